Context: an optimization exercise on an open-source flow, tuned for small area. The choices shown serve that exercise and are no tape-out recipe. RTL that was checked went through simulation tests only; none was proved equivalent to the original. The runs stand in the order in which they began. Some may have run side by side, so a run need not build on the results above it, and the first need not be the original design. The series may have gaps, and a smaller design here may also do less where the tests do not look. For runs 1, 8 and 9, only the layout was checked, not whether the RTL still works. The clock cells of run 9 come from the design's own scripts or RTL, not from TritonCTS. No driver is modelled on the clock port, so clock power and skew are understated where the tree is cut down; a real chip needs a root buffer or a tree. Power is estimated from default activity; no workload was simulated.

===== flow/run.sh =====
#!/bin/bash
# synth_recipe.tcl (not shown) runs the flow's synth.tcl, then flattens the netlist and writes it again
# the make line also repeats each setting of config.mk as NAME=value (left out here)
make -C /OpenROAD-flow-scripts/flow DESIGN_CONFIG=/design/flow/config.mk WORK_HOME=/design/flow/orfs CLKGATE_MAP_FILE= SYNTH_SCRIPT=/design/flow/synth_recipe.tcl finish

===== flow/design.v =====
module timer (
    input clk, reset,
    output reg [5:0] hour, minute
);
reg [25:0] counter;
reg [25:0] counter_n;
reg [5:0] hour_n, minute_n;
always @(*) begin
    counter_n = counter + 1;
    minute_n = minute;
    hour_n = hour;
    if (counter_n >= 60) begin counter_n = 0; minute_n = minute_n + 1; end
    if (minute_n >= 60) begin minute_n = 0; hour_n = hour_n + 1; end
    if (hour_n >= 24) begin hour_n = 0; end
end
always @(posedge clk, posedge reset) begin
    if (reset) begin
        hour <= 6'b0;
        minute <= 6'b0;
        counter <= 26'b0;
    end else begin
        hour <= hour_n;
        minute <= minute_n;
        counter <= counter_n;
    end
end
endmodule
module board (
    input clk, reset, car_entered, is_uni_car_entered, car_exited, is_uni_car_exited,
    output reg [15:0] uni_parked_car, parked_car,
    output [15:0] uni_vacated_space, vacated_space,
    output uni_is_vacated_space, is_vacated_space
);
wire [5:0] hour, minute;
timer tmr (clk, reset, hour, minute);
reg [15:0] uni_max, pub_max;
assign uni_vacated_space = uni_max <= uni_parked_car ? 0 : (pub_max > parked_car ? uni_max - uni_parked_car : 700 - parked_car - uni_parked_car);
assign vacated_space = pub_max <= parked_car ? 0 : (uni_max > uni_parked_car ? pub_max - parked_car : 700 - parked_car - uni_parked_car);
assign uni_is_vacated_space = uni_vacated_space > 0;
assign is_vacated_space = vacated_space > 0;
always @(*) begin
    uni_max = 0; pub_max = 0;
    if (hour >= 8 && hour < 13) begin uni_max = 500; pub_max = 200; end
    else if (hour == 13) begin uni_max = 450; pub_max = 250; end
    else if (hour == 14) begin uni_max = 400; pub_max = 300; end
    else if (hour == 15) begin uni_max = 350; pub_max = 350; end
    else if (hour >= 16 && hour < 21) begin uni_max = 200; pub_max = 500; end
end
reg [15:0] uni_parked_car_n, parked_car_n;
always @(*) begin
    uni_parked_car_n = uni_parked_car;
    parked_car_n = parked_car;
    if (car_exited) begin
        if (is_uni_car_exited && uni_parked_car_n != 0) uni_parked_car_n = uni_parked_car_n - 1;
        else if (parked_car_n != 0) parked_car_n = parked_car_n - 1;
    end
    if (car_entered) begin
        if (is_uni_car_entered && uni_parked_car_n < uni_max) uni_parked_car_n = uni_parked_car_n + 1;
        else if (parked_car_n < pub_max) parked_car_n = parked_car_n + 1;
    end
end
always @(posedge clk, posedge reset) begin
    if (reset) begin
        uni_parked_car <= 16'b0;
        parked_car <= 16'b0;
    end else begin
        uni_parked_car <= uni_parked_car_n;
        parked_car <= parked_car_n;
    end
end
endmodule

===== flow/constraint.sdc =====
create_clock -name core_clock -period 10.0 [get_ports {clk}]
set_input_delay 2.0000 -clock core_clock [delete_from_list [all_inputs] [get_ports {clk}]]
set_output_delay 2.0000 -clock core_clock [all_outputs]
set_load 0.01 [all_outputs]

===== flow/config.mk =====
export PLATFORM = sky130hd
export DESIGN_NAME = board
export DESIGN_NICKNAME = board
export VERILOG_FILES = /design/flow/design.v
export SDC_FILE = /design/flow/constraint.sdc
export NUM_CORES = 4
export LEC_CHECK = 0
export CAP_MARGIN = 20
export CORE_MARGIN = 2
export CORE_UTILIZATION = 40
export SLEW_MARGIN = 20

==> flow_summary.toml, run 1 <==
[timing]
whs_ps = 531.6
fin_crit_sh_pct = 77.08
fin_skew_ps = 9.323
hold_violations = 0
worst_pin_slew_ps = 718.4
period_needed_ps = 7708
maxSlewViolCount = 0
rsz0062_at_grt = "false"
fin_tns_setup_ps = 0
setup_viol = 0
fmax_mhz = 129.7
relSlewSlack_pct = 51.76

[die]
initial_core_util_pct = 40.98
core_mm2 = 0.01664
die-width_um = 134.6
dieHeight_um = 134.6
ios = 72
num_rows = 47
die_area_mm2 = 0.01811

[global_route]
grt_max_degree = 40
track_usage_pct = 22.70
grt_pass1_vias = 5923
antenna_found_initial = 0
grt-ovfl-total = 0
grt_first_pass_wirelength_mm = 31.92

[placed_design]
dp.final_hpwl_mm = 15.75
io_buffers = 71
gp_congestion = 0.9379

[detailed_routing]
vias_per_cell = 5.416
postRouteAntennaNets = 0
dr_total_vias = 6256
drc = 0
dr.pass1.iters = 5
wl_per_cell_um = 17.16
wl_mm = 19.82
drtIter0Drc = 442

[cts]
cts_htree_levels = 3
cts_tree = "built"
cts_sinks = 70
hold_buffers = 0
clockBufferDepth = 2
ctsResizeCount = 0
clk_pin_slew_ps = 60
cts_buffers = 9
post_cts_buffers = 0
worstSkewPairLatency_ps = 350
root_buffer = "clkbuf_16"

[logic_synthesis]
ys_seq_area_share_pct = 25.68
synth_seq_cells = 70
ys_async_sr_fraction_pct = 100.0
synth_area_mm2 = 0.006820
synth_edf_count = 0
synth_warnings = 2
ys_types = 68
synth-main-ff-cell = "dfrtp_1"
syn_inst = 844
synth_area_per_cell_um2 = 8.081

[cells_and_area]
multi_input_area_mm2 = 0.004741
n_antenna_cell = 0
area_growth_pct = 18.93
n_fill_cell = 1641
drive_above_1_share_pct = 4.064
seqCellArea_mm2 = 0.001752
nNetsFinal = 1014

[setup_path]
cp_slowest_cell = "clkdlybuf4s50_1"
worstPathRequired_ps = 8000
path_common_cell = "nor2b_1"
worst_setup_path_start_kind = "flop"
slowest_delay_ps = 520
critical_path.cell_chain = "nor2b_1 > nor2b_1 > o21ai_0 > nand2_1 > inv_1 > ha_1 > nor2b_1 > o21ai_0 > a21oi_1 > o21bai_1 > a211oi_1 > or2_2 > mux2i_1 > a21oi_1 > nor4_1 > nand4bb_1 > or4_1 > clkdlybuf4s50_1"
critPathKind = "flop to output pin"
cp_max_fo = 15
crit_path_end_kind = "output pin"
worstPathArrival_ps = 5710

[power]
peakVddDrop_mv = 0.1912
power_leakage_nw = 3.529
powerDensity_mw_per_mm2 = 206.6

[job]
drv_cap = 0

[hold_path]
hp-class = "flop to flop"

[outcome]
status = "no timing/DRC/antenna violations"
## Yosys cell counts (all sizes together), types with 3 or more instances
| cell type | number | area [µm²] |
|---|---|---|
| a41o | 3 | 30.03 |
| o2111ai | 3 | 26.28 |
| mux2 | 3 | 33.78 |
| nor4b | 3 | 26.28 |
| o21a | 8 | 60.06 |
| nor3b | 4 | 30.03 |
| clkbuf | 18 | 67.56 |
| nand2 | 73 | 276.5 |
| a21o | 8 | 60.06 |
| and3 | 10 | 62.56 |
| a21boi | 4 | 30.03 |
| o21bai | 4 | 30.03 |
| fa | 3 | 60.06 |
| nor2 | 75 | 289.0 |
| nand2b | 8 | 57.55 |
| and4 | 5 | 43.79 |
| xor2 | 18 | 157.7 |
| nand4 | 17 | 106.4 |
| nor3 | 34 | 170.2 |
| xnor2 | 67 | 586.8 |
| a21oi | 50 | 254.0 |
| a211oi | 7 | 52.55 |
| a22oi | 3 | 22.52 |
| o211ai | 4 | 30.03 |
| nor2b | 13 | 81.33 |
| inv | 87 | 326.6 |
| a211o | 4 | 35.03 |
| dfrtp | 70 | 1752 |
| ha | 75 | 938.4 |
| mux2i | 12 | 120.1 |
| o21ai | 37 | 185.2 |
| nor4 | 17 | 136.4 |
| or4 | 8 | 67.56 |
| and2 | 6 | 40.04 |
| nand4b | 4 | 35.03 |
| nand3b | 7 | 77.58 |
| nand3 | 33 | 165.2 |
| or3 | 6 | 37.54 |
| a31oi | 8 | 50.05 |
## registers in the layout, summed over array words and instances, names as in the netlist
register        count
tmr.counter        26
parked_car         16
uni_parked_car     16
tmr.hour            6
tmr.minute          6
## per-layer routing
layer  share of wire [%]  routed length (µm)  track usage (%)
met5                   0                   0                0
met1                  48                9486            31.50
met3                 5.6                1106            4.880
met2                  44                8757            35.69
met4                 2.4                 474            6.550
## cell type report
class / instances / area share, %
Sequential cell: 70 / 21.59
Inverter: 87 / 4.026
Tap cell: 220 / 3.393
Clock buffer: 11 / 2.992
Clock inverter: 5 / 0.4165
Multi-Input combinational cell: 687 / 58.45
Timing Repair Buffer: 75 / 9.132
## cells in the final DEF (no fill, tap or decap), types with 12 or more instances in the layout
cell             count
nor4_1              15
nand4_1             17
clkdlybuf4s50_1     71
nor2_1              74
nor2b_1             13
nand2_1             72
conb_1              21
nor3_1              34
xnor2_1             67
nand3_1             33
o21ai_0             36
a21oi_1             49
xor2_1              18
dfrtp_1             70
inv_1               86
mux2i_1             12
ha_1                75
## where the power goes
| group | internal, W | total (W) | switching (W) |
|---|---|---|---|
| sequential | 0.000331 | 0.000431 | 0.000101 |
| clock | 0.000175 | 0.000308 | 0.000133 |
| combinational | 0.000393 | 0.000937 | 0.000544 |
## kinds of logic after synthesis
group	synth area share (%)
simple gates	25.89
compound gates	14.66
buf+inv	5.907
xor+xnor	10.92
fa+ha+maj	14.64
flops	25.68
mux	2.257
other cells	0.05498
## final timing paths
path / startpoint / end / slack (ps) / cells past startpoint
max: tmr.hour[4]$_DFF_PP0_ / uni_is_vacated_space / 2290 / 18
min: uni_parked_car[14]$_DFF_PP0_ / uni_parked_car[14]$_DFF_PP0_ / 530 / 1
max reg2reg: uni_parked_car[3]$_DFF_PP0_ / parked_car[3]$_DFF_PP0_ / 4850 / 17
min reg2reg: uni_parked_car[14]$_DFF_PP0_ / uni_parked_car[14]$_DFF_PP0_ / 530 / 1
max in group asynchronous: reset / uni_parked_car[0]$_DFF_PP0_ / 6960 / 3
min in group asynchronous: reset / tmr.counter[11]$_DFF_PP0_ / 2080 / 2
## metrics by stage
step / setup WS [ps] / area, µm² / power, W / util, % / cells
after floorplan: 3760 / 6895 / 0.001081 / - / 864
after global placement: 2906 / 7835 / 0.001361 / 47.08 / 1139
after detailed placement: 2833 / 7835 / 0.001359 / 47.08 / 1139
after CTS: 2439 / 8112 / 0.001681 / 48.74 / 1155
after global routing: 1983 / 8112 / 0.001831 / 48.74 / 1155
final: 2292 / 8112 / 0.001676 / 48.74 / 1155
## worst max-delay path: cells and delay by family (launching register included)
kind,cells,cell delay (ps)
buffers and inverters,2,610
AOI/OAI and AO/OA,6,1090
adders and majority gates,1,350
muxes,1,290
DFF,1,470
and+or+nand+nor,8,2540
==> run 2, diff against run 1 <==
==> flow/design.v (replaced) <==
module timer (
    input clk, reset,
    output reg [4:0] hour
);
reg [11:0] sec;
wire tick = sec == 12'h452;
wire fb = ~(sec[11] ^ sec[5] ^ sec[2] ^ sec[0]) ^ tick;
always @(posedge clk, posedge reset) begin
    if (reset) begin
        sec <= 12'h8a4;
        hour <= 5'd0;
    end else begin
        sec <= {sec[10:0], fb};
        if (tick) hour <= (hour == 5'd23) ? 5'd0 : hour + 5'd1;
    end
end
endmodule
module fa (input a, b, c, output s, co);
assign s = a ^ b ^ c;
assign co = (a & b) | (c & (a | b));
endmodule
module board (
    input clk, reset, car_entered, is_uni_car_entered, car_exited, is_uni_car_exited,
    output [15:0] uni_parked_car, parked_car,
    output [15:0] uni_vacated_space, vacated_space,
    output uni_is_vacated_space, is_vacated_space
);
wire [4:0] hour;
timer tmr (clk, reset, hour);
reg [8:0] u, p;
assign uni_parked_car = {7'b0, u};
assign parked_car = {7'b0, p};
reg [8:0] nU, nP;
always @(*) begin
    case (hour)
    5'd8, 5'd9, 5'd10, 5'd11, 5'd12: begin nU = ~9'd500; nP = ~9'd200; end
    5'd13: begin nU = ~9'd450; nP = ~9'd250; end
    5'd14: begin nU = ~9'd400; nP = ~9'd300; end
    5'd15: begin nU = ~9'd350; nP = ~9'd350; end
    5'd16, 5'd17, 5'd18, 5'd19, 5'd20: begin nU = ~9'd200; nP = ~9'd500; end
    default: begin nU = ~9'd0; nP = ~9'd0; end
    endcase
end
wire [9:0] SA, SB, SD;
wire [9:0] ca, cb, cd;
assign ca[1] = u[0], SA[0] = ~u[0];
assign cb[1] = p[0], SB[0] = ~p[0];
assign cd[1] = ~(u[0] & p[0]), SD[0] = ~(u[0] ^ p[0]);
genvar i;
generate for (i = 1; i < 9; i = i + 1) begin : ar
    fa fa_a (nU[i], u[i], ca[i], SA[i], ca[i+1]);
    fa fa_b (nP[i], p[i], cb[i], SB[i], cb[i+1]);
    fa fa_d (SA[i], SB[i], cd[i], SD[i], cd[i+1]);
end endgenerate
assign SA[9] = ~ca[9];       
assign SB[9] = ~cb[9];
assign SD[9] = SA[9] ^ SB[9] ^ cd[9];
wire le_u = SA[9], lt_u = le_u & ~&SA[8:0];
wire le_p = SB[9], lt_p = le_p & ~&SB[8:0];
wire sel_a = lt_u & lt_p, sel_du = lt_u & ~lt_p, sel_dp = lt_p & ~lt_u;
wire neg = ~SD[9];
assign uni_vacated_space = {{7{sel_du & neg}}, ~(({9{sel_a}} & SA[8:0]) | ({9{sel_du}} & SD[8:0])) & {9{sel_a | sel_du}}};
assign vacated_space = {{7{sel_dp & neg}}, ~(({9{sel_a}} & SB[8:0]) | ({9{sel_dp}} & SD[8:0])) & {9{sel_a | sel_dp}}};
wire nzD = ~&SD;
assign uni_is_vacated_space = lt_u & (lt_p | nzD);
assign is_vacated_space = lt_p & (lt_u | nzD);
wire nz_u = |u, nz_p = |p;
wire dec_u = car_exited & is_uni_car_exited & nz_u;
wire dec_p = car_exited & ~(is_uni_car_exited & nz_u) & nz_p;
wire room_u = dec_u ? le_u : lt_u;
wire room_p = dec_p ? le_p : lt_p;
wire inc_u = car_entered & is_uni_car_entered & room_u;
wire inc_p = car_entered & ~(is_uni_car_entered & room_u) & room_p;
wire dn_u = dec_u & ~inc_u, dn_p = dec_p & ~inc_p;
wire [9:0] cu, cp;
wire [8:0] un, pn;
assign cu[0] = inc_u & ~dec_u;
assign cp[0] = inc_p & ~dec_p;
generate for (i = 0; i < 9; i = i + 1) begin : ct
    fa fa_u (u[i], dn_u, cu[i], un[i], cu[i+1]);
    fa fa_p (p[i], dn_p, cp[i], pn[i], cp[i+1]);
end endgenerate
always @(posedge clk, posedge reset) begin
    if (reset) begin
        u <= 9'b0;
        p <= 9'b0;
    end else begin
        u <= un;
        p <= pn;
    end
end
endmodule
==> flow/flow/run.sh (new file) <==
#!/bin/bash
# Standard ORFS layout with single-drive port buffers and a clock tree
# without dummy loads.
set -uo pipefail
export BUFFER_PORTS_ARGS="-buffer_cell sky130_fd_sc_hd__buf_1"
export CTS_ARGS="-sink_clustering_enable -repair_clock_nets -dont_use_dummy_load -buf_list sky130_fd_sc_hd__clkbuf_4"
bash standard.sh > standard.log 2>&1
==> flow/standard.sh (new file) <==
#!/bin/bash
# synth_recipe.tcl (not shown) runs the flow's synth.tcl, then flattens the netlist and writes it again
# the make line also repeats each setting of config.mk as NAME=value (left out here)
make -C /OpenROAD-flow-scripts/flow DESIGN_CONFIG=/design/flow/config.mk WORK_HOME=/design/flow/orfs CLKGATE_MAP_FILE= SYNTH_SCRIPT=/design/flow/synth_recipe.tcl "${@:-finish}"
--- a/flow/config.mk
+++ b/flow/config.mk
@@ -10,2 +10,4 @@
 export CORE_UTILIZATION = 40
 export SLEW_MARGIN = 20
+export SYNTH_HIERARCHICAL = 1
+export SYNTH_MINIMUM_KEEP_SIZE = 0
removed: flow/run.sh
==> run 2 against run 1 <==
Still clean. Wire length down 73%. Fmax down 18%. Cell area is 64% lower. Synthesized cell count is 73% lower. Register-to-register slack lost 4300 ps. Critical path depth rose by 7. Area after synthesis is 59% lower. Clock skew is 15 ps higher. Non-clock buffer count down 16. First-iteration DRC count shrank 80%. Hold slack worse by 150 ps. Setup slack worse by 1700 ps. Critical path type is now flop to flop. Largest cell class unchanged.
==> flow_summary.toml, run 2 <==
[outcome]
status = "no timing/DRC/antenna violations"

[cts]
cts_sinks = 35
clk_pin_slew_ps = 110
ctsResizeCount = 0
root_buffer = "clkbuf_4"
clockBufferDepth = 2
cts_tree = "built"
worstSkewPairLatency_ps = 340
post_cts_buffers = 0
hold_buffers = 0
cts_htree_levels = 2
cts_buffers = 5

[logic_synthesis]
synth_area_leaders = "fa_1 (30%), dfrtp_1 (28%), buf_4 (7.8%)"
yosysTopAreaCell = "fa_1"
yosysMostFrequentCell = "fa_1"
ys_seq_area_share_pct = 31.73
synth_top_cell_area_share_pct = 30.28
synth_warnings = 8
ys_types = 40
synth_area_mm2 = 0.002776
synth_seq_cells = 35
ys_async_sr_fraction_pct = 100.0
syn_inst = 228
synth_area_per_cell_um2 = 12.18
synth_edf_count = 0
yosys-top-cells-count = "fa_1 (42), dfrtp_1 (31), buf_4 (29)"
synth-main-ff-cell = "dfrtp_1"

[setup_path]
slowest_delay_ps = 610
startpoint = "tmr.hour[3]$_DFFE_PP0N_"
r2r-start = "tmr.hour[3]$_DFFE_PP0N_"
critPathKind = "flop to flop"
cp_max_fo = 9
crit_path_end_kind = "flop"
path_common_cell = "fa_1"
worstPathArrival_ps = 9620
cp_slowest_cell = "or4_1"
reg2reg_depth = 25
worstPathRequired_ps = 10190
crit_family = "adder cells"
r2r_end = "p[8]$_DFF_PP0_"
r2r_slack_ps = 570
crit_buf_inv = 2
worst_setup_path_start_kind = "flop"

[global_route]
grt-ovfl-total = 0
grt_first_pass_wirelength_mm = 9.121
grt_pass1_vias = 1843
grt_max_degree = 20
track_usage_pct = 15.58
antenna_found_initial = 0

[die]
num_rows = 30
die-width_um = 87.31
dieHeight_um = 87.31
die_area_mm2 = 0.007623
core_mm2 = 0.006756
initial_core_util_pct = 41.09
ios = 72

[power]
comb_power_share_pct = 59.3
power_frac_seq_pct = 32.6
swShare_pct = 48.25
peakVddDrop_mv = 0.1226
p_sw_w = 0.0003847
internal-power_w = 0.0004126
powerDensity_mw_per_mm2 = 269.5
power_frac_clock_pct = 8.1
power_leakage_nw = 1.155
p_total_w = 0.0007973

[cells_and_area]
largest_reg_flops = 12
final_cell_mix = "buf_1 (57), fa_1 (42), dfrtp_1 (31)"
area_growth_pct = 6.535
nNetsFinal = 330
top_regs = "tmr.sec (12), p (9), u (9)"
regMostFlops = "tmr.sec"
mostFrequentLayoutCell = "buf_1"
n_fill_cell = 652
n_antenna_cell = 0
drive_above_1_share_pct = 7.664

[timing]
period_needed_ps = 9427
fmax_mhz = 106.1
worst_pin_slew_ps = 675.6
hold_violations = 0
setup_viol = 0
relSlewSlack_pct = 54.91
fin_crit_sh_pct = 94.27
fin_skew_ps = 24.63
maxSlewViolCount = 0
rsz0062_at_grt = "false"
whs_ps = 380.1
fin_tns_setup_ps = 0

[detailed_routing]
drtIter0Drc = 90
wl_mm = 5.404
postRouteAntennaNets = 0
dr_total_vias = 1833
vias_per_cell = 5.178
drc = 0
dr.pass1.iters = 5
wl_per_cell_um = 15.27

[hold_path]
hp-class = "flop to flop"
worstHoldPathCells = 0
hold_start = "tmr.sec[6]$_DFF_PP0_"
worstHoldEndpoint = "tmr.sec[7]$_DFF_PP1_"

[placed_design]
io_buffers = 57
gp_congestion = 0.8488
dp.final_hpwl_mm = 4.452

[job]
drv_cap = 0
run 2: worst max path at each step:
stage	to	slack (ps)	cells past startpoint
floorplan	p[8]$_DFF_PP0_	750	24
global placement	p[8]$_DFF_PP0_	850	25
detailed placement	p[8]$_DFF_PP0_	630	25
CTS	p[8]$_DFF_PP0_	590	25
global route	p[8]$_DFF_PP0_	70	25
finish	p[8]$_DFF_PP0_	570	25
run 2: power by group through the flow:
stage	clock network (W)	registers, W	logic [W]
6_report	0.0000647	0.000260	0.000473
5_1_grt	0.0000738	0.000273	0.000550
4_1_cts	0.0000681	0.000264	0.000473
3_5_place_dp	0	0.000267	0.000470
3_3_place_gp	0	0.000266	0.000466
2_1_floorplan	0	0.000259	0.000344
run 2: through the flow:
step	cells	util, %	cell area [µm²]	worst slack, ps
6_report	354	43.78	2958	572.7
5_1_grt	354	43.78	2958	73.50
4_1_cts	354	43.78	2958	585.5
3_5_place_dp	349	43.22	2920	633.2
3_3_place_gp	349	43.22	2920	848.4
2_1_floorplan	241	-	2825	747.2
run 2: modules after synthesis (local to each module, per instance):
module  cells  area (µm²)
board     145        1282
timer      41       653.1
fa          1       20.02
run 2: cells by family (layout without fill, tap and decap cells):
group,count (synthesis),in the layout,share of synthesized area [%]
xor+xnor,7,7,2.208
flops,35,35,31.73
fa+ha+maj,48,48,32.99
mux,4,4,1.622
other cells,1,14,0.1351
simple gates,47,47,11.00
buf+inv,45,78,10.32
compound gates,41,41,10.00
run 2: layout make-up:
class                   instances  area [µm²]  share of cell area (%)
clock buffers                   5       37.54                   1.269
inverters                      14       52.55                   1.777
multi-input cells             161        1658                   56.05
flip-flops and latches         35       880.8                   29.78
well taps                      80       100.1                   3.384
repair buffers                 59       229.0                   7.741
run 2: layer usage:
layer  vias up  routed length, µm  global-route usage, %
li1        841                  -                      -
met1       895               2479                  22.60
met2        93               2456                  23.76
met3         4                409                  3.128
met4         0                 58                  4.615
met5         -                  0                      0
==> run 3, diff against run 2 <==
==> flow/run.sh (new file) <==
#!/bin/bash
# synth_recipe.tcl (not shown) runs the flow's synth.tcl, then flattens the netlist and writes it again
# the make line also repeats each setting of config.mk as NAME=value (left out here)
make -C /OpenROAD-flow-scripts/flow DESIGN_CONFIG=/design/flow/config.mk WORK_HOME=/design/flow/orfs CLKGATE_MAP_FILE= SYNTH_SCRIPT=/design/flow/synth_recipe.tcl finish
removed: flow/flow/run.sh
removed: flow/standard.sh
==> run 3 against run 2 <==
Synthesized cell count unchanged. Wire length rose by 6.7%. Core utilization increased by 6.1 points. Global-route usage is 1.1 points higher. Critical endpoint unchanged.
==> flow_summary.toml, run 3 <==
[setup_path]
r2r-start = "tmr.hour[3]$_DFFE_PP0N_"
worstPathArrival_ps = 9570
crit_path_end_kind = "flop"
worstPathRequired_ps = 10170
critPathKind = "flop to flop"
startpoint = "tmr.hour[3]$_DFFE_PP0N_"
cp_max_fo = 9
cp_slowest_cell = "or4_1"
crit_buf_inv = 2
slowest_delay_ps = 620
worst_setup_path_start_kind = "flop"
path_common_cell = "fa_1"
crit_family = "adder cells"

[cts]
cts_htree_levels = 2
root_buffer = "clkbuf_8"
cts_buffers = 5
hold_buffers = 0
clockBufferDepth = 2
cts_tree = "built"
cts_sinks = 35
worstSkewPairLatency_ps = 290
ctsResizeCount = 0
clk_pin_slew_ps = 70
post_cts_buffers = 0

[logic_synthesis]
ys_async_sr_fraction_pct = 100.0
synthAdderAreaFrac_pct = 32.99
yosys-mux-area-fraction_pct = 1.622
synth_area_per_cell_um2 = 12.18
synth_area_mm2 = 0.002776
synth_top_family_by_area = "adder cells"
synth-main-ff-cell = "dfrtp_1"
yosys-top-cells-count = "fa_1 (42), dfrtp_1 (31), buf_4 (29)"
synth_warnings = 8
syn_inst = 228
yosys.area_share.simple_pct = 11.00
synth_compound_area_share_pct = 10.00
synth_seq_cells = 35
yosysTopAreaCell = "fa_1"
synth_edf_count = 0
ys_types = 40
synth_xor_area_share_pct = 2.208
yosysMostFrequentCell = "fa_1"
synth_area_leaders = "fa_1 (30%), dfrtp_1 (28%), buf_4 (7.8%)"
ys_seq_area_share_pct = 31.73
synth_top_cell_area_share_pct = 30.28

[job]
drv_cap = 0

[cells_and_area]
largest_reg_flops = 12
layoutNonFillerInstCount = 357
regMostFlops = "tmr.sec"
drive_above_1_share_pct = 8.303
final_cell_mix = "clkdlybuf4s50_1 (57), fa_1 (42), dfrtp_1 (31)"
seqCellArea_um2 = 880.8
area_growth_pct = 21.32
multi_input_area_mm2 = 0.001658
n_antenna_cell = 0
nNetsFinal = 330
top_regs = "tmr.sec (12), p (9), u (9)"
n_fill_cell = 602
mostFrequentLayoutCell = "clkdlybuf4s50_1"

[global_route]
antenna_found_initial = 0
grt_max_degree = 20
track_usage_pct = 16.65
grt-ovfl-total = 0
grt_pass1_vias = 1895
grt_first_pass_wirelength_mm = 9.584

[detailed_routing]
dr.pass1.iters = 4
dr_total_vias = 1885
drtIter0Drc = 122
wl_per_cell_um = 16.15
postRouteAntennaNets = 0
wl_mm = 5.767
vias_per_cell = 5.280
drc = 0

[timing]
worst_pin_slew_ps = 665.1
relSlewSlack_pct = 55.61
fin_tns_setup_ps = 0
period_needed_ps = 9403
whs_ps = 377.5
maxSlewViolCount = 0
rsz0062_at_grt = "false"
fin_skew_ps = 8.249
fin_crit_sh_pct = 94.03
hold_violations = 0
setup_viol = 0
fmax_mhz = 106.3

[die]
die-width_um = 87.31
dieHeight_um = 87.31
core_mm2 = 0.006756
die_area_mm2 = 0.007623
ios = 72
initial_core_util_pct = 41.09
num_rows = 30

[placed_design]
gp_congestion = 0.8102
io_buffers = 57
dp.final_hpwl_mm = 4.735
dp_cells = 349

[power]
p_total_w = 0.0008933
powerDensity_mw_per_mm2 = 265.2
peakVddDrop_mv = 0.1824
power_leakage_nw = 1.318

[hold_path]
hold_start = "tmr.sec[6]$_DFF_PP0_"
hp-class = "flop to flop"

[outcome]
status = "no timing/DRC/antenna violations"
## run 3: cells by family (layout without fill, tap and decap cells)
| kind of cell | Yosys count | in the layout |
|---|---|---|
| other | 1 | 14 |
| xor gates and xnor gates | 7 | 7 |
| buffers and inverters | 45 | 81 |
| and+or+nand+nor | 47 | 47 |
| DFF | 35 | 35 |
| adders and majority gates | 48 | 48 |
| AOI/OAI and AO/OA | 41 | 41 |
| muxes | 4 | 4 |
## run 3: power breakdown
part           internal, W  switching [W]  total (W)
clock            0.0000555      0.0000493   0.000105
sequential        0.000182      0.0000836   0.000265
combinational     0.000257       0.000266   0.000523
## run 3: worst paths after layout
path / to / slack [ps] / depth (start not counted)
max: p[8]$_DFF_PP0_ / 600 / 25
min: tmr.sec[7]$_DFF_PP1_ / 380 / 0
max reg2reg: p[8]$_DFF_PP0_ / 600 / 25
min reg2reg: tmr.sec[7]$_DFF_PP1_ / 380 / 0
max in group asynchronous: tmr.sec[10]$_DFF_PP0_ / 7440 / 2
min in group asynchronous: p[7]$_DFF_PP0_ / 2130 / 2
## run 3: cell type report
class	instances	share of cell area, %
multi-input cells	161	49.22
flip-flops and latches	35	26.15
repair buffers	59	17.38
well taps	80	2.972
clock buffers	7	2.563
inverters	14	1.560
clock inverters	1	0.1486
## run 3: metal layers
layer | wire (µm) | track usage, % | vias to the layer above
met5 | 0 | 0 | -
met4 | 102 | 7.273 | 0
met3 | 369 | 3.223 | 9
met2 | 2591 | 23.21 | 81
met1 | 2703 | 25.11 | 945
li1 | - | - | 850
## run 3: per-module statistics from Yosys, one instance, submodules excluded
module,area (µm²),cells
board,1282,145
timer,653.1,41
fa,20.02,1
## run 3: per-stage QoR
step	instance area (µm²)	util [%]	setup WS (ps)
floorplan	2825	-	747.2
global route	3368	49.85	106.1
finish	3368	49.85	597.0
detailed placement	3277	48.50	609.3
global placement	3277	48.50	858.8
CTS	3368	49.85	601.0
==> run 4, diff against run 3 <==
==> flow/flow/run.sh (new file) <==
#!/bin/bash
# Layout with the standard ORFS flow and these changes:
#  - full adders are extracted only inside module fa; everything else is
#    mapped by ABC with the area script in abc_area.script;
#  - single-drive port buffers, a clock tree without dummy loads.
set -uo pipefail
here=$(pwd)
S=$here/scripts_mod
rm -rf "$S"; cp -r "$FLOW_HOME/scripts" "$S"
sed -i 's/extract_fa {\*}\[dont_use_extract_fa_args\]/extract_fa {*}[dont_use_extract_fa_args] fa/' "$S/synth.tcl"
cp "$here/flow/abc_area.script" "$S/abc_area.script"
export SCRIPTS_DIR=$S
export BUFFER_PORTS_ARGS="-buffer_cell sky130_fd_sc_hd__buf_1"
export CTS_ARGS="-sink_clustering_enable -repair_clock_nets -dont_use_dummy_load -buf_list sky130_fd_sc_hd__clkbuf_4"
export SKIP_REPAIR_TIE_FANOUT=1
bash standard.sh > standard.log 2>&1
==> flow/flow/abc_area.script (new file) <==
strash
dc2
&get -n
&dch -f
&nf -R 1000
&put
topo
==> flow/standard.sh (new file) <==
#!/bin/bash
# synth_recipe.tcl (not shown) runs the flow's synth.tcl, then flattens the netlist and writes it again
# the make line also repeats each setting of config.mk as NAME=value (left out here)
make -C /OpenROAD-flow-scripts/flow DESIGN_CONFIG=/design/flow/config.mk WORK_HOME=/design/flow/orfs CLKGATE_MAP_FILE= SYNTH_SCRIPT=/design/flow/synth_recipe.tcl "${@:-finish}"
--- a/flow/config.mk
+++ b/flow/config.mk
@@ -6,4 +6,5 @@
 export NUM_CORES = 4
 export LEC_CHECK = 0
+export ABC_AREA = 1
 export CAP_MARGIN = 20
 export CORE_MARGIN = 2
removed: flow/run.sh
==> run 4 against run 3 <==
Still clean. Clock power is 38% lower. Die area is 8.4% lower. Cell area is 20% lower. Sequential power is 2% lower. Setup slack better by 91 ps. Register-to-register slack better by 90 ps. Global-route usage is 0.57 points lower. Clock-buffer cell count is 2 lower. Combinational power is 11% lower. Non-clock buffer count stayed put. Core utilization is 5.3 points lower. First-iteration DRC count is 29% lower. Critical path type unchanged. Largest power group unchanged.
==> flow_summary.toml, run 4 <==
[detailed_routing]
wl_per_cell_um = 15.75
postRouteAntennaNets = 0
dr.pass1.iters = 4
wl_mm = 5.133
drc = 0
drtIter0Drc = 87
vias_per_cell = 5.423
dr_total_vias = 1768

[cells_and_area]
drive_above_1_share_pct = 4.382
nNetsFinal = 301
top_regs = "tmr.sec (12), p (9), u (9)"
area_growth_pct = 5.926
regMostFlops = "tmr.sec"
n_fill_cell = 604
seqCellArea_um2 = 880.8
final_cell_mix = "buf_1 (57), fa_1 (42), dfrtp_1 (31)"
multi_input_area_mm2 = 0.001420
largest_reg_flops = 12
mostFrequentLayoutCell = "buf_1"
utilization_pct = 44.54
n_antenna_cell = 0

[timing]
rsz0062_at_grt = "false"
relSlewSlack_pct = 58.30
period_needed_ps = 9312
fin_ws_ps = 688.1
fin_tns_setup_ps = 0
maxSlewViolCount = 0
fmax_mhz = 107.4
fin_skew_ps = 16.24
hold_violations = 0
whs_ps = 384.5
fin_crit_sh_pct = 93.12
worst_pin_slew_ps = 621.7
setup_viol = 0

[logic_synthesis]
synth-main-ff-cell = "dfrtp_1"
synth_edf_count = 0
synth_top_cell_area_share_pct = 33.19
yosysMostFrequentCell = "fa_1"
ys_async_sr_fraction_pct = 100.0
ys_seq_area_share_pct = 34.77
synth_seq_cells = 35
yosysTopAreaCell = "fa_1"
syn_inst = 215
yosys-top-cells-count = "fa_1 (42), dfrtp_1 (31), buf_4 (28)"
synth_area_per_cell_um2 = 11.78
synth_warnings = 8
synth_area_mm2 = 0.002534
synth_area_leaders = "fa_1 (33%), dfrtp_1 (31%), buf_4 (8.3%)"
ys_types = 28

[die]
num_rows = 28
initial_core_util_pct = 42.05
core_mm2 = 0.006026
die-width_um = 83.59
dieHeight_um = 83.59
ios = 72
die_area_mm2 = 0.006986

[cts]
post_cts_buffers = 0
cts_buffers = 5
cts_tree = "built"
cts_htree_levels = 2
cts_sinks = 35
worstSkewPairLatency_ps = 320
hold_buffers = 0
root_buffer = "clkbuf_4"
clockBufferDepth = 2
ctsResizeCount = 0
clk_pin_slew_ps = 100

[power]
power_leakage_nw = 0.9935
power_frac_seq_pct = 33.0
p_sw_w = 0.0003771
swShare_pct = 47.89
internal-power_w = 0.0004102
powerDensity_mw_per_mm2 = 293.3
power_frac_clock_pct = 8.2
peakVddDrop_mv = 0.1602
comb_power_share_pct = 58.8

[placed_design]
place_ws_ps = 681.6
gp_congestion = 0.8255
io_buffers = 57
dp.final_hpwl_mm = 4.231

[setup_path]
cp_max_fo = 9
crit_path_end_kind = "flop"
worst_setup_path_start_kind = "flop"
critPathKind = "flop to flop"
cp_slowest_cell = "fa_1"
worstPathRequired_ps = 10210
worstPathArrival_ps = 9520
r2r-start = "tmr.hour[3]$_DFFE_PP0N_"
slowest_delay_ps = 600
crit_family = "adder cells"
path_common_cell = "fa_1"
r2r_slack_ps = 690
crit_buf_inv = 1
startpoint = "tmr.hour[3]$_DFFE_PP0N_"
critical_path.cell_chain = "nor2b_1 > buf_4 > nand3_1 > fa_1 > fa_1 > fa_1 > fa_1 > fa_1 > fa_1 > fa_1 > fa_1 > nand3_1 > nor4_1 > a21oi_1 > o21a_1 > fa_1 > fa_1 > fa_1 > fa_1 > fa_1 > fa_1 > fa_1 > fa_1 > fa_1"

[global_route]
grt-ovfl-total = 0
antenna_found_initial = 0
grt_first_pass_wirelength_mm = 9.087
grt_pass1_vias = 1782
track_usage_pct = 16.08
grt_max_degree = 19

[hold_path]
hold_start = "tmr.sec[8]$_DFF_PP0_"
hp-class = "flop to flop"

[job]
drv_cap = 0

[outcome]
status = "no timing/DRC/antenna violations"
==> run 4: per-stage QoR <==
step	area, µm²	instances	total power, W
2_1_floorplan	2534	215	0.0005960
3_3_place_gp	2646	321	0.0007168
3_5_place_dp	2646	321	0.0007270
4_1_cts	2684	326	0.0007944
5_1_grt	2684	326	0.0008656
6_report	2684	326	0.0007873
==> run 4: modules after synthesis (local to each module, per instance) <==
| module | copies in the design | cells inside | flops+latches | area, µm² |
|---|---|---|---|---|
| board | 1 | 133 | 18 | 1135 |
| timer | 1 | 40 | 17 | 558.0 |
| fa | 42 | 1 | 0 | 20.02 |
==> run 4: path summary, 6_finish.rpt <==
check / to / depth (start not counted)
worst max-delay path: p[8]$_DFF_PP0_ / 24
worst min-delay path: tmr.sec[9]$_DFF_PP0_ / 0
worst max register to register: p[8]$_DFF_PP0_ / 24
worst min register to register: tmr.sec[9]$_DFF_PP0_ / 0
max in group asynchronous: p[4]$_DFF_PP0_ / 2
min in group asynchronous: tmr.sec[0]$_DFF_PP0_ / 2
==> run 4: area by class of cell <==
type                       count  area share (%)
clock buffer                   5           1.399
inverter                       6          0.8392
multi-input combinational    146           52.91
sequential                    35           32.82
tap                           75           3.497
timing repair buffer          59           8.531
==> run 4: worst register-to-register path, stage by stage (launching register included) <==
cell and delay, ps:
dfrtp_1 420, nor2b_1 150, buf_4 160, nand3_1 180
fa_1 470, fa_1 390, fa_1 390, fa_1 390
fa_1 390, fa_1 390, fa_1 390, fa_1 600
nand3_1 110, nor4_1 440, a21oi_1 220, o21a_1 450
fa_1 510, fa_1 390, fa_1 390, fa_1 390
fa_1 390, fa_1 390, fa_1 390, fa_1 400
fa_1 440
==> run 4: kinds of logic after synthesis <==
logic type / count (synthesis) / synth area share, %
simple gates: 58 / 11.51
fa+ha+maj: 42 / 33.19
compound gates: 38 / 8.790
flops: 35 / 34.77
buf+inv: 34 / 9.185
xor+xnor: 7 / 2.420
other cells: 1 / 0.1480
==> run 4: power by group through the flow <==
stage | logic [W] | clock network (W) | registers [W]
after floorplan | 0.000336 | 0 | 0.000260
after global placement | 0.000451 | 0 | 0.000266
after detailed placement | 0.000462 | 0 | 0.000265
after CTS | 0.000464 | 0.0000677 | 0.000263
after global routing | 0.000518 | 0.0000749 | 0.000273
final | 0.000463 | 0.0000646 | 0.000260
==> run 4: routing by layer <==
metal	vias up	GRT usage, %	part of all wire (%)
met3	6	2.770	5.9
li1	791	-	-
met4	0	4.399	1.2
met1	904	24.94	50
met2	67	23.27	43
met5	-	0	0
==> run 5, diff against run 4 <==
--- a/flow/flow/run.sh
+++ b/flow/flow/run.sh
@@ -12,5 +12,5 @@
 export SCRIPTS_DIR=$S
 export BUFFER_PORTS_ARGS="-buffer_cell sky130_fd_sc_hd__buf_1"
-export CTS_ARGS="-sink_clustering_enable -repair_clock_nets -dont_use_dummy_load -buf_list sky130_fd_sc_hd__clkbuf_4"
+export CTS_ARGS="-dont_use_dummy_load -buf_list sky130_fd_sc_hd__clkbuf_8 -sink_clustering_size 40 -sink_clustering_max_diameter 400 -sink_clustering_enable"
 export SKIP_REPAIR_TIE_FANOUT=1
 bash standard.sh > standard.log 2>&1
--- a/flow/config.mk
+++ b/flow/config.mk
@@ -7,8 +7,8 @@
 export LEC_CHECK = 0
 export ABC_AREA = 1
-export CAP_MARGIN = 20
+export CAP_MARGIN = 0
 export CORE_MARGIN = 2
 export CORE_UTILIZATION = 40
-export SLEW_MARGIN = 20
+export SLEW_MARGIN = 0
 export SYNTH_HIERARCHICAL = 1
 export SYNTH_MINIMUM_KEEP_SIZE = 0
==> run 5 against run 4 <==
Clock skew fell by 9.4 ps. Power is 3.0% higher. Die area stayed put. Combinational power hardly changed. Core utilization rose by 0.52 points. Sequential share of layout area fell by 0.38 points. Setup slack gained 38 ps. Fmax is 0.41% higher. Final cell count is the same. Critical endpoint unchanged. Largest power group unchanged.
==> flow_summary.toml, run 5 <==
[detailed_routing]
drtIter0Drc = 98
wl_per_cell_um = 15.76
dr.pass1.iters = 4
postRouteAntennaNets = 0
drc = 0
vias_per_cell = 5.387
dr_total_vias = 1756
wl_mm = 5.139

[placed_design]
dp_cells = 321
io_buffers = 57
dp.final_hpwl_mm = 4.231
gp_congestion = 0.8255
place_ws_ps = 681.6
place_area_mm2 = 0.002646

[cts]
hold_buffers = 0
cts_sinks = 35
clockBufferDepth = 2
ctsResizeCount = 0
cts_buffers = 5
root_buffer = "clkbuf_8"
cts_htree_levels = 2
post_cts_buffers = 0
cts_tree = "built"
clk_pin_slew_ps = 60
worstSkewPairLatency_ps = 270

[logic_synthesis]
yosysTopAreaCell = "fa_1"
yosys.area_share.simple_pct = 11.51
ys_seq_area_share_pct = 34.77
synth_area_mm2 = 0.002534
synth_edf_count = 0
synth_top_cell_area_share_pct = 33.19
synth-main-ff-cell = "dfrtp_1"
ys_async_sr_fraction_pct = 100.0
synth_top_family_by_area = "adder cells"
synth_warnings = 8
ys_types = 28
syn_inst = 215
synth_seq_cells = 35
yosysMostFrequentCell = "fa_1"
synth_compound_area_share_pct = 8.790
synth_area_per_cell_um2 = 11.78
yosys-top-cells-count = "fa_1 (42), dfrtp_1 (31), buf_4 (28)"
synth_xor_area_share_pct = 2.420
synthAdderAreaFrac_pct = 33.19
yosys-mux-area-fraction_pct = 0
synth_area_leaders = "fa_1 (33%), dfrtp_1 (31%), buf_4 (8.3%)"

[timing]
fin_ws_ps = 726.1
worst_pin_slew_ps = 623.6
setup_viol = 0
fin_crit_sh_pct = 92.74
maxSlewViolCount = 0
fin_skew_ps = 6.866
fmax_mhz = 107.8
hold_violations = 0
fin_tns_setup_ps = 0
rsz0062_at_grt = "false"
relSlewSlack_pct = 58.17
period_needed_ps = 9274

[setup_path]
cp_max_fo = 9
crit_family = "adder cells"
path_common_cell = "fa_1"
worst_setup_path_start_kind = "flop"
critPathKind = "flop to flop"
r2r_slack_ps = 730
worstPathRequired_ps = 10150
cp_slowest_cell = "fa_1"
crit_buf_inv = 1
crit_path_end_kind = "flop"
worstPathArrival_ps = 9420
critical_path.cell_chain = "nor2b_1 > buf_4 > nand3_1 > fa_1 > fa_1 > fa_1 > fa_1 > fa_1 > fa_1 > fa_1 > fa_1 > nand3_1 > nor4_1 > a21oi_1 > o21a_1 > fa_1 > fa_1 > fa_1 > fa_1 > fa_1 > fa_1 > fa_1 > fa_1 > fa_1"
slowest_delay_ps = 600

[global_route]
grt_use_met2_pct = 23.56
antenna_found_initial = 0
grtUsageMet1_pct = 24.68
grt-ovfl-total = 0
grt_max_degree = 19
grt_use_met3_pct = 3.066
track_usage_pct = 16.08
grt_pass1_vias = 1787
grt_first_pass_wirelength_mm = 9.080
grt.busiest_layer = "met1"

[hold_path]
hp-class = "flop to flop"

[cells_and_area]
regMostFlops = "tmr.sec"
n_antenna_cell = 0
area_growth_pct = 7.160
design_area_mm2 = 0.002715
drive_above_1_share_pct = 4.382
largest_reg_flops = 12
mostFrequentLayoutCell = "buf_1"
top_regs = "tmr.sec (12), p (9), u (9)"
final_cell_mix = "buf_1 (57), fa_1 (42), dfrtp_1 (31)"
nNetsFinal = 301
layoutNonFillerInstCount = 326

[die]
core_mm2 = 0.006026
ios = 72
dieHeight_um = 83.59
die_area_mm2 = 0.006986
die-width_um = 83.59
num_rows = 28
initial_core_util_pct = 42.05

[power]
powerDensity_mw_per_mm2 = 298.7
power_leakage_nw = 1.006
p_total_w = 0.0008111
peakVddDrop_mv = 0.1624

[outcome]
status = "no timing/DRC/antenna violations"

[job]
drv_cap = 0
-- run 5: layer usage --
| metal | part of all wire [%] | vias to the layer above |
|---|---|---|
| met5 | 0 | - |
| met4 | 0.66 | 0 |
| met3 | 6.0 | 2 |
| met2 | 44 | 71 |
| met1 | 49 | 891 |
| li1 | - | 792 |
-- run 5: metrics by stage --
stage	utilization [%]	hold slack [ps]
2_1_floorplan	-	346.4
3_3_place_gp	43.92	356.7
3_5_place_dp	43.92	362.5
4_1_cts	45.06	376.4
5_1_grt	45.06	389.7
6_report	45.06	377.1
-- run 5: worst register-to-register path: cells and delay by family, from the launching register on --
family                     cells  cell delay [ps]
adders and majority gates     17             7090
AOI/OAI and AO/OA              2              670
and+or+nand+nor                4              860
DFF                            1              410
buffers and inverters          1              160
-- run 5: worst paths after layout --
| kind | start | to | depth (start not counted) |
|---|---|---|---|
| setup / recovery | tmr.hour[3]$_DFFE_PP0N_ | p[8]$_DFF_PP0_ | 24 |
| hold / removal | tmr.sec[8]$_DFF_PP0_ | tmr.sec[9]$_DFF_PP0_ | 0 |
| max in group asynchronous | reset | p[0]$_DFF_PP0_ | 2 |
| setup reg to reg | tmr.hour[3]$_DFFE_PP0N_ | p[8]$_DFF_PP0_ | 24 |
| hold reg to reg | tmr.sec[8]$_DFF_PP0_ | tmr.sec[9]$_DFF_PP0_ | 0 |
| min in group asynchronous | reset | tmr.sec[0]$_DFF_PP0_ | 2 |
-- run 5: Yosys stat by module (local to each module, per instance) --
module | cell area, µm² | cells inside
timer | 558.0 | 40
board | 1135 | 133
fa | 20.02 | 1
-- run 5: final cells by class --
type | instances | area [µm²]
Clock buffer | 5 | 68.82
Timing Repair Buffer | 59 | 229.0
Multi-Input combinational cell | 146 | 1420
Fill cell | 602 | 3311
Sequential cell | 35 | 880.8
Tap cell | 75 | 93.84
Inverter | 6 | 22.52
-- run 5: logic make-up after synthesis --
family	after synthesis
flip-flops	35
other	1
XOR/XNOR	7
AO/OA/AOI/OAI	38
AND/OR/NAND/NOR	58
adder cells (fa/ha/maj)	42
buffers and inverters	34
-- run 5: where the power goes --
group	switching [W]	total [W]	internal [W]
Sequential	0.0000786	0.000260	0.000182
Clock	0.0000433	0.0000881	0.0000448
Combinational	0.000257	0.000463	0.000205
Total	0.000379	0.000811	0.000432
==> run 6, diff against run 5 <==
--- a/flow/flow/run.sh
+++ b/flow/flow/run.sh
@@ -12,5 +12,5 @@
 export SCRIPTS_DIR=$S
 export BUFFER_PORTS_ARGS="-buffer_cell sky130_fd_sc_hd__buf_1"
-export CTS_ARGS="-dont_use_dummy_load -buf_list sky130_fd_sc_hd__clkbuf_8 -sink_clustering_size 40 -sink_clustering_max_diameter 400 -sink_clustering_enable"
+export CTS_ARGS="-dont_use_dummy_load -buf_list sky130_fd_sc_hd__clkbuf_8 -root_buf sky130_fd_sc_hd__clkbuf_8 -sink_clustering_enable -sink_clustering_size 50 -sink_clustering_max_diameter 1000 -sink_clustering_levels 1"
 export SKIP_REPAIR_TIE_FANOUT=1
 bash standard.sh > standard.log 2>&1
--- a/flow/config.mk
+++ b/flow/config.mk
@@ -7,8 +7,8 @@
 export LEC_CHECK = 0
 export ABC_AREA = 1
-export CAP_MARGIN = 0
+export CAP_MARGIN = 20
 export CORE_MARGIN = 2
 export CORE_UTILIZATION = 40
-export SLEW_MARGIN = 0
+export SLEW_MARGIN = 20
 export SYNTH_HIERARCHICAL = 1
 export SYNTH_MINIMUM_KEEP_SIZE = 0
==> run 6 against run 5 <==
First-iteration DRC count is the same. Clock skew is the same. Global-route usage is the same. Critical path type unchanged. Setup slack is the same.
==> flow_summary.toml, run 6 <==
[timing]
whs_ps = 377.1
period_needed_ps = 9274
worst_pin_slew_ps = 623.6
setup_viol = 0
fin_tns_setup_ps = 0
fin_crit_sh_pct = 92.74
fin_ws_ps = 726.1
fin_skew_ps = 6.866
relSlewSlack_pct = 58.17
rsz0062_at_grt = "false"
maxSlewViolCount = 0
fmax_mhz = 107.8
hold_violations = 0

[power]
swShare_pct = 46.75
power_frac_clock_pct = 10.9
powerDensity_mw_per_mm2 = 298.7
power_leakage_nw = 1.006
comb_power_share_pct = 57.0
internal-power_w = 0.0004319
peakVddDrop_mv = 0.1624
power_frac_seq_pct = 32.1
p_sw_w = 0.0003791

[setup_path]
worstPathRequired_ps = 10150
crit_path_end_kind = "flop"
critPathKind = "flop to flop"
worstPathArrival_ps = 9420
slowest_delay_ps = 600
cp_max_fo = 9
path_common_cell = "fa_1"
worst_setup_path_start_kind = "flop"
cp_slowest_cell = "fa_1"
critical_path.cell_chain = "nor2b_1 > buf_4 > nand3_1 > fa_1 > fa_1 > fa_1 > fa_1 > fa_1 > fa_1 > fa_1 > fa_1 > nand3_1 > nor4_1 > a21oi_1 > o21a_1 > fa_1 > fa_1 > fa_1 > fa_1 > fa_1 > fa_1 > fa_1 > fa_1 > fa_1"

[logic_synthesis]
ys_types = 28
synth_edf_count = 0
synth-main-ff-cell = "dfrtp_1"
synth_seq_cells = 35
synth_area_mm2 = 0.002534
synth_area_per_cell_um2 = 11.78
synth_warnings = 8
syn_inst = 215
ys_async_sr_fraction_pct = 100.0
synth_top_cell_area_share_pct = 33.19
ys_seq_area_share_pct = 34.77
yosysMostFrequentCell = "fa_1"
yosys-top-cells-count = "fa_1 (42), dfrtp_1 (31), buf_4 (28)"
yosysTopAreaCell = "fa_1"
synth_area_leaders = "fa_1 (33%), dfrtp_1 (31%), buf_4 (8.3%)"

[hold_path]
hp-class = "flop to flop"

[placed_design]
dp_cells = 321
place_ws_ps = 681.6
gp_congestion = 0.8255
io_buffers = 57
dp.final_hpwl_mm = 4.231

[detailed_routing]
dr_total_vias = 1756
wl_per_cell_um = 15.76
wl_mm = 5.139
vias_per_cell = 5.387
postRouteAntennaNets = 0
drc = 0
dr.pass1.iters = 4
drtIter0Drc = 98

[die]
num_rows = 28
ios = 72
dieHeight_um = 83.59
die-width_um = 83.59
initial_core_util_pct = 42.05
die_area_mm2 = 0.006986
core_mm2 = 0.006026

[cts]
cts_tree = "built"
post_cts_buffers = 0
ctsResizeCount = 0
hold_buffers = 0
clockBufferDepth = 2
root_buffer = "clkbuf_8"
clk_pin_slew_ps = 60
cts_htree_levels = 2
worstSkewPairLatency_ps = 270
cts_sinks = 35
cts_buffers = 5

[global_route]
track_usage_pct = 16.08
grt_first_pass_wirelength_mm = 9.080
antenna_found_initial = 0
grt_pass1_vias = 1787
grt-ovfl-total = 0
grt_max_degree = 19

[cells_and_area]
regMostFlops = "tmr.sec"
utilization_pct = 45.06
largest_reg_flops = 12
top_regs = "tmr.sec (12), p (9), u (9)"
n_fill_cell = 602
area_growth_pct = 7.160
nNetsFinal = 301
mostFrequentLayoutCell = "buf_1"
drive_above_1_share_pct = 4.382
final_cell_mix = "buf_1 (57), fa_1 (42), dfrtp_1 (31)"
layoutNonFillerInstCount = 326
n_antenna_cell = 0

[outcome]
status = "no timing/DRC/antenna violations"

[job]
drv_cap = 0
==> run 6: through the flow <==
stage | total power (W) | area (µm²)
final | 0.0008111 | 2715
after global placement | 0.0007168 | 2646
after detailed placement | 0.0007270 | 2646
after floorplan | 0.0005960 | 2534
after CTS | 0.0008189 | 2715
after global routing | 0.0008899 | 2715
==> run 6: area by class of cell <==
class                   instances  area, µm²  share of cell area, %
multi-input cells             146       1420                  52.30
flip-flops and latches         35      880.8                  32.44
repair buffers                 59      229.0                  8.433
well taps                      75      93.84                  3.456
clock buffers                   5      68.82                  2.535
inverters                       6      22.52                 0.8295
==> run 6: final timing paths <==
kind,startpoint,end,slack [ps],cells after the start
worst min register to register,tmr.sec[8]$_DFF_PP0_,tmr.sec[9]$_DFF_PP0_,380,0
max in group asynchronous,reset,p[0]$_DFF_PP0_,7960,2
worst max register to register,tmr.hour[3]$_DFFE_PP0N_,p[8]$_DFF_PP0_,730,24
min in group asynchronous,reset,tmr.sec[0]$_DFF_PP0_,1710,2
worst max-delay path,tmr.hour[3]$_DFFE_PP0N_,p[8]$_DFF_PP0_,730,24
worst min-delay path,tmr.sec[8]$_DFF_PP0_,tmr.sec[9]$_DFF_PP0_,380,0
==> run 6: modules after synthesis, one instance, submodules excluded <==
module,cells inside,times used,flip-flops and latches,area (µm²)
board,133,1,18,1135
fa,1,42,0,20.02
timer,40,1,17,558.0
==> run 6: layer usage <==
metal  track usage (%)  part of all wire, %  vias up
met5                 0                    0        -
met4             3.959                 0.66        0
met3             3.066                  6.0        2
met2             23.56                   44       71
met1             24.68                   49      891
li1                  -                    -      792
==> run 6: cells by family (layout without fill, tap and decap cells) <==
| family | count (synthesis) | after routing | synth area share [%] |
|---|---|---|---|
| buf+inv | 34 | 70 | 9.185 |
| compound gates | 38 | 38 | 8.790 |
| fa+ha+maj | 42 | 42 | 33.19 |
| other cells | 1 | 1 | 0.1480 |
| flops | 35 | 35 | 34.77 |
| xor+xnor | 7 | 7 | 2.420 |
| simple gates | 58 | 58 | 11.51 |
==> run 6: critical path: cells and delay by family (launching register included) <==
family | cells | cell delay, ps
compound gates | 2 | 670
fa+ha+maj | 17 | 7080
buf+inv | 1 | 160
flops | 1 | 410
simple gates | 4 | 860
==> run 6: power by group through the flow <==
stage / registers [W] / logic (W) / clock network (W)
after floorplan: 0.000260 / 0.000336 / 0
after global placement: 0.000266 / 0.000451 / 0
after detailed placement: 0.000265 / 0.000462 / 0
after CTS: 0.000263 / 0.000464 / 0.0000918
after global routing: 0.000273 / 0.000518 / 0.0000989
final: 0.000260 / 0.000463 / 0.0000881
==> run 7, diff against run 6 <==
--- a/flow/flow/run.sh
+++ b/flow/flow/run.sh
@@ -12,5 +12,6 @@
 export SCRIPTS_DIR=$S
 export BUFFER_PORTS_ARGS="-buffer_cell sky130_fd_sc_hd__buf_1"
-export CTS_ARGS="-dont_use_dummy_load -buf_list sky130_fd_sc_hd__clkbuf_8 -root_buf sky130_fd_sc_hd__clkbuf_8 -sink_clustering_enable -sink_clustering_size 50 -sink_clustering_max_diameter 1000 -sink_clustering_levels 1"
+export CTS_ARGS="-dont_use_dummy_load -buf_list sky130_fd_sc_hd__clkbuf_16 -root_buf sky130_fd_sc_hd__clkbuf_16 -sink_clustering_size 50 -sink_clustering_max_diameter 1000"
+export GPL_KEEP_OVERFLOW=0
 export SKIP_REPAIR_TIE_FANOUT=1
 bash standard.sh > standard.log 2>&1
==> run 7 against run 6 <==
Register-to-register slack got worse by 50 ps. Critical path type unchanged. Global-route usage shrank 0.48 points. Synthesized cell count is the same. Sequential power about the same. Non-clock buffer count fell by 2. Clock-buffer cell count stayed put. Sequential share of layout area fell by 0.56 points. Setup slack worse by 47 ps. Largest cell class unchanged. Power grew 5.0%. Highest routed layer unchanged. Cell area up 1.8%. Area after synthesis unchanged.
==> flow_summary.toml, run 7 <==
[setup_path]
critical_path.cell_chain = "nor2b_2 > nand3_1 > fa_1 > fa_1 > fa_1 > fa_1 > fa_1 > fa_1 > fa_1 > fa_1 > nand3_1 > nor4_1 > a21oi_1 > o21a_1 > fa_1 > fa_1 > fa_1 > fa_1 > fa_1 > fa_1 > fa_1 > fa_1 > fa_1"
slowest_delay_ps = 600
critPathKind = "flop to flop"
worstPathArrival_ps = 9460
crit_buf_inv = 0
crit_family = "adder cells"
path_common_cell = "fa_1"
cp_max_fo = 9
worst_setup_path_start_kind = "flop"
worstPathRequired_ps = 10140
crit_path_end_kind = "flop"
cp_slowest_cell = "fa_1"

[die]
core_mm2 = 0.006026
ios = 72
die-width_um = 83.59
dieHeight_um = 83.59
num_rows = 28
die_area_mm2 = 0.006986
initial_core_util_pct = 42.05

[logic_synthesis]
synth-main-ff-cell = "dfrtp_1"
synth_area_mm2 = 0.002534
yosys-top-cells-count = "fa_1 (42), dfrtp_1 (31), buf_4 (28)"
synth_area_leaders = "fa_1 (33%), dfrtp_1 (31%), buf_4 (8.3%)"
synth_area_per_cell_um2 = 11.78
ys_async_sr_fraction_pct = 100.0
yosysMostFrequentCell = "fa_1"
synth_edf_count = 0
ys_types = 28
yosysTopAreaCell = "fa_1"
syn_inst = 215
synth_seq_cells = 35
synth_warnings = 8
synth_top_cell_area_share_pct = 33.19
ys_seq_area_share_pct = 34.77

[detailed_routing]
postRouteAntennaNets = 0
dr_total_vias = 1741
vias_per_cell = 5.373
wl_mm = 4.966
wl_per_cell_um = 15.33
dr.pass1.iters = 4
drtIter0Drc = 80
drc = 0

[global_route]
grt_first_pass_wirelength_mm = 8.631
track_usage_pct = 15.61
grt_pass1_vias = 1687
grt-ovfl-total = 0
grt_max_degree = 19
antenna_found_initial = 0

[placed_design]
io_buffers = 57
place_area_mm2 = 0.002635
gp_congestion = 0.8187
dp_cells = 319
dp.final_hpwl_mm = 4.148

[power]
power_leakage_nw = 1.021
powerDensity_mw_per_mm2 = 308.3
peakVddDrop_mv = 0.1467

[timing]
whs_ps = 365.1
rsz0062_at_grt = "false"
maxSlewViolCount = 0
fmax_mhz = 107.3
hold_violations = 0
setup_viol = 0
fin_crit_sh_pct = 93.21
relSlewSlack_pct = 48.70
worst_pin_slew_ps = 769.4
fin_skew_ps = 10.29
period_needed_ps = 9321
fin_tns_setup_ps = 0

[cells_and_area]
design_area_mm2 = 0.002763
nNetsFinal = 299
regMostFlops = "tmr.sec"
area_growth_pct = 9.037
top_regs = "tmr.sec (12), p (9), u (9)"
n_antenna_cell = 0
utilization_pct = 45.85
mostFrequentLayoutCell = "buf_1"
final_cell_mix = "buf_1 (57), fa_1 (42), dfrtp_1 (31)"
layoutNonFillerInstCount = 324
drive_above_1_share_pct = 4.418
seqCellArea_um2 = 880.8
largest_reg_flops = 12
n_fill_cell = 576
multi_input_area_mm2 = 0.001426

[cts]
worstSkewPairLatency_ps = 270
clockBufferDepth = 2
clk_pin_slew_ps = 50
cts_buffers = 5
cts_tree = "built"
cts_sinks = 35
hold_buffers = 0
root_buffer = "clkbuf_16"
cts_htree_levels = 2

[job]
drv_cap = 0

[hold_path]
hp-class = "flop to flop"

[outcome]
status = "no timing/DRC/antenna violations"
## run 7: cell counts after synthesis
Identical to the previous run, type by type.
## run 7: area by class of cell
| type | instances | share of cell area [%] |
|---|---|---|
| multi-input combinational | 146 | 51.63 |
| inverter | 6 | 0.8152 |
| tap | 75 | 3.397 |
| timing repair buffer | 57 | 7.745 |
| sequential | 35 | 31.88 |
| clock buffer | 5 | 4.529 |
## run 7: timing repair
item	in CTS	in global routing
resized for setup	0	1
setup endpoints to repair	0	1
setup buffers	0	0
## run 7: worst register-to-register path: stages (launching register included)
cell,delay (ps)
dfrtp_1,400
nor2b_2,330
nand3_1,240
fa_1,480
fa_1,380
fa_1,380
fa_1,380
fa_1,390
fa_1,390
fa_1,390
fa_1,600
nand3_1,100
nor4_1,420
a21oi_1,240
o21a_1,440
fa_1,500
fa_1,390
fa_1,390
fa_1,390
fa_1,380
fa_1,380
fa_1,390
fa_1,390
fa_1,430
## run 7: path summary, 6_finish.rpt
kind                                        endpoint                    start  slack (ps)  cells after the start
worst max-delay path                  p[8]$_DFF_PP0_  tmr.hour[3]$_DFFE_PP0N_         680                     23
worst min-delay path            tmr.sec[4]$_DFF_PP0_     tmr.sec[3]$_DFF_PP0_         370                      0
worst max register to register        p[8]$_DFF_PP0_  tmr.hour[3]$_DFFE_PP0N_         680                     23
worst min register to register  tmr.sec[4]$_DFF_PP0_     tmr.sec[3]$_DFF_PP0_         370                      0
max in group asynchronous             p[0]$_DFF_PP0_                    reset        7950                      2
min in group asynchronous       tmr.sec[0]$_DFF_PP0_                    reset        1700                      2
## run 7: report_power, final
part	internal, W	total [W]	switching (W)
sequential	0.000182	0.000259	0.0000773
combinational	0.000203	0.000457	0.000253
clock	0.0000875	0.000136	0.0000483
## run 7: Yosys stat by module (local to each module, per instance)
module	times used	flops+latches	area, µm²
board	1	18	1135
fa	42	0	20.02
timer	1	17	558.0
## run 7: cell families (layout without fill, tap and decap cells)
logic type               after synthesis  count (layout)  synth area share [%]
buffers and inverters                 34              68                 9.185
XOR/XNOR                               7               7                 2.420
AND/OR/NAND/NOR                       58              58                 11.51
AO/OA/AOI/OAI                         38              38                 8.790
adder cells (fa/ha/maj)               42              42                 33.19
other                                  1               1                0.1480
flip-flops                            35              35                 34.77
## run 7: through the flow
step           setup slack [ps]  power (W)
2_1_floorplan              1044  0.0005960
6_report                  678.6  0.0008518
3_5_place_dp              433.1  0.0007261
4_1_cts                   444.4  0.0008662
5_1_grt                   79.77  0.0009349
3_3_place_gp              760.2  0.0007151
## run 7: per-layer routing
| metal | track usage [%] | vias up | part of all wire [%] |
|---|---|---|---|
| li1 | - | 786 | - |
| met1 | 23.58 | 876 | 48 |
| met2 | 22.76 | 74 | 44 |
| met3 | 3.066 | 5 | 6.8 |
| met4 | 4.839 | 0 | 1.3 |
| met5 | 0 | - | 0 |
==> run 8, diff against run 7 <==
--- a/flow/design.v
+++ b/flow/design.v
@@ -1,16 +1,34 @@
 module timer (
     input clk, reset,
-    output reg [4:0] hour
+    output [8:0] nU, nP        
 );
 reg [11:0] sec;
-wire tick = sec == 12'h452;
-wire fb = ~(sec[11] ^ sec[5] ^ sec[2] ^ sec[0]) ^ tick;
+reg [2:0] r;
+reg [1:0] q;                   
+wire tick = (sec & 12'hedf) == 12'ha10;
+wire fb = ~(sec[11] ^ sec[8] ^ sec[3]);
+wire wrap = tick & (&r);
+wire lt5 = ~r[2] | ~(r[1] | r[0]);
+wire q1 = q[0], q2 = q[1];
+wire c8 = q1 & lt5;
+wire c13 = q1 & (r == 3'd5);
+wire c14 = q1 & (r == 3'd6);
+wire c15 = q1 & (r == 3'd7);
+wire c16 = q2 & lt5;
+wire [8:0] U = {c8 | c13 | c14 | c15, c8 | c13 | c14 | c16, c8 | c13 | c15 | c16, c8,
+                c8 | c14 | c15, c15 | c16, c8 | c15, c13 | c15, 1'b0};
+wire [8:0] P = {c14 | c15 | c16, c8 | c13 | c16, c8 | c13 | c15 | c16, c13 | c14 | c16,
+                c13 | c15 | c16, c8 | c13 | c14 | c15, c14 | c15 | c16, c13 | c15, 1'b0};
+assign nU = ~U;
+assign nP = ~P;
 always @(posedge clk, posedge reset) begin
     if (reset) begin
-        sec <= 12'h8a4;
-        hour <= 5'd0;
+        sec <= 12'h420;
+        r <= 3'd0;
+        q <= 2'd0;
     end else begin
-        sec <= {sec[10:0], fb};
-        if (tick) hour <= (hour == 5'd23) ? 5'd0 : hour + 5'd1;
+        sec <= {sec[10:6], sec[5] & ~tick, sec[4:0], fb};
+        if (tick) r <= r + 3'd1;
+        if (wrap) q <= {q[0], ~(q[0] | q[1])};
     end
 end
@@ -26,20 +44,9 @@
     output uni_is_vacated_space, is_vacated_space
 );
-wire [4:0] hour;
-timer tmr (clk, reset, hour);
+wire [8:0] nU, nP;
+timer tmr (clk, reset, nU, nP);
 reg [8:0] u, p;
 assign uni_parked_car = {7'b0, u};
 assign parked_car = {7'b0, p};
-reg [8:0] nU, nP;
-always @(*) begin
-    case (hour)
-    5'd8, 5'd9, 5'd10, 5'd11, 5'd12: begin nU = ~9'd500; nP = ~9'd200; end
-    5'd13: begin nU = ~9'd450; nP = ~9'd250; end
-    5'd14: begin nU = ~9'd400; nP = ~9'd300; end
-    5'd15: begin nU = ~9'd350; nP = ~9'd350; end
-    5'd16, 5'd17, 5'd18, 5'd19, 5'd20: begin nU = ~9'd200; nP = ~9'd500; end
-    default: begin nU = ~9'd0; nP = ~9'd0; end
-    endcase
-end
 wire [9:0] SA, SB, SD;
 wire [9:0] ca, cb, cd;
==> flow/flow/run.sh (replaced) <==
#!/bin/bash
# Layout with the standard ORFS flow and these changes:
#  - full adders are extracted only inside module fa; everything else is
#    mapped by ABC with the area script in abc_area.script;
#  - single-drive port buffers;
#  - one clock buffer (flow/clock_buffer.tcl) instead of a clock tree;
#  - one tie cell for all constant outputs; no buffers kept from placement.
set -uo pipefail
here=$(pwd)
S=$here/scripts_mod
rm -rf "$S"; cp -r "$FLOW_HOME/scripts" "$S"
sed -i 's/extract_fa {\*}\[dont_use_extract_fa_args\]/extract_fa {*}[dont_use_extract_fa_args] fa/' "$S/synth.tcl"
cp "$here/flow/abc_area.script" "$S/abc_area.script"
sed -i 's|^log_cmd clock_tree_synthesis .*|source $::env(CLOCK_BUFFER_TCL)|' "$S/cts.tcl"
grep -q CLOCK_BUFFER_TCL "$S/cts.tcl" || echo "cts.tcl patch failed"
export CLOCK_BUFFER_TCL=$here/flow/clock_buffer.tcl
export CLOCK_BUFFER_CELL=sky130_fd_sc_hd__clkbuf_8
export SCRIPTS_DIR=$S
export BUFFER_PORTS_ARGS="-buffer_cell sky130_fd_sc_hd__buf_1"
# export CTS_ARGS="-sink_clustering_enable -repair_clock_nets -dont_use_dummy_load -buf_list sky130_fd_sc_hd__clkbuf_4"
export SKIP_REPAIR_TIE_FANOUT=1
export GPL_KEEP_OVERFLOW=0
bash standard.sh > standard.log 2>&1
==> flow/flow/clock_buffer.tcl (new file) <==
# Clock distribution for a small design: one clock buffer, placed at the
# centre of the flip-flops, drives every flip-flop clock pin.
set block [ord::get_db_block]
set dbu [$block getDbUnitsPerMicron]
set sx 0.0
set sy 0.0
set n 0
foreach inst [$block getInsts] {
  set m [$inst getMaster]
  foreach mt [$m getMTerms] {
    if {[$mt getSigType] eq "CLOCK" || [$mt getName] eq "CLK"} {
      set loc [$inst getLocation]
      set sx [expr {$sx + [lindex $loc 0]}]
      set sy [expr {$sy + [lindex $loc 1]}]
      incr n
      break
    }
  }
}
set x [expr {$sx / $n / $dbu}]
set y [expr {$sy / $n / $dbu}]
puts "clock buffer for $n flip-flops at $x $y"
insert_buffer -buffer_cell $::env(CLOCK_BUFFER_CELL) -net clk -location [list $x $y] \
  -buffer_name clkbuf_root -net_name clk_root
[[$block findNet clk_root] setSigType CLOCK]
[[$block findNet clk] setSigType CLOCK]
==> run 8 against run 7 <==
The flow now stops in clock tree synthesis. Synthesized cell count up 1.4%. Area after synthesis up 0.44%.
==> flow_summary.toml, run 8 <==
[outcome]
status = "stopped before the end"
lastStage = "clock tree synthesis"
error_line = "Error: cts.tcl, 36 invalid command name \"NULL\""

[logic_synthesis]
synth_warnings = 8
syn_inst = 218
synth_area_per_cell_um2 = 11.67
synth_area_mm2 = 0.002545

[placed_design]
dp.final_hpwl_mm = 4.121
gp_congestion = 0.8883
place_area_mm2 = 0.002619
dp_cells = 320
io_buffers = 57

[die]
die-width_um = 83.77
dieHeight_um = 83.77
ios = 72
num_rows = 29
initial_core_util_pct = 40.78
[run 8: worst min-delay path by stage]
stage                                        to  slack [ps]  cells after the start                  from
after floorplan            tmr.sec[7]$_DFF_PP0_         350                      0  tmr.sec[6]$_DFF_PP0_
after global placement    tmr.sec[10]$_DFF_PP1_         360                      0  tmr.sec[9]$_DFF_PP0_
after detailed placement   tmr.sec[8]$_DFF_PP0_         360                      0  tmr.sec[7]$_DFF_PP0_
[run 8: through the flow]
step | power, W | setup WS (ps)
3_5_place_dp | 0.0007226 | 846.1
3_3_place_gp | 0.0007182 | 1132
2_1_floorplan | 0.0005962 | 1304
[run 8: power groups by stage]
stage | sequential [W] | combinational [W] | clock (W)
floorplan | 0.000260 | 0.000336 | 0
global placement | 0.000268 | 0.000450 | 0
detailed placement | 0.000269 | 0.000453 | 0
==> run 9, diff against run 8 <==
--- a/flow/flow/run.sh
+++ b/flow/flow/run.sh
@@ -15,5 +15,5 @@
 grep -q CLOCK_BUFFER_TCL "$S/cts.tcl" || echo "cts.tcl patch failed"
 export CLOCK_BUFFER_TCL=$here/flow/clock_buffer.tcl
-export CLOCK_BUFFER_CELL=sky130_fd_sc_hd__clkbuf_8
+export CLOCK_BUFFER_CELL=sky130_fd_sc_hd__clkbuf_16
 export SCRIPTS_DIR=$S
 export BUFFER_PORTS_ARGS="-buffer_cell sky130_fd_sc_hd__buf_1"
--- a/flow/flow/clock_buffer.tcl
+++ b/flow/flow/clock_buffer.tcl
@@ -23,4 +23,10 @@
 insert_buffer -buffer_cell $::env(CLOCK_BUFFER_CELL) -net clk -location [list $x $y] \
   -buffer_name clkbuf_root -net_name clk_root
-[[$block findNet clk_root] setSigType CLOCK]
-[[$block findNet clk] setSigType CLOCK]
+foreach inst [$block getInsts] {
+  if {[string match "clkbuf_root*" [$inst getName]]} {
+    foreach it [$inst getITerms] {
+      set net [$it getNet]
+      if {$net ne "NULL" && [[$it getMTerm] getSigType] eq "SIGNAL"} { $net setSigType CLOCK }
+    }
+  }
+}
==> run 9 against run 8 <==
The run now finishes clean. Area after synthesis is the same. Synthesized cell count is the same.
==> flow_summary.toml, run 9 <==
[setup_path]
cp_max_fo = 9
path_common_cell = "fa_1"
startpoint = "tmr.q[0]$_DFFE_PP0P_"
r2r_end = "p[8]$_DFF_PP0_"
crit_buf_inv = 0
crit_family = "adder cells"
worstPathArrival_ps = 9190
reg2reg_depth = 22
worstPathRequired_ps = 10070
critical_path.cell_chain = "nand3_1 > fa_1 > fa_1 > fa_1 > fa_1 > fa_1 > fa_1 > fa_1 > fa_1 > nand3_1 > nor4_1 > a21oi_1 > o21a_1 > fa_1 > fa_1 > fa_1 > fa_1 > fa_1 > fa_1 > fa_1 > fa_1 > fa_1"
crit_path_end_kind = "flop"
r2r-start = "tmr.q[0]$_DFFE_PP0P_"
cp_slowest_cell = "fa_1"
critPathKind = "flop to flop"
worst_setup_path_start_kind = "flop"
r2r_slack_ps = 880
slowest_delay_ps = 570

[placed_design]
gp_congestion = 0.8883
dp_cells = 320
place_area_mm2 = 0.002619
dp.final_hpwl_mm = 4.121
io_buffers = 57

[cells_and_area]
final_cell_mix = "buf_1 (57), fa_1 (42), dfrtp_1 (33)"
n_fill_cell = 604
multi_input_area_mm2 = 0.001408
area_growth_pct = 3.884
design_area_mm2 = 0.002644
largest_reg_flops = 12
drive_above_1_share_pct = 1.639
top_regs = "tmr.sec (12), p (9), u (9)"
layoutNonFillerInstCount = 321
nNetsFinal = 294
mostFrequentLayoutCell = "buf_1"
n_antenna_cell = 0
seqCellArea_um2 = 878.3
regMostFlops = "tmr.sec"

[die]
die-width_um = 83.77
initial_core_util_pct = 40.78
dieHeight_um = 83.77
die_area_mm2 = 0.007017
num_rows = 29
core_mm2 = 0.006241
ios = 72

[power]
p_total_w = 0.0007738
power_leakage_nw = 0.9778
peakVddDrop_mv = 0.1832
powerDensity_mw_per_mm2 = 292.7

[timing]
maxSlewViolCount = 0
fmax_mhz = 109.7
hold_violations = 0
relSlewSlack_pct = 47.30
worst_pin_slew_ps = 790.4
fin_skew_ps = 2.442
whs_ps = 387.6
setup_viol = 0
rsz0062_at_grt = "false"
period_needed_ps = 9118
fin_tns_setup_ps = 0
fin_crit_sh_pct = 91.18

[cts]
hold_buffers = 0
ctsResizeCount = 0
clk_pin_slew_ps = 120
post_cts_buffers = 0
worstSkewPairLatency_ps = 180

[hold_path]
worstHoldPathCells = 0
hp-class = "flop to flop"
hold_start = "tmr.sec[2]$_DFF_PP0_"
worstHoldEndpoint = "tmr.sec[3]$_DFF_PP0_"

[global_route]
grt-ovfl-total = 0
track_usage_pct = 14.77
antenna_found_initial = 0
grt_max_degree = 36
grt_pass1_vias = 1735
grt_first_pass_wirelength_mm = 8.604

[detailed_routing]
dr.max_layer_used = "met4"
wl_per_cell_um = 15.26
postRouteAntennaNets = 0
drtIter0Drc = 46
dr.pass1.iters = 4
met1Wirelength_mm = 2.420
wl_met3_um = 242
dr_total_vias = 1680
vias_per_cell = 5.234
drc = 0
wl_met2_mm = 2.174
wl_mm = 4.900

[logic_synthesis]
synth_area_mm2 = 0.002545
synth_area_per_cell_um2 = 11.67
synth_warnings = 8
syn_inst = 218

[job]
drv_cap = 0

[outcome]
status = "no timing/DRC/antenna violations"
-- run 9: cell type report, clock buffers not listed --
cell class / count / area share (%)
Timing Repair Buffer: 57 / 8.093
Inverter: 6 / 0.8519
Multi-Input combinational cell: 145 / 53.24
Tap cell: 77 / 3.644
Sequential cell: 35 / 33.22
-- run 9: layer usage --
| metal | up-vias | track usage, % |
|---|---|---|
| met1 | 854 | 24.29 |
| met3 | 4 | 0.4946 |
| met5 | - | 0 |
| met2 | 63 | 22.84 |
| li1 | 759 | - |
| met4 | 0 | 1.466 |
-- run 9: worst max path at each step --
| stage | endpoint | slack [ps] | cells after the start |
|---|---|---|---|
| after detailed placement | p[8]$_DFF_PP0_ | 850 | 22 |
| after floorplan | p[8]$_DFF_PP0_ | 1300 | 23 |
| after CTS | p[8]$_DFF_PP0_ | 870 | 22 |
| after global placement | p[8]$_DFF_PP0_ | 1130 | 22 |
| after global routing | p[8]$_DFF_PP0_ | 310 | 22 |
| final | p[8]$_DFF_PP0_ | 880 | 22 |
-- run 9: through the flow --
step	util, %	worst slack [ps]
after detailed placement	41.96	846.1
final	42.36	881.6
after global routing	42.36	306.6
after CTS	42.36	869.6
after global placement	41.90	1132
after floorplan	-	1304
-- run 9: power breakdown --
| group | total [W] | switching (W) | internal, W |
|---|---|---|---|
| logic | 0.000458 | 0.000255 | 0.000203 |
| registers | 0.000263 | 0.0000817 | 0.000181 |
| clock network | 0.0000529 | 0.0000341 | 0.0000188 |

==> what the ideal ports hide <==
The results above use ideal ports. As a check the final layouts listed here were re-extracted and re-timed, cells and wires unchanged.
Step 1 assumes that a clkbuf_16 drives the clock port and a buf_2 every other input.
Step 2 times the ports against the registers' clock, not the clock port: input delays grow and output delays shrink by t, the midpoint of the rising clock arrivals with the driver on.
a / b / c = ideal ports / drivers / drivers and shift; a / b = the first two.
| run | shift t [ns] | slack for setup (ns) | worst setup path after step 2 |
|---|---|---|---|
| run 1 | 0.384 | 2.292 / 2.248 / 2.632 | register to output |
| run 2 | 0.348 | 0.573 / 0.573 / 0.573 | register to register |
| run 3 | 0.312 | 0.597 / 0.597 / 0.597 | register to register |
| run 4 | 0.341 | 0.688 / 0.688 / 0.688 | register to register |
| run 5 | 0.297 | 0.726 / 0.726 / 0.726 | register to register |
| run 6 | 0.297 | 0.726 / 0.726 / 0.726 | register to register |
| run 7 | 0.300 | 0.679 / 0.679 / 0.679 | register to register |
| run 9 | 0.207 | 0.882 / 0.882 / 0.882 | register to register |
After both steps setup and hold are still met in every run listed.
